Context: an optimization exercise on an open-source flow, tuned for small area. The choices shown serve that exercise and are no tape-out recipe. Function was checked by simulation only, so behaviour that the tests miss may differ from the original. Runs are listed by start time; runs that overlapped did not see each other's results, and the first one shown may already differ from the original design. Not every run is shown, and edits may drop behaviour that the tests do not exercise. Power figures rest on the tool's default switching activity, not on a simulated workload.

`design/flow/config.mk`:
```
export PLATFORM = sky130hd
export DESIGN_NAME = top_hms_clock
export DESIGN_NICKNAME = top_hms_clock
export VERILOG_FILES = /design/flow/design.v
export SDC_FILE = /design/flow/constraint.sdc
export NUM_CORES = 4
export LEC_CHECK = 0
export CAP_MARGIN = 20
export CORE_MARGIN = 2
export CORE_UTILIZATION = 40
export SLEW_MARGIN = 20
```
`design/flow/constraint.sdc`:
```
create_clock -name core_clock -period 10.0 [get_ports {clk}]
set_input_delay 2.0000 -clock core_clock [delete_from_list [all_inputs] [get_ports {clk}]]
set_output_delay 2.0000 -clock core_clock [all_outputs]
set_load 0.01 [all_outputs]
```
`design/flow/design.v`:
```
module	nco(
		o_gen_clk,
		i_nco_num,
		clk,
		rst_n);
output		o_gen_clk	;	 
input	[31:0]	i_nco_num	;
input		clk		;	 
input		rst_n		;
reg	[15:0]	cnt		;	 
reg		o_gen_clk	;
always @(posedge clk or negedge rst_n) begin
	if(rst_n == 1'b0) begin
		cnt		<= 16'd0;
		o_gen_clk	<= 1'd0	;
	end else begin
		if(cnt >= i_nco_num/2-1) begin
			cnt 	<= 16'd0;
			o_gen_clk	<= ~o_gen_clk;
		end else begin
			cnt <= cnt + 1'b1;
		end
	end
end
endmodule
module	edge_rise(
		o_rise,
		i_sig,
		clk,
		rst_n);
output		o_rise		;
input		i_sig		;
input		clk		;
input		rst_n		;
reg		dly_sig		;
always @(posedge clk or negedge rst_n) begin
	if(rst_n == 1'b0) begin
		dly_sig <= 1'b1;
	end else begin
		dly_sig <= i_sig;
	end
end
assign		o_rise = i_sig & ~dly_sig;
endmodule
module	fnd_dec(
		o_seg,
		i_num);
output	[6:0]	o_seg		;	 
input	[3:0]	i_num		;
reg	[6:0]	o_seg		;
always @(i_num) begin
 	case(i_num)
 		4'd0 : o_seg = 7'b111_1110	;
 		4'd1 : o_seg = 7'b011_0000	;
 		4'd2 : o_seg = 7'b110_1101	;
 		4'd3 : o_seg = 7'b111_1001	;
 		4'd4 : o_seg = 7'b011_0011	;
 		4'd5 : o_seg = 7'b101_1011	;
 		4'd6 : o_seg = 7'b101_1111	;
 		4'd7 : o_seg = 7'b111_0000	;
 		4'd8 : o_seg = 7'b111_1111	;
 		4'd9 : o_seg = 7'b111_0011	;
		default : o_seg = 7'b000_0000	;
	endcase
end
endmodule
module	divide_month(
		o_date_day,
		o_max_hit_date_day,
		i_date_day_28,
		i_date_day_30,
		i_date_day_31,
		i_date_month,
		i_max_hit_date_day_28,
		i_max_hit_date_day_30,
		i_max_hit_date_day_31,
		clk,
		rst_n);
output	[5:0]	o_date_day		;
output		o_max_hit_date_day	;
input	[5:0]	i_date_day_28		;
input	[5:0]	i_date_day_30		;
input	[5:0]	i_date_day_31		;
input	[5:0]	i_date_month		;
input		i_max_hit_date_day_28		;
input		i_max_hit_date_day_30		;
input		i_max_hit_date_day_31		;
input		clk			;
input		rst_n			;
reg		o_max_hit_date_day	;
reg	[5:0]	o_date_day		;
always @ (posedge clk or negedge rst_n )begin
	if(rst_n == 1'b0) begin
		o_date_day <= 6'd0		;
		o_max_hit_date_day <= 1'b0	;
	end else if((i_date_month == 6'd3)||(i_date_month == 6'd5)||(i_date_month == 6'd8)||(i_date_month == 6'd10)) begin
		o_date_day <= i_date_day_30	;
		o_max_hit_date_day <= i_max_hit_date_day_30	;
	end else if ((i_date_month == 6'd0)||(i_date_month == 6'd2)||(i_date_month == 6'd4)||(i_date_month == 6'd6)||(i_date_month == 6'd7)||(i_date_month == 6'd9)||(i_date_month == 6'd11)) begin
		o_date_day <= i_date_day_31	;
		o_max_hit_date_day <= i_max_hit_date_day_31	;
	end else if ((i_date_month == 6'd1)) begin
		o_date_day <= i_date_day_28	;
		o_max_hit_date_day <= i_max_hit_date_day_28	;
	end else begin
		o_date_day <= 6'd0		;
		o_max_hit_date_day <= 1'b0	;
	end
end
endmodule
module	double_fig_sep(
		o_left,
		o_right,
		i_double_fig);
output	[3:0]	o_left		;
output	[3:0]	o_right		;
input	[5:0]	i_double_fig	;
assign		o_left	= i_double_fig / 10	;
assign		o_right	= i_double_fig % 10	;
endmodule
module	led_disp(
		o_seg,
		o_seg_dp,
		o_seg_enb,
		i_six_digit_seg,
		i_six_dp,
		i_blink_position,
		clk,
		rst_n);
output	[5:0]	o_seg_enb		;
output		o_seg_dp		;
output	[6:0]	o_seg			;
input	[41:0]	i_six_digit_seg		;
input	[5:0]	i_six_dp		;
input	[1:0]	i_blink_position	;
input		clk			;
input		rst_n			;
wire		gen_clk		;
nco		u_nco(
		.o_gen_clk	( gen_clk	),
		.i_nco_num	( 32'd2		),
		.clk		( clk		),
		.rst_n		( rst_n		));
wire		gen_clk_rise	;
edge_rise	u_edge_gen_clk(
		.o_rise		( gen_clk_rise	),
		.i_sig		( gen_clk	),
		.clk		( clk		),
		.rst_n		( rst_n		));
reg	[3:0]	cnt_common_node	;
always @(posedge clk or negedge rst_n) begin
	if(rst_n == 1'b0) begin
		cnt_common_node <= 4'd0;
	end else if(gen_clk_rise) begin
		if(cnt_common_node >= 4'd5) begin
			cnt_common_node <= 4'd0;
		end else begin
			cnt_common_node <= cnt_common_node + 1'b1;
		end
	end
end
reg	[5:0]	o_seg_enb		;
always @(cnt_common_node) begin
	case (cnt_common_node)
		4'd0 : o_seg_enb = 6'b111110;
		4'd1 : o_seg_enb = 6'b111101;
		4'd2 : o_seg_enb = 6'b111011;
		4'd3 : o_seg_enb = 6'b110111;
		4'd4 : o_seg_enb = 6'b101111;
		default : o_seg_enb = 6'b011111;
	endcase
end
reg		o_seg_dp		;
always @(*) begin
	case (cnt_common_node)
		4'd0 : o_seg_dp = i_six_dp[0];
		4'd1 : o_seg_dp = i_six_dp[1];
		4'd2 : o_seg_dp = i_six_dp[2];
		4'd3 : o_seg_dp = i_six_dp[3];
		4'd4 : o_seg_dp = i_six_dp[4];
		default : o_seg_dp = i_six_dp[5];
	endcase
end
reg	[6:0]	o_seg			;
always @(*) begin
	case (cnt_common_node)
		4'd0 : o_seg = i_six_digit_seg[6:0];
		4'd1 : o_seg = i_six_digit_seg[13:7];
		4'd2 : o_seg = i_six_digit_seg[20:14];
		4'd3 : o_seg = i_six_digit_seg[27:21];
		4'd4 : o_seg = i_six_digit_seg[34:28];
		default : o_seg = i_six_digit_seg[41:35];
	endcase
end
endmodule
module 	seg_blink(
		o_seg_sec_left,
		o_seg_sec_right,
		o_seg_min_left,
		o_seg_min_right,
		o_seg_hour_left,
		o_seg_hour_right,
		i_seg_sec_left,
		i_seg_sec_right,
		i_seg_min_left,
		i_seg_min_right,
		i_seg_hour_left,
		i_seg_hour_right,
		i_clock_sec,
		i_clock_min,
		i_clock_hour,
		i_alarm_sec,
		i_alarm_min,
		i_alarm_hour,
		i_position,
		i_mode,
		clk,
		rst_n);
input	[6:0]	i_seg_sec_left		;
input	[6:0]	i_seg_sec_right		;
input	[6:0]	i_seg_min_left		;
input	[6:0]	i_seg_min_right		;
input	[6:0]	i_seg_hour_left		;
input	[6:0]	i_seg_hour_right	;
input	[5:0]	i_clock_sec		;
input	[5:0]	i_clock_min		;
input	[5:0]	i_clock_hour		;
input	[5:0]	i_alarm_sec		;
input	[5:0]	i_alarm_min		;
input	[5:0]	i_alarm_hour		;
input	[1:0]	i_position		;
input	[2:0]	i_mode			;
input		clk			;
input		rst_n			;
output	[6:0]	o_seg_sec_left		;
output	[6:0]	o_seg_sec_right		;
output	[6:0]	o_seg_min_left		;
output	[6:0]	o_seg_min_right		;
output	[6:0]	o_seg_hour_left		;
output	[6:0]	o_seg_hour_right	;
reg	[6:0]	o_seg_sec_left		;
reg	[6:0]	o_seg_sec_right		;
reg	[6:0]	o_seg_min_left		;
reg	[6:0]	o_seg_min_right		;
reg	[6:0]	o_seg_hour_left		;
reg	[6:0]	o_seg_hour_right	;
wire		clk_1hz			;
nco		u1_nco(
		.o_gen_clk	( clk_1hz	),
		.i_nco_num	( 32'd100	),
		.clk		( clk		),
		.rst_n		( rst_n		));
always @ (posedge clk or negedge rst_n)	begin
	if(rst_n == 1'b0) begin
		o_seg_sec_right <= 7'b0000000;
		o_seg_sec_left  <= 7'b0000000;
		o_seg_min_right <= 7'b0000000;
		o_seg_min_left  <= 7'b0000000;
		o_seg_hour_right <= 7'b0000000;
		o_seg_hour_left  <= 7'b0000000;
	end else if(i_mode == 3'b001 || i_mode == 3'b010) begin
		if(i_position == 2'b00) begin
			if(clk_1hz == 1'b0) begin
			o_seg_sec_right <= 7'b0000000;
			o_seg_sec_left  <= 7'b0000000;
			o_seg_min_right <= i_seg_min_right;
			o_seg_min_left  <= i_seg_min_left ;
			o_seg_hour_right <= i_seg_hour_right;
			o_seg_hour_left  <= i_seg_hour_left ;
			end else begin
			o_seg_sec_right <= i_seg_sec_right;
			o_seg_sec_left  <= i_seg_sec_left ;
			o_seg_min_right <= i_seg_min_right;
			o_seg_min_left  <= i_seg_min_left ;
			o_seg_hour_right <= i_seg_hour_right;
			o_seg_hour_left  <= i_seg_hour_left ;
			end
		end else if(i_position == 2'b01) begin
			if(clk_1hz == 1'b0) begin
			o_seg_sec_right <= i_seg_sec_right;
			o_seg_sec_left  <= i_seg_sec_left ;
			o_seg_min_right <= 7'b0000000;
			o_seg_min_left  <= 7'b0000000;
			o_seg_hour_right <= i_seg_hour_right;
			o_seg_hour_left  <= i_seg_hour_left ;
			end else begin
			o_seg_sec_right <= i_seg_sec_right;
			o_seg_sec_left  <= i_seg_sec_left ;
			o_seg_min_right <= i_seg_min_right;
			o_seg_min_left  <= i_seg_min_left ;
			o_seg_hour_right <= i_seg_hour_right;
			o_seg_hour_left  <= i_seg_hour_left ;
			end
		end else if(i_position == 2'b10 ) begin
			if(clk_1hz == 1'b0) begin
			o_seg_sec_right <= i_seg_sec_right;
			o_seg_sec_left  <= i_seg_sec_left ;
			o_seg_min_right <= i_seg_min_right;
			o_seg_min_left  <= i_seg_min_left ;
			o_seg_hour_right <= 7'b0000000;
			o_seg_hour_left  <= 7'b0000000;
			end else begin
			o_seg_sec_right <= i_seg_sec_right;
			o_seg_sec_left  <= i_seg_sec_left ;
			o_seg_min_right <= i_seg_min_right;
			o_seg_min_left  <= i_seg_min_left ;
			o_seg_hour_right<= i_seg_hour_right;
			o_seg_hour_left  <= i_seg_hour_left ;
			end
		end else begin
			o_seg_sec_right <= i_seg_sec_right;
			o_seg_sec_left  <= i_seg_sec_left ;
			o_seg_min_right <= i_seg_min_right;
			o_seg_min_left  <= i_seg_min_left ;
			o_seg_hour_right <= i_seg_hour_right;
			o_seg_hour_left  <= i_seg_hour_left ;
		end
	end else if(i_mode == 3'b000) begin
		if((i_clock_sec + 6'd10  == i_alarm_sec) && (i_clock_min == i_alarm_min) && (i_clock_hour  == i_alarm_hour)) begin
			if(clk_1hz == 1'b0) begin
			o_seg_sec_right <= 7'b0000000;
			o_seg_sec_left  <= 7'b0000000;
			o_seg_min_right <= 7'b0000000;
			o_seg_min_left  <= 7'b0000000;
			o_seg_hour_right <= 7'b0000000;
			o_seg_hour_left  <= 7'b0000000;
			end else begin
			o_seg_sec_right <= i_seg_sec_right;
			o_seg_sec_left  <= i_seg_sec_left ;
			o_seg_min_right <= i_seg_min_right;
			o_seg_min_left  <= i_seg_min_left ;
			o_seg_hour_right<= i_seg_hour_right;
			o_seg_hour_left  <= i_seg_hour_left ;
			end
		end else begin
			o_seg_sec_right <= i_seg_sec_right;
			o_seg_sec_left  <= i_seg_sec_left ;
			o_seg_min_right <= i_seg_min_right;
			o_seg_min_left  <= i_seg_min_left ;
			o_seg_hour_right<= i_seg_hour_right;
			o_seg_hour_left  <= i_seg_hour_left ;
		end
	end else begin
		o_seg_sec_right <= i_seg_sec_right;
		o_seg_sec_left  <= i_seg_sec_left ;
		o_seg_min_right <= i_seg_min_right;
		o_seg_min_left  <= i_seg_min_left ;
		o_seg_hour_right <= i_seg_hour_right;
		o_seg_hour_left  <= i_seg_hour_left ;
	end
end
endmodule
module	hms_cnt(
		o_hms_cnt,
		o_max_hit,
		i_max_cnt,
		i_sw1,
		i_sw2,
		i_mode,
		i_en,
		clk,
		rst_n);
output	[5:0]	o_hms_cnt		;
output		o_max_hit		;
input	[5:0]	i_max_cnt		;
input		i_sw1			;
input		i_sw2			;
input	[2:0]	i_mode			;
input		i_en			;
input		clk			;
input		rst_n			;
reg	[5:0]	o_hms_cnt		;
reg		o_max_hit		;
always @(posedge clk or negedge rst_n) begin
	if(rst_n == 1'b0 ) begin
		o_hms_cnt <= 6'd0;
		o_max_hit <= 1'b0;
	end else if(i_en) begin
		if(o_hms_cnt >= i_max_cnt) begin
			o_hms_cnt <= 6'd0;
			o_max_hit <= 1'b1;
		end else if ( (i_sw1 == 1'b0) && (i_mode == 3'b011) && (i_sw2 == 1'b1)) begin
			o_hms_cnt <= 6'd0;
			o_max_hit <= 1'b0;
		end else begin
			o_hms_cnt <= o_hms_cnt + 1'b1;
			o_max_hit <= 1'b0;
		end
	end
end
endmodule
module  debounce(
		o_sw,
		i_sw,
		i_en,
		clk,
		rst_n);
output		o_sw			;
input		i_sw			;
input		i_en			;
input		clk			;
input		rst_n			;
reg		dly1_sw			;
always @(posedge clk or negedge rst_n) begin
	if(rst_n == 1'b0) begin
		dly1_sw <= 1'b1;
	end else if(i_en) begin
		dly1_sw <= i_sw;
	end
end
reg		dly2_sw			;
always @(posedge clk or negedge rst_n) begin
	if(rst_n == 1'b0) begin
		dly2_sw <= 1'b1;
	end else if(i_en) begin
		dly2_sw <= dly1_sw;
	end
end
assign		o_sw = dly1_sw | ~dly2_sw;
endmodule
module	controller(
		o_mode,
		o_dp,
		o_position,
		o_alarm_en,
		o_timer,             
		o_timer_reset,       
		o_sec_clk,
		o_min_clk,
		o_hour_clk,
		o_alarm_sec_clk,
		o_alarm_min_clk,
		o_alarm_hour_clk,
		o_timer_sec_clk,
		o_timer_min_clk,
		o_timer_hour_clk,
		o_date_day_clk,
		o_date_month_clk,
		o_date_year_clk,
		i_max_hit_clock_sec,
		i_max_hit_clock_min,
		i_max_hit_clock_hour,
		i_max_hit_alarm_sec,
		i_max_hit_alarm_min,
		i_max_hit_alarm_hour,
		i_max_hit_timer_sec,
	  	i_max_hit_timer_min,
  	        i_max_hit_timer_hour,
		i_max_hit_date_day,
		i_max_hit_date_month,
		i_max_hit_date_year,
		i_sw0,
		i_sw1,
		i_sw2,
		i_sw3,
		clk,
		rst_n);
output	[2:0]	o_mode			;
output	[5:0]	o_dp			;
output	[1:0]	o_position		;
output		o_alarm_en		;
output  	o_timer  	        ;
output  	o_timer_reset 		;   
output		o_sec_clk		;
output		o_min_clk		;
output		o_hour_clk		;
output		o_alarm_sec_clk		;
output		o_alarm_min_clk		;
output		o_alarm_hour_clk	;
output		o_timer_sec_clk		;
output		o_timer_min_clk		;
output		o_timer_hour_clk	;
output		o_date_day_clk		;
output		o_date_month_clk	;
output		o_date_year_clk		;
input		i_max_hit_clock_sec	;
input		i_max_hit_clock_min	;
input		i_max_hit_clock_hour	;
input		i_max_hit_alarm_sec	;
input		i_max_hit_alarm_min	;
input		i_max_hit_alarm_hour	;
input		i_max_hit_timer_sec	;
input		i_max_hit_timer_min	;
input		i_max_hit_timer_hour	;
input		i_max_hit_date_day	;
input		i_max_hit_date_month	;
input		i_max_hit_date_year	;
input		i_sw0			;
input		i_sw1			;
input		i_sw2			;
input		i_sw3			;
input		clk			;
input		rst_n			;
parameter	MODE_CLOCK = 3'b000	;
parameter	MODE_SETUP = 3'b001	;
parameter	MODE_ALARM = 3'b010	;
parameter 	MODE_TIMER = 3'b011 	;  
parameter	MODE_DATE  = 3'b100	;
parameter	MODE_DATE_SETUP = 3'b101;
parameter	POS_SEC	= 2'b00		;
parameter	POS_MIN	= 2'b01		;
parameter	POS_HOUR= 2'b10		;
parameter	TIMER_START = 1'b1  	;    
parameter 	TIMER_STOP = 1'b0 	;
parameter 	TIMER_STOP_1 = 1'b0 	;
parameter 	TIMER_STOP_RESET = 1'b1	;
wire		clk_100hz		;
nco		u0_nco(
		.o_gen_clk	( clk_100hz	),
		.i_nco_num	( 32'd4		),
		.clk		( clk		),
		.rst_n		( rst_n		));
wire		clk_100hz_rise		;
edge_rise	u_edge_100hz(
		.o_rise		( clk_100hz_rise	),
		.i_sig		( clk_100hz	),
		.clk		( clk		),
		.rst_n		( rst_n		));
wire		sw0			;
debounce	u0_debounce(
		.o_sw		( sw0		),
		.i_sw		( i_sw0		),
		.i_en		( clk_100hz_rise),
		.clk		( clk		),
		.rst_n		( rst_n		));
wire		sw1			;
debounce	u1_debounce(
		.o_sw		( sw1		),
		.i_sw		( i_sw1		),
		.i_en		( clk_100hz_rise),
		.clk		( clk		),
		.rst_n		( rst_n		));
wire		sw2			;
debounce	u2_debounce(
		.o_sw		( sw2		),
		.i_sw		( i_sw2		),
		.i_en		( clk_100hz_rise),
		.clk		( clk		),
		.rst_n		( rst_n		));
wire		sw3			;
debounce	u3_debounce(
		.o_sw		( sw3		),
		.i_sw		( i_sw3		),
		.i_en		( clk_100hz_rise),
		.clk		( clk		),
		.rst_n		( rst_n		));
wire		sw0_rise, sw1_rise, sw2_rise, sw3_rise;
edge_rise	u_edge_sw0( .o_rise( sw0_rise ), .i_sig( sw0 ), .clk( clk ), .rst_n( rst_n ));
edge_rise	u_edge_sw1( .o_rise( sw1_rise ), .i_sig( sw1 ), .clk( clk ), .rst_n( rst_n ));
edge_rise	u_edge_sw2( .o_rise( sw2_rise ), .i_sig( sw2 ), .clk( clk ), .rst_n( rst_n ));
edge_rise	u_edge_sw3( .o_rise( sw3_rise ), .i_sig( sw3 ), .clk( clk ), .rst_n( rst_n ));
reg	[2:0]	o_mode			;
reg	[5:0]	o_dp			;
always @(posedge clk or negedge rst_n) begin
	if(rst_n == 1'b0) begin
		o_mode <= MODE_CLOCK;
		o_dp   <= 6'b010101;	 
	end else if(sw0_rise) begin
		if(o_mode >= MODE_DATE_SETUP) begin
			o_mode <= MODE_CLOCK;
			o_dp   <= 6'b010101; 	 
		end else begin
			o_mode <= o_mode + 1'b1;
			o_dp   <= o_mode + 1'b1;	 
		end
	end
end
reg	[1:0]	o_position		;
always @(posedge clk or negedge rst_n) begin
	if(rst_n == 1'b0) begin
		o_position <= POS_SEC;
	end else if(sw1_rise) begin
		if(o_position >= POS_HOUR) begin
		o_position <= POS_SEC;
		end else begin
		o_position <= o_position + 1'b1;
		end
	end
end
reg 	 o_timer ;
always @(posedge clk or negedge rst_n) begin
	if(rst_n == 1'b0) begin
		o_timer <= TIMER_STOP;
	end else if(sw1_rise) begin
		o_timer <= o_timer + 1'b1;
	end
end
reg	o_reset;
always @(posedge clk or negedge rst_n) begin
	if(rst_n == 1'b0) begin
		o_reset <= 1'b0;
	end else if(sw2_rise) begin
		o_reset <= o_reset + 1'b1;
	end
end
assign	o_timer_reset = o_reset	;
reg		o_alarm_en		;
always @(posedge clk or negedge rst_n) begin
	if(rst_n == 1'b0) begin
		o_alarm_en <= 1'b0;
	end else if(sw3_rise) begin
		o_alarm_en <= o_alarm_en + 1'b1;
	end
end
wire		clk_1hz			;
nco		u1_nco(
		.o_gen_clk	( clk_1hz	),
		.i_nco_num	( 32'd100	),
		.clk		( clk		),
		.rst_n		( rst_n		));
reg		o_sec_clk		;
reg		o_min_clk		;
reg		o_hour_clk		;
reg		o_alarm_sec_clk		;
reg		o_alarm_min_clk		;
reg		o_alarm_hour_clk	;
reg		o_timer_sec_clk		;
reg		o_timer_min_clk		;
reg		o_timer_hour_clk	;
reg		o_date_day_clk		;
reg		o_date_month_clk	;
reg		o_date_year_clk		;
reg	[11:0]	hold_clk		;
always @(posedge clk or negedge rst_n) begin
	if(rst_n == 1'b0) begin
		hold_clk <= 12'd0;
	end else begin
		hold_clk <= {o_sec_clk, o_min_clk, o_hour_clk,
			     o_alarm_sec_clk, o_alarm_min_clk, o_alarm_hour_clk,
			     o_timer_sec_clk, o_timer_min_clk, o_timer_hour_clk,
			     o_date_day_clk, o_date_month_clk, o_date_year_clk};
	end
end
always @(*) begin
	{o_sec_clk, o_min_clk, o_hour_clk,
	 o_alarm_sec_clk, o_alarm_min_clk, o_alarm_hour_clk,
	 o_timer_sec_clk, o_timer_min_clk, o_timer_hour_clk,
	 o_date_day_clk, o_date_month_clk, o_date_year_clk} = hold_clk;
	case(o_mode)
		MODE_CLOCK : begin
			o_sec_clk = clk_1hz;
			o_min_clk = i_max_hit_clock_sec;
			o_hour_clk= i_max_hit_clock_min;
		end
		MODE_SETUP : begin
			case(o_position)
				POS_SEC	 : begin
					o_sec_clk = ~sw2;
					o_min_clk = 1'b0;
					o_hour_clk= 1'b0;
				end
				POS_MIN	 : begin
					o_sec_clk = 1'b0;
					o_min_clk = ~sw2;
					o_hour_clk= 1'b0;
				end
				POS_HOUR : begin
					o_sec_clk = 1'b0;
					o_min_clk = 1'b0;
					o_hour_clk= ~sw2;
				end
				default : begin
				end
			endcase
		end
		MODE_ALARM : begin
			case(o_position)
				POS_SEC	 : begin
					o_sec_clk = clk_1hz;
					o_min_clk = i_max_hit_clock_sec;
					o_hour_clk= i_max_hit_clock_min;
					o_alarm_sec_clk  = ~sw2;
					o_alarm_min_clk  = 1'b0;
					o_alarm_hour_clk = 1'b0;
				end
				POS_MIN  : begin
					o_sec_clk = clk_1hz;
					o_min_clk = i_max_hit_clock_sec;
					o_hour_clk= i_max_hit_clock_min;
					o_alarm_sec_clk = 1'b0;
					o_alarm_min_clk = ~sw2;
					o_alarm_hour_clk = 1'b0;
				end
				POS_HOUR : begin
					o_sec_clk = clk_1hz;
					o_min_clk = i_max_hit_clock_sec;
					o_hour_clk= i_max_hit_clock_min;
					o_alarm_sec_clk = 1'b0;
					o_alarm_min_clk = 1'b0;
					o_alarm_hour_clk = ~sw2;
				end
				default : begin
				end
			endcase
		end
	     	 MODE_TIMER : begin         
	               case(o_timer)
	                  TIMER_START : begin
			   o_sec_clk = clk_1hz;
			   o_min_clk = i_max_hit_clock_sec;
			   o_hour_clk= i_max_hit_clock_min;
	        	   o_timer_sec_clk = clk_1hz;
	      		   o_timer_min_clk = i_max_hit_timer_sec;
	       		   o_timer_hour_clk= i_max_hit_timer_min;
			 end
			  TIMER_STOP : begin
				case(o_reset)
				 TIMER_STOP_1 : begin        
				   o_sec_clk = clk_1hz;
				   o_min_clk = i_max_hit_clock_sec;
				   o_hour_clk= i_max_hit_clock_min;
				   o_timer_sec_clk = 1'b0;
				   o_timer_min_clk = 1'b0;
				   o_timer_hour_clk= 1'b0;
				end
				TIMER_STOP_RESET : begin       
				   o_sec_clk = clk_1hz;
				   o_min_clk = i_max_hit_clock_sec;
				   o_hour_clk= i_max_hit_clock_min;
				    o_timer_sec_clk = 1'b0;
	      			   o_timer_min_clk = 1'b0;
	       			   o_timer_hour_clk= 1'b0;
				 end
				endcase
			 end
			endcase
		end
		MODE_DATE : begin
				o_sec_clk = clk_1hz;
				o_min_clk = i_max_hit_clock_sec;
				o_hour_clk= i_max_hit_clock_min;
				o_date_day_clk = i_max_hit_clock_hour;
				o_date_month_clk  = i_max_hit_date_day;
				o_date_year_clk = i_max_hit_date_month;
		end
		MODE_DATE_SETUP : begin
			case(o_position)
				POS_SEC  : begin
					o_sec_clk = clk_1hz;
					o_min_clk = i_max_hit_clock_sec;
					o_hour_clk= i_max_hit_clock_min;
					o_date_day_clk = ~sw2;
					o_date_month_clk = 1'b0;
					o_date_year_clk = 1'b0;
				end
				POS_MIN  : begin
					o_sec_clk = clk_1hz;
					o_min_clk = i_max_hit_clock_sec;
					o_hour_clk= i_max_hit_clock_min;
					o_date_day_clk = 1'b0;
					o_date_month_clk =~sw2;
					o_date_year_clk = 1'b0;
				end
				POS_HOUR : begin
					o_sec_clk = clk_1hz;
					o_min_clk = i_max_hit_clock_sec;
					o_hour_clk= i_max_hit_clock_min;
					o_date_day_clk = 1'b0;
					o_date_month_clk = 1'b0;
					o_date_year_clk = ~sw2;
				end
				default : begin
				end
			endcase
		end
		default: begin
			o_sec_clk = 1'b0;
			o_min_clk = 1'b0;
			o_hour_clk= 1'b0;
			o_alarm_sec_clk = 1'b0;
			o_alarm_min_clk = 1'b0;
			o_alarm_hour_clk= 1'b0;
			o_timer_sec_clk = 1'b0;
			o_timer_min_clk = 1'b0;
			o_timer_hour_clk= 1'b0;
			o_date_day_clk = 1'b0;
			o_date_month_clk = 1'b0;
			o_date_year_clk = 1'b0;
			end
		endcase
		end
endmodule
module	minsec(
		o_sec,
		o_min,
		o_hour,
		o_clock_sec,
		o_clock_min,
		o_clock_hour,
		o_alarm_sec,
		o_alarm_min,
		o_alarm_hour,
		o_date_day,
		o_date_month,
		o_date_year,
		o_max_hit_clock_sec,
		o_max_hit_clock_min,
		o_max_hit_clock_hour,
		o_max_hit_alarm_sec,
		o_max_hit_alarm_min,
		o_max_hit_alarm_hour,
		o_max_hit_timer_sec,
		o_max_hit_timer_min,
		o_max_hit_timer_hour,
		o_max_hit_date_day,
		o_max_hit_date_month,
		o_max_hit_date_year,
		o_alarm,
		o_alarm_ontime,
		i_mode,
		i_sec_clk,
		i_min_clk,
		i_hour_clk,
		i_alarm_sec_clk,
		i_alarm_min_clk,
		i_alarm_hour_clk,
		i_alarm_en,
		i_timer_sec_clk,
		i_timer_min_clk,
		i_timer_hour_clk,
		i_date_day_clk,
		i_date_month_clk,
		i_date_year_clk,
		i_sw1,
		i_sw2,
		clk,
		rst_n);
output	[5:0]	o_sec			;
output	[5:0]	o_min			;
output	[5:0]	o_hour			;
output		o_max_hit_clock_sec	;
output		o_max_hit_clock_min	;
output		o_max_hit_clock_hour	;
output		o_max_hit_alarm_sec	;
output		o_max_hit_alarm_min	;
output		o_max_hit_alarm_hour	;
output		o_alarm			;
output  o_alarm_ontime ;
output		o_max_hit_timer_sec	;
output		o_max_hit_timer_min	;
output		o_max_hit_timer_hour	;
output		o_max_hit_date_day	;
output		o_max_hit_date_month	;
output		o_max_hit_date_year	;
output	[5:0]	o_clock_sec		;
output	[5:0]	o_clock_min		;
output	[5:0]	o_clock_hour		;
output	[5:0]	o_alarm_sec		;
output	[5:0]	o_alarm_min		;
output	[5:0]	o_alarm_hour		;
output	[5:0]	o_date_day		;
output	[5:0]	o_date_month		;
output	[5:0]	o_date_year		;
input	[2:0]	i_mode		;
input		i_sec_clk	;
input		i_min_clk	;
input		i_hour_clk	;
input		i_alarm_sec_clk	;
input		i_alarm_min_clk	;
input		i_alarm_hour_clk;
input		i_alarm_en	;
input		i_timer_sec_clk	;
input		i_timer_min_clk	;
input		i_timer_hour_clk;
input		i_date_day_clk	;
input		i_date_month_clk	;
input		i_date_year_clk;
input		i_sw1		;
input		i_sw2		;
input		clk		;
input		rst_n		;
parameter	MODE_CLOCK = 3'b000	;
parameter	MODE_SETUP = 3'b001	;
parameter	MODE_ALARM = 3'b010	;
parameter 	MODE_TIMER = 3'b011 	;  
parameter	MODE_DATE  = 3'b100	;
parameter	MODE_DATE_SETUP  = 3'b101	;
wire	sec_en, min_en, hour_en;
wire	alarm_sec_en, alarm_min_en, alarm_hour_en;
wire	timer_sec_en, timer_min_en, timer_hour_en;
wire	date_day_en, date_month_en, date_year_en;
edge_rise	u_edge_sec	( .o_rise( sec_en	), .i_sig( i_sec_clk		), .clk( clk ), .rst_n( rst_n ));
edge_rise	u_edge_min	( .o_rise( min_en	), .i_sig( i_min_clk		), .clk( clk ), .rst_n( rst_n ));
edge_rise	u_edge_hour	( .o_rise( hour_en	), .i_sig( i_hour_clk		), .clk( clk ), .rst_n( rst_n ));
edge_rise	u_edge_asec	( .o_rise( alarm_sec_en	), .i_sig( i_alarm_sec_clk	), .clk( clk ), .rst_n( rst_n ));
edge_rise	u_edge_amin	( .o_rise( alarm_min_en	), .i_sig( i_alarm_min_clk	), .clk( clk ), .rst_n( rst_n ));
edge_rise	u_edge_ahour	( .o_rise( alarm_hour_en), .i_sig( i_alarm_hour_clk	), .clk( clk ), .rst_n( rst_n ));
edge_rise	u_edge_tsec	( .o_rise( timer_sec_en	), .i_sig( i_timer_sec_clk	), .clk( clk ), .rst_n( rst_n ));
edge_rise	u_edge_tmin	( .o_rise( timer_min_en	), .i_sig( i_timer_min_clk	), .clk( clk ), .rst_n( rst_n ));
edge_rise	u_edge_thour	( .o_rise( timer_hour_en), .i_sig( i_timer_hour_clk	), .clk( clk ), .rst_n( rst_n ));
edge_rise	u_edge_dday	( .o_rise( date_day_en	), .i_sig( i_date_day_clk	), .clk( clk ), .rst_n( rst_n ));
edge_rise	u_edge_dmonth	( .o_rise( date_month_en), .i_sig( i_date_month_clk	), .clk( clk ), .rst_n( rst_n ));
edge_rise	u_edge_dyear	( .o_rise( date_year_en	), .i_sig( i_date_year_clk	), .clk( clk ), .rst_n( rst_n ));
wire	[5:0]	clock_sec	;
hms_cnt		u0_hms_cnt(
		.o_hms_cnt	( clock_sec		),
		.o_max_hit	( o_max_hit_clock_sec	),
		.i_max_cnt	( 6'd59			),
		.i_sw1	( i_sw1),
		.i_sw2	( i_sw2),
		.i_mode	( i_mode),
		.i_en		( sec_en		),
		.clk		( clk			),
		.rst_n		( rst_n			));
wire	[5:0]	clock_min	;
hms_cnt		u1_hms_cnt(
		.o_hms_cnt	( clock_min	),
		.o_max_hit	( o_max_hit_clock_min	),
		.i_max_cnt	( 6'd59			),
		.i_sw1	( i_sw1),
		.i_sw2	( i_sw2),
		.i_mode	( i_mode),
		.i_en		( min_en		),
		.clk		( clk			),
		.rst_n		( rst_n			));
wire	[5:0]	clock_hour	;
hms_cnt		u2_hms_cnt(
		.o_hms_cnt	( clock_hour		),
		.o_max_hit	( o_max_hit_clock_hour	),
		.i_max_cnt	( 6'd23			),
		.i_sw1	( i_sw1),
		.i_sw2	( i_sw2),
		.i_mode	( i_mode),
		.i_en		( hour_en		),
		.clk		( clk			),
		.rst_n		( rst_n			));
wire	[5:0]	alarm_sec	;
hms_cnt		u_hms_cnt_alarm_sec(
		.o_hms_cnt	( alarm_sec		),
		.o_max_hit	( o_max_hit_alarm_sec	),
		.i_max_cnt	( 6'd59			),
		.i_sw1	( i_sw1),
		.i_sw2	( i_sw2),
		.i_mode	( i_mode),
		.i_en		( alarm_sec_en		),
		.clk		( clk			),
		.rst_n		( rst_n			));
wire	[5:0]	alarm_min	;
hms_cnt		u_hms_cnt_alarm_min(
		.o_hms_cnt	( alarm_min		),
		.o_max_hit	( o_max_hit_alarm_min	),
		.i_max_cnt	( 6'd59			),
		.i_sw1	( i_sw1),
		.i_sw2	( i_sw2),
		.i_mode	( i_mode),
		.i_en		( alarm_min_en		),
		.clk		( clk			),
		.rst_n		( rst_n			));
wire	[5:0]	alarm_hour	;
hms_cnt		u_hms_cnt_alarm_hour(
		.o_hms_cnt	( alarm_hour		),
		.o_max_hit	( o_max_hit_alarm_hour	),
		.i_max_cnt	( 6'd23			),
		.i_sw1	( i_sw1),
		.i_sw2	( i_sw2),
		.i_mode	( i_mode),
		.i_en		( alarm_hour_en		),
		.clk		( clk			),
		.rst_n		( rst_n			));
wire	[5:0]	timer_sec	;
hms_cnt		u_hms_cnt_timer_sec(
		.o_hms_cnt	( timer_sec		),
		.o_max_hit	( o_max_hit_timer_sec	),
		.i_max_cnt	( 6'd59			),
		.i_sw1	( i_sw1),
		.i_sw2	( i_sw2),
		.i_mode	( i_mode),
		.i_en		( timer_sec_en		),
		.clk		( clk			),
		.rst_n		( rst_n			));
wire	[5:0]	timer_min	;
hms_cnt		u_hms_cnt_timer_min(
		.o_hms_cnt	( timer_min	),
		.o_max_hit	( o_max_hit_timer_min	),
		.i_max_cnt	( 6'd59			),
		.i_sw1	( i_sw1),
		.i_sw2	( i_sw2),
		.i_mode	( i_mode),
		.i_en		( timer_min_en		),
		.clk		( clk			),
		.rst_n		( rst_n			));
wire	[5:0]	timer_hour	;
hms_cnt		u_hms_cnt_timer_hour(
		.o_hms_cnt	( timer_hour		),
		.o_max_hit	( o_max_hit_timer_hour	),
		.i_max_cnt	( 6'd23			),
		.i_sw1	( i_sw1),
		.i_sw2	( i_sw2),
		.i_mode	( i_mode),
		.i_en		( timer_hour_en		),
		.clk		( clk			),
		.rst_n		( rst_n			));
wire	[5:0]	date_day_28	;
wire		max_hit_date_day_28	;
hms_cnt		u_hms_cnt_date_day_28(
		.o_hms_cnt	( date_day_28		),
		.o_max_hit	( max_hit_date_day_28	),
		.i_max_cnt	( 6'd27			),
		.i_sw1	( i_sw1),
		.i_sw2	( i_sw2),
		.i_mode	( i_mode),
		.i_en		( date_day_en		),
		.clk		( clk			),
		.rst_n		( rst_n			));
wire	[5:0]	date_day_30	;
wire		max_hit_date_day_30	;
hms_cnt		u_hms_cnt_date_day_30(
		.o_hms_cnt	( date_day_30		),
		.o_max_hit	( max_hit_date_day_30	),
		.i_max_cnt	( 6'd29			),
		.i_sw1	( i_sw1),
		.i_sw2	( i_sw2),
		.i_mode	( i_mode),
		.i_en		( date_day_en		),
		.clk		( clk			),
		.rst_n		( rst_n			));
wire	[5:0]	date_day_31	;
wire		max_hit_date_day_31	;
hms_cnt		u_hms_cnt_date_day_31(
		.o_hms_cnt	( date_day_31		),
		.o_max_hit	( max_hit_date_day_31	),
		.i_max_cnt	( 6'd30			),
		.i_sw1	( i_sw1),
		.i_sw2	( i_sw2),
		.i_mode	( i_mode),
		.i_en		( date_day_en		),
		.clk		( clk			),
		.rst_n		( rst_n			));
wire	[5:0]	date_month	;
hms_cnt		u_hms_cnt_date_month(
		.o_hms_cnt	( date_month	),
		.o_max_hit	( o_max_hit_date_month	),
		.i_max_cnt	( 6'd11			),
		.i_sw1	( i_sw1),
		.i_sw2	( i_sw2),
		.i_mode	( i_mode),
		.i_en		( date_month_en		),
		.clk		( clk			),
		.rst_n		( rst_n			));
wire	[5:0]	date_year	;
hms_cnt		u_hms_cnt_date_year(
		.o_hms_cnt	( date_year		),
		.o_max_hit	( o_max_hit_date_year	),
		.i_max_cnt	( 6'd35			),	 
		.i_sw1	( i_sw1),
		.i_sw2	( i_sw2),
		.i_mode	( i_mode),
		.i_en		( date_year_en		),
		.clk		( clk			),
		.rst_n		( rst_n			));
wire	[5:0]	date_day	;
divide_month	u_divide_month(
				.o_date_day	(date_day),
				.o_max_hit_date_day	( o_max_hit_date_day),
				.i_date_day_28	(date_day_28),
				.i_date_day_30	(date_day_30),
				.i_date_day_31	(date_day_31),
				.i_date_month	(date_month),
				.i_max_hit_date_day_28	( max_hit_date_day_28),
				.i_max_hit_date_day_30	( max_hit_date_day_30),
				.i_max_hit_date_day_31	( max_hit_date_day_31),
				.clk		(clk	),
				.rst_n		(rst_n));
assign	o_clock_sec	= clock_sec	;
assign	o_clock_min	= clock_min	;
assign	o_clock_hour	= clock_hour	;
assign	o_alarm_sec	= alarm_sec	;
assign	o_alarm_min	= alarm_min	;
assign	o_alarm_hour	= alarm_hour	;
assign	o_date_day	= date_day	;
assign	o_date_month	= date_month	;
assign	o_date_year	= date_year	;
reg	[5:0]	o_sec		;
reg	[5:0]	o_min		;
reg	[5:0]	o_hour		;
always @ (*) begin
	case(i_mode)
		MODE_ALARM:	begin
			o_sec	= alarm_sec	;
			o_min	= alarm_min	;
			o_hour	= alarm_hour	;
		end
		MODE_TIMER : begin
		  	o_sec	= timer_sec	;
			o_min	= timer_min	;
			o_hour	= timer_hour	;
		end
		MODE_DATE : begin
			o_sec	= date_day + 1'b1	;
			o_min	= date_month + 1'b1	;
			o_hour	= date_year		;
		end
		MODE_DATE_SETUP : begin
			o_sec	= date_day + 1'b1	;
			o_min	= date_month + 1'b1	;
			o_hour	= date_year		;
		end
		default : begin	 
			o_sec	= clock_sec	;
			o_min	= clock_min	;
			o_hour	= clock_hour	;
		end
	endcase
end
reg		o_alarm		;
always @ (posedge clk or negedge rst_n) begin
	if (rst_n == 1'b0) begin
		o_alarm <= 1'b0		;
	end else begin
		if( (clock_sec == alarm_sec) && (clock_min == alarm_min) && (clock_hour == alarm_hour)) begin
			o_alarm <= 1'b1 & i_alarm_en	;
		end else begin
			o_alarm <= o_alarm & i_alarm_en	;
		end
	end
end
reg		o_alarm_ontime	;
always @ (posedge clk or negedge rst_n) begin
	if (rst_n == 1'b0) begin
		o_alarm_ontime <= 1'b0		;  
	end else begin
		if( (clock_sec == 6'd00) && (clock_min == 6'd00) && (clock_hour == 6'd12)) begin
			o_alarm_ontime <=  1'b1 	;  
		end else begin
			o_alarm_ontime <=  1'b0;
		end
	end
end
endmodule
module	buzz(
		o_buzz,
		i_buzz_en,
		clk,
		rst_n);
output		o_buzz		;
input		i_buzz_en	;
input		clk		;
input		rst_n		;
parameter	C = 96	;
parameter	D = 85	;
parameter	E = 76	;
parameter	F = 72	;
parameter	G = 64	;
parameter	A = 57	;
parameter	B = 51	;
parameter C0 = 48 ;
parameter D0 = 43 ;
parameter E2 = 40 ;  
parameter E0 = 38 ;
parameter F0 = 36 ;
parameter F1 = 34 ;  
parameter G0 = 32 ;
parameter A0 = 28 ;
parameter B0 = 25 ;
parameter C1 = 24 ;
parameter D1 = 21 ;
parameter E1 = 19 ;
parameter F2 = 18 ;
parameter F3 = 17 ; 
parameter G1 = 16 ;
parameter A1 = 14 ;
parameter B1 = 13 ;
wire		clk_bit		;
nco	u_nco_bit(
		.o_gen_clk	( clk_bit	),
		.i_nco_num	( 32'd100	),
		.clk		( clk		),
		.rst_n		( rst_n		));
wire		clk_bit_rise	;
edge_rise	u_edge_bit(
		.o_rise		( clk_bit_rise	),
		.i_sig		( clk_bit	),
		.clk		( clk		),
		.rst_n		( rst_n		));
reg	[6:0]	cnt		;
always @ (posedge clk or negedge rst_n) begin
	if(rst_n == 1'b0) begin
		cnt <= 7'd0;
	end else if(clk_bit_rise) begin
	  if(i_buzz_en == 1'b0) begin
	    cnt <= 7'd0 ;
	  end else begin
		if(cnt >= 7'd127) begin
			cnt <= 7'd0;
		end else begin
			cnt <= cnt + 1'd1;
		end
	  end
	end
end
reg	[127:0]	nco_num		;
always @ (*) begin
	case(cnt)
		7'd00: nco_num = G	;
		7'd01: nco_num = G	;
		7'd02: nco_num = B	;
		7'd03: nco_num = B	;
		7'd04: nco_num = D0	;
		7'd05: nco_num = D0	;
		7'd06: nco_num = F1	;
		7'd07: nco_num = G0 ;
		7'd08: nco_num = G0 ;
		7'd09: nco_num = F1	;
		7'd10: nco_num = F1	;
		7'd11: nco_num = E0	;
		7'd12: nco_num = E0	;
		7'd13: nco_num = D0	;
		7'd14: nco_num = D0	;
		7'd15: nco_num = A0	;
		7'd16: nco_num = A0	;
		7'd17: nco_num = G0	;
		7'd18: nco_num = G0	;
		7'd19: nco_num = G0	;
		7'd20: nco_num = G0	;
		7'd21: nco_num = F1	;
		7'd22: nco_num = G0	;
		7'd23: nco_num = G0	;
		7'd24: nco_num = F1	; 
		7'd25: nco_num = E0	;
		7'd26: nco_num = E0	;
		7'd27: nco_num = D0	;
		7'd28: nco_num = D0	;
		7'd29: nco_num = C0	;
		7'd30: nco_num = C0	;
		7'd31: nco_num = E0	;
		7'd32: nco_num = E0	;
		7'd33: nco_num = G0	;
		7'd34: nco_num = G0	;
		7'd35: nco_num = A0	;
		7'd36: nco_num = B0	;
		7'd37: nco_num = B0	;
		7'd38: nco_num = A0	;
		7'd39: nco_num = G0	;
		7'd40: nco_num = G0	;
		7'd41: nco_num = E0	;
		7'd42: nco_num = E0	;
		7'd43: nco_num = B0	;
		7'd44: nco_num = B0	;
		7'd45: nco_num = D1	;
		7'd46: nco_num = D1	;
		7'd47: nco_num = B0	;
		7'd48: nco_num = A0	;
		7'd49: nco_num = G0	;
		7'd50: nco_num = A0	;
		7'd51: nco_num = A0	;
		7'd52: nco_num = G0	;
		7'd53: nco_num = E2	;
		7'd54: nco_num = E2	;
		7'd55: nco_num = D0	;
		7'd56: nco_num = D0	;
		7'd57: nco_num = G0	;
		7'd58: nco_num = G0	;
		7'd59: nco_num = A0	;
		7'd60: nco_num = A0	;
		7'd61: nco_num = F1	;
		7'd62: nco_num = F1	;
		7'd63: nco_num = G0	;
		7'd64: nco_num = G0	;
		7'd65: nco_num = E0	;
		7'd66: nco_num = E0	;
		7'd67: nco_num = F1	;
		7'd68: nco_num = F1	;
		7'd69: nco_num = E2	;
		7'd70: nco_num = E2	;
		7'd71: nco_num = E2	;
		7'd72: nco_num = E2	;
		7'd73: nco_num = B0	;
		7'd74: nco_num = B0	;
		7'd75: nco_num = A0	;
		7'd76: nco_num = A0	;
		7'd77: nco_num = A0	;
		7'd78: nco_num = G0	;
		7'd79: nco_num = G0	;
		7'd80: nco_num = F1	;
		7'd81: nco_num = F1	;
		7'd82: nco_num = G0	;
		7'd83: nco_num = G0	;
		7'd84: nco_num = E2	;
		7'd85: nco_num = E2	;
		7'd86: nco_num = E2	;
		7'd87: nco_num = E2	;
		7'd88: nco_num = D0	;
		7'd89: nco_num = D0	;
		7'd90: nco_num = E0	;
		7'd91: nco_num = E0	;
		7'd92: nco_num = G0	;
		7'd93: nco_num = D1	;
		7'd94: nco_num = D1	;
		7'd95: nco_num = C1	;
		7'd96: nco_num = C1	;
		7'd97: nco_num = C1	;
		7'd98: nco_num = C1	;
		7'd99: nco_num = C1	;
		7'd100: nco_num = C1	;
		7'd101: nco_num = C1	;
		7'd102: nco_num = C1	;
		7'd103: nco_num = C1	;
		7'd104: nco_num = B0	;
		7'd105: nco_num = B0	;
		7'd106: nco_num = A0	;
		7'd107: nco_num = A0	;
		7'd108: nco_num = G0	;
		7'd109: nco_num = G0	;
		7'd110: nco_num = E0	;
		7'd111: nco_num = E0	;
		7'd112: nco_num = E2	;
		7'd113: nco_num = A0	;
		7'd114: nco_num = A0	;
		7'd115: nco_num = A0	;
		7'd116: nco_num = A0	;
		7'd117: nco_num = A0	;
		7'd118: nco_num = B0	;
		7'd119: nco_num = B0	;
		7'd120: nco_num = G0	;
		7'd121: nco_num = G0	;
		7'd122: nco_num = G0	;
		7'd123: nco_num = G0	;
		7'd124: nco_num = G0	;
		7'd125: nco_num = G0	;
		7'd126: nco_num = G0	;
		7'd127: nco_num = G0	;
	endcase
end
wire		buzz		;
nco	u_nco_buzz(
		.o_gen_clk	( buzz		),
		.i_nco_num	( nco_num[31:0]	),
		.clk		( clk		),
		.rst_n		( rst_n		));
assign		o_buzz = buzz & i_buzz_en;
endmodule
module	buzz0(
		o_buzz0,
		i_buzz_en0,
		clk,
		rst_n);
output		o_buzz0	;
input		i_buzz_en0	;
input		clk		;
input		rst_n		;
parameter G0 = 32 ;
parameter B0 = 25 ;
parameter D1 = 21 ;
wire		clk_bit		;
nco	u_nco_bit(
		.o_gen_clk	( clk_bit	),
		.i_nco_num	( 32'd100	),
		.clk		( clk		),
		.rst_n		( rst_n		));
wire		clk_bit_rise	;
edge_rise	u_edge_bit(
		.o_rise		( clk_bit_rise	),
		.i_sig		( clk_bit	),
		.clk		( clk		),
		.rst_n		( rst_n		));
reg	[6:0]	cnt		;
always @ (posedge clk or negedge rst_n) begin
	if(rst_n == 1'b0) begin
		cnt <= 7'd0;
	end else if(clk_bit_rise) begin
	  if(i_buzz_en0 == 1'b0) begin
	    cnt <= 7'd0 ;
	  end else begin
		if(cnt >= 7'd126) begin
			cnt <= 7'd0;
		end else begin
			cnt <= cnt + 1'd1;
		end
	  end
	end
end
reg	[127:0]	nco_num		;
always @ (*) begin
	case(cnt)
		7'd00: nco_num = D1	;
		7'd01: nco_num = B0	;
		default: nco_num = G0	;
	endcase
end
wire		buzz		;
nco	u_nco_buzz(
		.o_gen_clk	( buzz		),
		.i_nco_num	( nco_num[31:0]	),
		.clk		( clk		),
		.rst_n		( rst_n		));
assign		o_buzz0 = buzz & i_buzz_en0;
endmodule
module buzz_mux(
    o_buzz_mux,
    i_buzz_en,
    i_buzz_en0,
    clk,
    rst_n
      );
input clk ;
input rst_n;
input i_buzz_en;
input i_buzz_en0 ;
output  o_buzz_mux   ;
wire  buzz0   ;
wire  buzz   ;
buzz u_buzz(
      .o_buzz     ( buzz      ),
		  .i_buzz_en  ( i_buzz_en     ),
		  .clk        ( clk      ),
		  .rst_n      ( rst_n      ));
buzz0 u_buzz0(
      .o_buzz0    ( buzz0      ),
		  .i_buzz_en0 ( i_buzz_en0     ),
		  .clk        ( clk      ),
		  .rst_n      ( rst_n      ));
reg	[1:0]	sel		;
always @ (*) begin
	if ( buzz == 1'b0 && buzz0 == 1'b0 ) begin
		sel = 2'b00	;
	end else if ( buzz0 == 1'b1 && buzz == 1'b0 ) begin
		sel = 2'b01 	;
	end else if ( buzz0 == 1'b0 && buzz == 1'b1 ) begin
		sel = 2'b10	;
	end else begin
		sel = 2'b11	;
	end
end
reg o_buzz_mux  ;
always @ (*) begin
  	if ( sel == 2'b00 ) begin
    	  o_buzz_mux = 1'b0	;
  	end else if( sel == 2'b01 ) begin
    	  o_buzz_mux = buzz0	;
	end else if( sel == 2'b10 || sel == 2'b11 ) begin
    	  o_buzz_mux = buzz	;
	end else begin
	  o_buzz_mux = 1'b0	;
  	end
end
endmodule
module	top_hms_clock(
		o_seg_enb,
		o_seg_dp,
		o_seg,
		o_buzz_mux,
		i_sw0,
		i_sw1,
		i_sw2,
		i_sw3,
		clk,
		rst_n);
output	[5:0]	o_seg_enb	;
output		o_seg_dp	;
output	[6:0]	o_seg		;
output		o_buzz_mux		;
input		i_sw0		;
input		i_sw1		;
input		i_sw2		;
input		i_sw3		;
input		clk		;
input		rst_n		;
wire	[2:0]	mode		;
wire	[5:0]	dp		;
wire	[1:0]	position	;
wire     	timer  ;
wire		alarm_en	;
wire		sec_clk		;
wire		min_clk		;
wire		hour_clk	;
wire		max_hit_clock_sec	;
wire		max_hit_clock_min	;
wire		max_hit_clock_hour	;
wire		max_hit_alarm_sec	;
wire		max_hit_alarm_min	;
wire		max_hit_alarm_hour	;
wire		max_hit_timer_sec	;
wire		max_hit_timer_min	;
wire		max_hit_timer_hour	;
wire		max_hit_date_day	;
wire		max_hit_date_month	;
wire		max_hit_date_year	;
wire		alarm_sec_clk	;
wire		alarm_min_clk	;
wire		alarm_hour_clk	;
wire		timer_sec_clk	;
wire		timer_min_clk	;
wire		timer_hour_clk	;
wire		date_day_clk	;
wire		date_month_clk	;
wire		date_year_clk	;
controller	u_controller(	.o_mode			( mode			),
				.o_dp			( dp			),
				.o_position		( position		),
				.o_alarm_en		( alarm_en		),
				.o_timer     (  timer   ),
				.o_timer_reset (          ),
				.o_sec_clk		( sec_clk		),
				.o_min_clk		( min_clk		),
				.o_hour_clk		( hour_clk		),
				.o_alarm_sec_clk	( alarm_sec_clk		),
				.o_alarm_min_clk	( alarm_min_clk		),
				.o_alarm_hour_clk	( alarm_hour_clk	),
				.o_timer_sec_clk	( timer_sec_clk		),
				.o_timer_min_clk	( timer_min_clk		),
				.o_timer_hour_clk	( timer_hour_clk	),
				.o_date_day_clk		( date_day_clk		),
				.o_date_month_clk	( date_month_clk	),
				.o_date_year_clk	( date_year_clk		),
				.i_max_hit_clock_sec	( max_hit_clock_sec	),
				.i_max_hit_clock_min	( max_hit_clock_min	),
				.i_max_hit_clock_hour	( max_hit_clock_hour	),
				.i_max_hit_alarm_sec	( max_hit_alarm_sec	),
				.i_max_hit_alarm_min	( max_hit_alarm_min	),
				.i_max_hit_alarm_hour	( max_hit_alarm_hour	),
				.i_max_hit_timer_sec	( max_hit_timer_sec	),
				.i_max_hit_timer_min	( max_hit_timer_min	),
				.i_max_hit_timer_hour	( max_hit_timer_hour	),
				.i_max_hit_date_day	( max_hit_date_day	),
				.i_max_hit_date_month	( max_hit_date_month	),
				.i_max_hit_date_year	( max_hit_date_year	),
				.i_sw0			( i_sw0			),
				.i_sw1			( i_sw1			),
				.i_sw2			( i_sw2			),
				.i_sw3			( i_sw3			),
				.clk			  ( clk			),
				.rst_n			( rst_n			));
wire	[5:0]	min_double_fig	;
wire	[5:0]	sec_double_fig	;
wire	[5:0]	hour_double_fig	;
wire	 	    alarm			;
wire       alarm_ontime ;
wire	[5:0]	i_clock_sec		;
wire	[5:0]	i_clock_min		;
wire	[5:0]	i_clock_hour		;
wire	[5:0]	i_alarm_sec		;
wire	[5:0]	i_alarm_min		;
wire	[5:0]	i_alarm_hour		;
wire	[5:0]	i_date_day		;
wire	[5:0]	i_date_month		;
wire	[5:0]	i_date_year		;
minsec		u_minsec(	.o_sec			( sec_double_fig 	),
				.o_min			( min_double_fig 	),
				.o_hour			( hour_double_fig	),
				.o_clock_sec		( i_clock_sec		),
				.o_clock_min		( i_clock_min		),
				.o_clock_hour		( i_clock_hour		),
				.o_alarm_sec		( i_alarm_sec		),
				.o_alarm_min		( i_alarm_min		),
				.o_alarm_hour		( i_alarm_hour		),
				.o_date_day		( i_date_day		),
				.o_date_month		( i_date_month		),
				.o_date_year		( i_date_year		),
				.o_max_hit_clock_sec	( max_hit_clock_sec	),
				.o_max_hit_clock_min	( max_hit_clock_min	),
				.o_max_hit_clock_hour	( max_hit_clock_hour	),
				.o_max_hit_alarm_sec	( max_hit_alarm_sec	),
				.o_max_hit_alarm_min	( max_hit_alarm_min	),
				.o_max_hit_alarm_hour	( max_hit_alarm_hour	),
			   	.o_max_hit_timer_sec	( max_hit_timer_sec	),
				.o_max_hit_timer_min	( max_hit_timer_min	),
				.o_max_hit_timer_hour	( max_hit_timer_hour	),
				.o_max_hit_date_day	(max_hit_date_day),
				.o_max_hit_date_month	(max_hit_date_month),
				.o_max_hit_date_year	(max_hit_date_year),
				.o_alarm		( alarm		 	),
				.o_alarm_ontime		( alarm_ontime		 	),
				.i_mode			( mode			),
				.i_sec_clk		( sec_clk		),
				.i_min_clk		( min_clk	 	),
				.i_hour_clk		( hour_clk	 	),
				.i_alarm_sec_clk	( alarm_sec_clk		),
				.i_alarm_min_clk	( alarm_min_clk		),
				.i_alarm_hour_clk	( alarm_hour_clk	),
				.i_alarm_en		( alarm_en		),
				.i_timer_sec_clk	( timer_sec_clk		),
				.i_timer_min_clk	( timer_min_clk		),
				.i_timer_hour_clk	( timer_hour_clk	),
				.i_date_day_clk		( date_day_clk		),
				.i_date_month_clk	( date_month_clk	),
				.i_date_year_clk	( date_year_clk		),
				.i_sw1			( i_sw1			),
				.i_sw2			( i_sw2			),
				.clk			( clk			),
				.rst_n			( rst_n			));
wire	[3:0]	left_min_num	;
wire	[3:0]	right_min_num	;
wire	[3:0]	left_sec_num	;
wire	[3:0]	right_sec_num	;
wire	[3:0]	left_hour_num	;
wire	[3:0]	right_hour_num	;
double_fig_sep	u_double_fig_sep0(	.o_left		( left_hour_num		),
					.o_right	( right_hour_num	),
					.i_double_fig	( hour_double_fig	));
double_fig_sep	u_double_fig_sep1(	.o_left		( left_min_num		),
					.o_right	( right_min_num		),
					.i_double_fig	( min_double_fig	));
double_fig_sep	u_double_fig_sep2(	.o_left		( left_sec_num		),
					.o_right	( right_sec_num		),
					.i_double_fig	( sec_double_fig	));
wire	[6:0]	seg_hour_left	;
wire	[6:0]	seg_hour_right	;
wire	[6:0]	seg_min_left	;
wire	[6:0]	seg_min_right	;
wire	[6:0]	seg_sec_left	;
wire	[6:0]	seg_sec_right	;
fnd_dec		u_fnd_dec_hour0	(	.o_seg		( seg_hour_left		),
					.i_num		( left_hour_num		));
fnd_dec		u_fnd_dec_hour1	(	.o_seg		( seg_hour_right	),
					.i_num		( right_hour_num	));
fnd_dec		u_fnd_dec_min0	(	.o_seg		( seg_min_left		),
					.i_num		( left_min_num		));
fnd_dec		u_fnd_dec_min1	(	.o_seg		( seg_min_right		),
					.i_num		( right_min_num		));
fnd_dec		u_fnd_dec_sec0	(	.o_seg		( seg_sec_left		),
					.i_num		( left_sec_num		));
fnd_dec		u_fnd_dec_sec1	(	.o_seg		( seg_sec_right		),
					.i_num		( right_sec_num		));
wire	[6:0]	o_seg_hour_left	;
wire	[6:0]	o_seg_hour_right;
wire	[6:0]	o_seg_min_left	;
wire	[6:0]	o_seg_min_right	;
wire	[6:0]	o_seg_sec_left	;
wire	[6:0]	o_seg_sec_right	;
seg_blink	u_seg_blink	(	.o_seg_sec_left		(o_seg_sec_left),
					.o_seg_sec_right	(o_seg_sec_right),
					.o_seg_min_left		(o_seg_min_left),
					.o_seg_min_right	(o_seg_min_right),
					.o_seg_hour_left	(o_seg_hour_left),
					.o_seg_hour_right	(o_seg_hour_right),
					.i_seg_sec_left		(seg_sec_left),
					.i_seg_sec_right	(seg_sec_right),
					.i_seg_min_left		(seg_min_left),
					.i_seg_min_right	(seg_min_right),
					.i_seg_hour_left	(seg_hour_left),
					.i_seg_hour_right	(seg_hour_right),
					.i_clock_sec		( i_clock_sec		),
					.i_clock_min		( i_clock_min		),
					.i_clock_hour		( i_clock_hour		),
					.i_alarm_sec		( i_alarm_sec		),
					.i_alarm_min		( i_alarm_min		),
					.i_alarm_hour		( i_alarm_hour		),
					.i_position		( position),
					.i_mode			( mode		),
					.clk			(clk),
					.rst_n			( rst_n		));
wire	[41:0]	six_digit_seg	;
assign	six_digit_seg = {o_seg_hour_left, o_seg_hour_right, o_seg_min_left, o_seg_min_right, o_seg_sec_left, o_seg_sec_right};
led_disp	u_led_disp(	.o_seg		( o_seg		),
				.o_seg_dp	( o_seg_dp	),
				.o_seg_enb	( o_seg_enb	),
				.i_six_digit_seg( six_digit_seg	),
				.i_six_dp	( dp		),
				.i_blink_position( position	),
				.clk		( clk		),
				.rst_n		( rst_n		));
buzz_mux    u_buzz_mux(
               .o_buzz_mux     ( o_buzz_mux   ),
               .i_buzz_en      ( alarm        ),
               .i_buzz_en0     ( alarm_ontime ),
               .clk            ( clk          ),
               .rst_n          ( rst_n        ));
endmodule
```
`design/flow/run.sh`:
```
#!/bin/bash
# synth_recipe.tcl (not shown) runs the flow's synth.tcl, then flattens the netlist and writes it again
# the make line also repeats each setting of config.mk as NAME=value (left out here)
make -C /OpenROAD-flow-scripts/flow DESIGN_CONFIG=/design/flow/config.mk WORK_HOME=/design/flow/orfs CLKGATE_MAP_FILE= SYNTH_SCRIPT=/design/flow/synth_recipe.tcl finish
```
==> flow_summary_export.csv, run 1 <==
group,metric,value,unit
clocking,ctsHoldBuffers,0,
placement,dp.final_hpwl,30000,um
logic_synthesis,synth_largest_area_cell,"dfrtp_1",
clocking,clkLatencyLatePin,0.56,ns
clocking,cts_setup_buffers,0,
route,wl_per_cell,15.9,um
route,routed-via-count,14543,
global_routing,grt_pass1_wl,71400,um
logic_synthesis,synth_cell_types,99,
run,maxCapViolCount,0,
global_routing,grt_max_degree,170,
timing,fmax,0.162,GHz
clocking,clk_pin_slew,0.06,ns
route,wl_met3,1560,um
logic_synthesis,yosysMostFrequentCell,"dfrtp_1",
critical_path,cp.required,10.43,ns
critical_path,crit_slowest_cell,"dfrtp_1",
critical_path,rr_endpoint,"u_seg_blink.o_seg_min_right[2]$_DFF_PN0_",
critical_path,worstPathCellList,"inv_1 > ha_1 > buf_4 > or4b_4 > nand2_2 > a211oi_2 > nor2_1 > inv_1 > ha_1 > inv_1 > ha_1 > nor2b_1 > and3_1 > a221o_1 > a21oi_1 > or2_0 > o21ai_0 > a21o_1 > inv_1 > ha_1 > nor3_1 > o21ai_0 > o2111a_1 > a32o_1",
hold_path,min_path_type,"flip-flop to flip-flop",
floorplan,die_w,222,um
timing,relSlewSlack,32.1,%
route,ant_nets,0,
clocking,cts-root-buf,"clkbuf_16",
critical_path,rr_worst_depth,24,
clocking,cts_buffers,38,
logic_synthesis,syn-cell-area,0.0190,mm2
timing,fin_crit,6.17,ns
logic_synthesis,ys_top_cells_by_count,"dfrtp_1 (302), nor2_1 (175), nand2_1 (166), o21ai_0 (146), ha_1 (140)",
logic_synthesis,async_flop_share,100,%
logic_synthesis,synth_ff_type,"dfrtp_1",
clocking,cts.htree.levels,2,
hold_path,hold_start,"u_led_disp.u_nco.o_gen_clk$_DFF_PN0_",
timing,fin_crit_sh,61.7,%
clocking,cts_tree,"done",
floorplan,dieArea,0.0491,mm2
logic_synthesis,ys_warn_count,13,
route,top_layer_used,"met4",
timing,hold_violations,0,
critical_path,cp_max_fo,30,
outcome,status,"finished clean",
critical_path,crit_path_start_kind,"flip-flop",
logic_synthesis,ys_ff_latch,332,
hold_path,min_to,"u_led_disp.u_edge_gen_clk.dly_sig$_DFF_PN1_",
layout,drive_gt1_share,8.69,%
route,wl_met2,19600,um
floorplan,fp.coreArea,0.0467,mm2
critical_path,worstSetupEndpointType,"flip-flop",
layout,nets,2188,
layout,num_antenna_cells,0,
layout,synthToLayoutAreaGrowth,12.1,%
floorplan,num_rows,79,
floorplan,dieHeight,222,um
route,dr.pass1.iters,5,
logic_synthesis,syn_inst,1999,
clocking,cts_resized,0,
logic_synthesis,ys_seq_area_share,44.0,%
timing,clock_skew,0.0183,ns
logic_synthesis,avgSynthCellArea,9.48,um2
placement,gp_congestion,0.862,
critical_path,critical_path_arrival,6.60,ns
route,drc,0,
timing,setup_violations,0,
clocking,cts_buffer_depth,3,
timing,drv_slew,0,
logic_synthesis,synthTopCellsByArea,"dfrtp_1 (40%), ha_1 (9.2%), dfstp_2 (4.2%)",
global_routing,antenna_found_initial,0,
floorplan,pin_count,21,
critical_path,cpPeakStageDelay,0.79,ns
route,drt-initial-drc-count,1264,
route,viasPerCell,5.43,
global_routing,overflow,0,
logic_synthesis,yosysTopAreaCellShare,39.9,%
route,met1_length,20200,um
hold_path,hold_path_depth,0,
clocking,cts_sinks,332,
logic_synthesis,synth_edf_count,0,
route,wirelength,42600,um
global_routing,grt_usage,17.5,%
global_routing,grt_pass1_vias,13886,
placement,placement.io_buffers,20,
critical_path,ff2ff_setup_slack,3.83,ns
timing,worst_slew_pin_slew,1.02,ns
critical_path,reg2reg_from,"u_controller.o_mode[2]$_DFFE_PN0P_",
critical_path,worstSetupPathType,"flip-flop to flip-flop",
floorplan,initial_core_util,40.6,%
timing,rsz0062_at_grt,"no",
timing,fin_tns_setup,0,ns
## how the worst max path moves through the flow
| stage | from | endpoint | slack, ns | depth (start not counted) |
|---|---|---|---|---|
| global route | u_controller.o_mode[2]$_DFFE_PN0P_ | u_seg_blink.o_seg_min_right[2]$_DFF_PN0_ | 3.29 | 24 |
| CTS | u_controller.o_mode[2]$_DFFE_PN0P_ | u_seg_blink.o_seg_min_right[2]$_DFF_PN0_ | 3.95 | 24 |
| finish | u_controller.o_mode[2]$_DFFE_PN0P_ | u_seg_blink.o_seg_min_right[2]$_DFF_PN0_ | 3.83 | 24 |
| floorplan | u_controller.o_mode[2]$_DFFE_PN0P_ | u_seg_blink.o_seg_min_right[2]$_DFF_PN0_ | 4.71 | 27 |
| global placement | u_controller.o_mode[2]$_DFFE_PN0P_ | u_seg_blink.o_seg_min_right[2]$_DFF_PN0_ | 4.17 | 23 |
| detailed placement | u_controller.o_mode[2]$_DFFE_PN0P_ | u_seg_blink.o_seg_sec_right[2]$_DFF_PN0_ | 3.99 | 22 |
## kinds of logic after synthesis
logic type,synth area share (%)
AO/OA/AOI/OAI,20.0
XOR/XNOR,3.33
adder cells (fa/ha/maj),9.24
buffers and inverters,4.42
flip-flops,44.0
multiplexers,1.44
other,0.0198
AND/OR/NAND/NOR,17.6
## per-stage QoR
stage	area, um2	utilization (%)	setup WS [ns]	hold slack, ns	std cells
floorplan	19200	-	4.71	0.375	2062
global placement	19800	42.5	4.17	0.387	2607
detailed placement	19800	42.5	3.99	0.396	2609
CTS	21200	45.5	3.95	0.407	2678
global route	21200	45.5	3.29	0.419	2678
finish	21200	45.5	3.83	0.402	2678
## routing by layer
metal | vias to the layer above | global-route usage, %
met5 | - | 0
met4 | 0 | 5.78
met3 | 68 | 2.98
met2 | 244 | 28.2
met1 | 7030 | 24.0
li1 | 7201 | -
## flip-flops by register name, indices dropped and copies added (netlist names), 7 cells and up
name                               flops
u_buzz_mux.u_buzz0.u_nco_buzz.cnt     16
u_buzz_mux.u_buzz0.cnt                 7
u_controller.u1_nco.cnt               16
u_seg_blink.o_seg_sec_right            7
u_seg_blink.o_seg_hour_right           7
u_buzz_mux.u_buzz0.u_nco_bit.cnt      16
u_controller.hold_clk                 12
u_seg_blink.o_seg_hour_left            7
u_seg_blink.o_seg_min_left             7
u_seg_blink.o_seg_min_right            7
u_buzz_mux.u_buzz.cnt                  7
u_controller.u0_nco.cnt               16
u_buzz_mux.u_buzz.u_nco_bit.cnt       16
u_seg_blink.u1_nco.cnt                16
u_seg_blink.o_seg_sec_left             7
u_buzz_mux.u_buzz.u_nco_buzz.cnt      16
## layout make-up
| class | count | area [um2] |
|---|---|---|
| fill | 4435 | 25400 |
| timing repair buffer | 30 | 288 |
| clock buffer | 52 | 1100 |
| multi-input combinational | 1526 | 10000 |
| clock inverter | 17 | 279 |
| inverter | 114 | 428 |
| sequential | 332 | 8350 |
| tap | 607 | 759 |
## worst max-delay path: cells and delay by family (launching register included)
| family | cells | cell delay, ns |
|---|---|---|
| AO/OA/AOI/OAI | 8 | 1.50 |
| buffers and inverters | 5 | 0.67 |
| AND/OR/NAND/NOR | 7 | 2.17 |
| adder cells (fa/ha/maj) | 4 | 0.92 |
| flip-flops | 1 | 0.79 |
## cell usage in the layout (no fill, tap or decap), types with 32 or more instances in the layout
cell type and count:
nor2_1 175, a21oi_1 102, clkbuf_16 39, nand3_1 80, dfrtp_1 302, inv_1 106, nor2b_1 32, conb_1 64
ha_1 140, nand2b_1 36, xnor2_1 33, o31ai_1 33, xor2_1 39, nand2_1 166, and3_1 33, o21ai_0 146
Power of run 1 is not shown: the default activity estimate is doubtful for this run.
==> run 2, diff against run 1 <==
==> design/flow/design.v (replaced) <==
module	top_hms_clock(
		o_seg_enb,
		o_seg_dp,
		o_seg,
		o_buzz_mux,
		i_sw0,
		i_sw1,
		i_sw2,
		i_sw3,
		clk,
		rst_n);
output	[5:0]	o_seg_enb	;
output		o_seg_dp	;
output	[6:0]	o_seg		;
output		o_buzz_mux	;
input		i_sw0		;
input		i_sw1		;
input		i_sw2		;
input		i_sw3		;
input		clk		;
input		rst_n		;
reg	[5:0]	tb_m	;
reg		tb_h	;
always @(posedge clk or negedge rst_n) begin
	if(rst_n == 1'b0) begin
		tb_m <= 6'd0;
		tb_h <= 1'b0;
	end else if(tb_m == 6'd49) begin
		tb_m <= 6'd0;
		tb_h <= ~tb_h;
	end else begin
		tb_m <= tb_m + 1'b1;
	end
end
wire	clk_1hz		= tb_h;				 
wire	tick_1hz	= tb_h & (tb_m == 6'd0);	 
wire	tick_scan	= tb_m[0];			 
wire	tick_sample	= ~tb_m[0] & (tb_m[1] ^ tb_h);	 
reg	[3:0]	db1	;
reg	[3:0]	db2	;
always @(posedge clk or negedge rst_n) begin
	if(rst_n == 1'b0) begin
		db1 <= 4'hf;
		db2 <= 4'hf;
	end else if(tick_sample) begin
		db1 <= {i_sw3, i_sw2, i_sw1, i_sw0};
		db2 <= db1;
	end
end
wire	[3:0]	sw = db1 | ~db2;
reg	[2:0]	sw_dly	;	 
always @(posedge clk or negedge rst_n) begin
	if(rst_n == 1'b0) begin
		sw_dly <= 3'b111;
	end else begin
		sw_dly <= {sw[3], sw[1], sw[0]};
	end
end
wire	sw0_rise = sw[0] & ~sw_dly[0];
wire	sw1_rise = sw[1] & ~sw_dly[1];
wire	sw3_rise = sw[3] & ~sw_dly[2];
wire	sw2_low  = ~sw[2];
reg	[2:0]	mode	;
reg	[1:0]	pos	;
reg		timer	;
reg		alarm_en;
always @(posedge clk or negedge rst_n) begin
	if(rst_n == 1'b0) begin
		mode <= 3'd0;
	end else if(sw0_rise) begin
		mode <= (mode >= 3'd5) ? 3'd0 : mode + 1'b1;
	end
end
always @(posedge clk or negedge rst_n) begin
	if(rst_n == 1'b0) begin
		pos   <= 2'd0;
		timer <= 1'b0;
	end else if(sw1_rise) begin
		pos   <= (pos >= 2'd2) ? 2'd0 : pos + 1'b1;
		timer <= ~timer;
	end
end
always @(posedge clk or negedge rst_n) begin
	if(rst_n == 1'b0) begin
		alarm_en <= 1'b0;
	end else if(sw3_rise) begin
		alarm_en <= ~alarm_en;
	end
end
wire	m_clock	= (mode == 3'd0);
wire	m_setup	= (mode == 3'd1);
wire	m_alarm	= (mode == 3'd2);
wire	m_timer	= (mode == 3'd3);
wire	m_date	= (mode == 3'd4);
wire	m_dset	= (mode == 3'd5);
wire	p0 = (pos == 2'd0);
wire	p1 = (pos == 2'd1);
wire	p2 = (pos == 2'd2);
wire		mh_csec, mh_cmin, mh_chour, mh_tsec, mh_tmin, mh_dd, mh_month;
reg	[11:0]	sel_dly	;
reg	[11:0]	sel	;
always @(*) begin
	sel = sel_dly;
	sel[0] = m_setup ? (p0 & sw2_low) : clk_1hz;
	sel[1] = m_setup ? (p1 & sw2_low) : mh_csec;
	sel[2] = m_setup ? (p2 & sw2_low) : mh_cmin;
	if(m_alarm) begin
		sel[3] = p0 & sw2_low;
		sel[4] = p1 & sw2_low;
		sel[5] = p2 & sw2_low;
	end
	if(m_timer) begin
		sel[6] = timer & clk_1hz;
		sel[7] = timer & mh_tsec;
		sel[8] = timer & mh_tmin;
	end
	if(m_date) begin
		sel[9]  = mh_chour;
		sel[10] = mh_dd;
		sel[11] = mh_month;
	end
	if(m_dset) begin
		sel[9]  = p0 & sw2_low;
		sel[10] = p1 & sw2_low;
		sel[11] = p2 & sw2_low;
	end
end
always @(posedge clk or negedge rst_n) begin
	if(rst_n == 1'b0) begin
		sel_dly <= 12'd0;
	end else begin
		sel_dly <= sel;
	end
end
wire	[11:0]	en = sel & ~sel_dly;
wire	clr = m_timer & ~i_sw1 & i_sw2;
reg	[5:0]	csec, cmin, asec, amin, tsec, tmin;
reg	[4:0]	chour, ahour, thour;
reg		r_mh_csec, r_mh_cmin, r_mh_chour, r_mh_tsec, r_mh_tmin;
assign	mh_csec	 = r_mh_csec;
assign	mh_cmin	 = r_mh_cmin;
assign	mh_chour = r_mh_chour;
assign	mh_tsec	 = r_mh_tsec;
assign	mh_tmin	 = r_mh_tmin;
always @(posedge clk or negedge rst_n) begin
	if(rst_n == 1'b0) begin
		csec <= 6'd0; r_mh_csec <= 1'b0;
	end else if(en[0]) begin
		if(csec == 6'd59) begin
			csec <= 6'd0; r_mh_csec <= 1'b1;
		end else if(clr) begin
			csec <= 6'd0; r_mh_csec <= 1'b0;
		end else begin
			csec <= csec + 1'b1; r_mh_csec <= 1'b0;
		end
	end
end
always @(posedge clk or negedge rst_n) begin
	if(rst_n == 1'b0) begin
		cmin <= 6'd0; r_mh_cmin <= 1'b0;
	end else if(en[1]) begin
		if(cmin == 6'd59) begin
			cmin <= 6'd0; r_mh_cmin <= 1'b1;
		end else if(clr) begin
			cmin <= 6'd0; r_mh_cmin <= 1'b0;
		end else begin
			cmin <= cmin + 1'b1; r_mh_cmin <= 1'b0;
		end
	end
end
always @(posedge clk or negedge rst_n) begin
	if(rst_n == 1'b0) begin
		chour <= 5'd0; r_mh_chour <= 1'b0;
	end else if(en[2]) begin
		if(chour == 5'd23) begin
			chour <= 5'd0; r_mh_chour <= 1'b1;
		end else if(clr) begin
			chour <= 5'd0; r_mh_chour <= 1'b0;
		end else begin
			chour <= chour + 1'b1; r_mh_chour <= 1'b0;
		end
	end
end
always @(posedge clk or negedge rst_n) begin
	if(rst_n == 1'b0) begin
		asec <= 6'd0;
	end else if(en[3]) begin
		asec <= (asec == 6'd59) ? 6'd0 : asec + 1'b1;
	end
end
always @(posedge clk or negedge rst_n) begin
	if(rst_n == 1'b0) begin
		amin <= 6'd0;
	end else if(en[4]) begin
		amin <= (amin == 6'd59) ? 6'd0 : amin + 1'b1;
	end
end
always @(posedge clk or negedge rst_n) begin
	if(rst_n == 1'b0) begin
		ahour <= 5'd0;
	end else if(en[5]) begin
		ahour <= (ahour == 5'd23) ? 5'd0 : ahour + 1'b1;
	end
end
always @(posedge clk or negedge rst_n) begin
	if(rst_n == 1'b0) begin
		tsec <= 6'd0; r_mh_tsec <= 1'b0;
	end else if(en[6]) begin
		if(tsec == 6'd59) begin
			tsec <= 6'd0; r_mh_tsec <= 1'b1;
		end else if(clr) begin
			tsec <= 6'd0; r_mh_tsec <= 1'b0;
		end else begin
			tsec <= tsec + 1'b1; r_mh_tsec <= 1'b0;
		end
	end
end
always @(posedge clk or negedge rst_n) begin
	if(rst_n == 1'b0) begin
		tmin <= 6'd0; r_mh_tmin <= 1'b0;
	end else if(en[7]) begin
		if(tmin == 6'd59) begin
			tmin <= 6'd0; r_mh_tmin <= 1'b1;
		end else if(clr) begin
			tmin <= 6'd0; r_mh_tmin <= 1'b0;
		end else begin
			tmin <= tmin + 1'b1; r_mh_tmin <= 1'b0;
		end
	end
end
always @(posedge clk or negedge rst_n) begin
	if(rst_n == 1'b0) begin
		thour <= 5'd0;
	end else if(en[8]) begin
		if(thour == 5'd23) begin
			thour <= 5'd0;
		end else if(clr) begin
			thour <= 5'd0;
		end else begin
			thour <= thour + 1'b1;
		end
	end
end
reg	[4:0]	d28, d30, d31;
reg		day_ticked;	 
always @(posedge clk or negedge rst_n) begin
	if(rst_n == 1'b0) begin
		d28 <= 5'd1;
		d30 <= 5'd1;
		d31 <= 5'd1;
	end else if(en[9]) begin
		d28 <= (d28 == 5'd28) ? 5'd1 : d28 + 1'b1;
		d30 <= (d30 == 5'd30) ? 5'd1 : d30 + 1'b1;
		d31 <= (d31 == 5'd31) ? 5'd1 : d31 + 1'b1;
	end
end
always @(posedge clk or negedge rst_n) begin
	if(rst_n == 1'b0) begin
		day_ticked <= 1'b0;
	end else if(d28 != 5'd1) begin
		day_ticked <= 1'b1;
	end
end
reg	[3:0]	month	;
reg		r_mh_month;
assign	mh_month = r_mh_month;
always @(posedge clk or negedge rst_n) begin
	if(rst_n == 1'b0) begin
		month <= 4'd1; r_mh_month <= 1'b0;
	end else if(en[10]) begin
		if(month == 4'd12) begin
			month <= 4'd1; r_mh_month <= 1'b1;
		end else begin
			month <= month + 1'b1; r_mh_month <= 1'b0;
		end
	end
end
reg	[5:0]	year	;
always @(posedge clk or negedge rst_n) begin
	if(rst_n == 1'b0) begin
		year <= 6'd0;
	end else if(en[11]) begin
		year <= (year == 6'd35) ? 6'd0 : year + 1'b1;
	end
end
reg	[4:0]	day	;
always @(posedge clk or negedge rst_n) begin
	if(rst_n == 1'b0) begin
		day <= 5'd1;
	end else begin
		case(month)
			4'd2 : day <= d28;
			4'd4, 4'd6, 4'd9, 4'd11 : day <= d30;
			default : day <= d31;
		endcase
	end
end
assign	mh_dd = (day == 5'd1) & day_ticked;
wire	eq_hm = (cmin == amin) & (chour == ahour);
reg	alarm	;
reg	ontime	;
always @(posedge clk or negedge rst_n) begin
	if(rst_n == 1'b0) begin
		alarm  <= 1'b0;
		ontime <= 1'b0;
	end else begin
		alarm  <= alarm_en & (alarm | ((csec == asec) & eq_hm));
		ontime <= (csec == 6'd0) & (cmin == 6'd0) & (chour == 5'd12);
	end
end
reg	[2:0]	node	;
always @(posedge clk or negedge rst_n) begin
	if(rst_n == 1'b0) begin
		node <= 3'd0;
	end else if(tick_scan) begin
		node <= (node >= 3'd5) ? 3'd0 : node + 1'b1;
	end
end
wire	[2:0]	node_nx = tick_scan ? ((node >= 3'd5) ? 3'd0 : node + 1'b1) : node;
wire	[1:0]	pair = node_nx[2:1];
reg	[5:0]	val	;
always @(*) begin
	case(mode)
		3'd2 : val = (pair == 2'd0) ? asec : (pair == 2'd1) ? amin : {1'b0, ahour};
		3'd3 : val = (pair == 2'd0) ? tsec : (pair == 2'd1) ? tmin : {1'b0, thour};
		3'd4, 3'd5 : val = (pair == 2'd0) ? {1'b0, day} : (pair == 2'd1) ? {2'b0, month} : year;
		default : val = (pair == 2'd0) ? csec : (pair == 2'd1) ? cmin : {1'b0, chour};
	endcase
end
wire	pre_alarm = ((csec + 6'd10) == asec) & eq_hm;
wire	blank = ~clk_1hz & (((m_setup | m_alarm) & (pos == pair)) | (m_clock & pre_alarm));
wire	[3:0]	tens = val / 10;
wire	[3:0]	ones = val % 10;
reg	[3:0]	digit	;	 
always @(posedge clk or negedge rst_n) begin
	if(rst_n == 1'b0) begin
		digit <= 4'hf;
	end else begin
		digit <= blank ? 4'hf : (node_nx[0] ? tens : ones);
	end
end
reg	[6:0]	o_seg	;
always @(*) begin
	case(digit)
		4'd0 : o_seg = 7'b111_1110;
		4'd1 : o_seg = 7'b011_0000;
		4'd2 : o_seg = 7'b110_1101;
		4'd3 : o_seg = 7'b111_1001;
		4'd4 : o_seg = 7'b011_0011;
		4'd5 : o_seg = 7'b101_1011;
		4'd6 : o_seg = 7'b101_1111;
		4'd7 : o_seg = 7'b111_0000;
		4'd8 : o_seg = 7'b111_1111;
		4'd9 : o_seg = 7'b111_0011;
		default : o_seg = 7'b000_0000;
	endcase
end
reg	[5:0]	o_seg_enb	;
always @(*) begin
	case(node)
		3'd0 : o_seg_enb = 6'b111110;
		3'd1 : o_seg_enb = 6'b111101;
		3'd2 : o_seg_enb = 6'b111011;
		3'd3 : o_seg_enb = 6'b110111;
		3'd4 : o_seg_enb = 6'b101111;
		default : o_seg_enb = 6'b011111;
	endcase
end
wire	[5:0]	dp = m_clock ? 6'b010101 : {3'b000, mode};
assign	o_seg_dp = (node >= 3'd5) ? dp[5] : dp[node];
reg	[6:0]	mel	;
reg	[6:0]	mel0	;
always @(posedge clk or negedge rst_n) begin
	if(rst_n == 1'b0) begin
		mel  <= 7'd0;
		mel0 <= 7'd0;
	end else if(tick_1hz) begin
		mel  <= alarm ? mel + 1'b1 : 7'd0;
		mel0 <= (ontime & (mel0 != 7'd126)) ? mel0 + 1'b1 : 7'd0;
	end
end
reg	[4:0]	mel_th	;
always @(*) begin
	case(mel)
		7'd0: mel_th = 5'd31;
		7'd1: mel_th = 5'd31;
		7'd2: mel_th = 5'd24;
		7'd3: mel_th = 5'd24;
		7'd4: mel_th = 5'd20;
		7'd5: mel_th = 5'd20;
		7'd6: mel_th = 5'd16;
		7'd7: mel_th = 5'd15;
		7'd8: mel_th = 5'd15;
		7'd9: mel_th = 5'd16;
		7'd10: mel_th = 5'd16;
		7'd11: mel_th = 5'd18;
		7'd12: mel_th = 5'd18;
		7'd13: mel_th = 5'd20;
		7'd14: mel_th = 5'd20;
		7'd15: mel_th = 5'd13;
		7'd16: mel_th = 5'd13;
		7'd17: mel_th = 5'd15;
		7'd18: mel_th = 5'd15;
		7'd19: mel_th = 5'd15;
		7'd20: mel_th = 5'd15;
		7'd21: mel_th = 5'd16;
		7'd22: mel_th = 5'd15;
		7'd23: mel_th = 5'd15;
		7'd24: mel_th = 5'd16;
		7'd25: mel_th = 5'd18;
		7'd26: mel_th = 5'd18;
		7'd27: mel_th = 5'd20;
		7'd28: mel_th = 5'd20;
		7'd29: mel_th = 5'd23;
		7'd30: mel_th = 5'd23;
		7'd31: mel_th = 5'd18;
		7'd32: mel_th = 5'd18;
		7'd33: mel_th = 5'd15;
		7'd34: mel_th = 5'd15;
		7'd35: mel_th = 5'd13;
		7'd36: mel_th = 5'd11;
		7'd37: mel_th = 5'd11;
		7'd38: mel_th = 5'd13;
		7'd39: mel_th = 5'd15;
		7'd40: mel_th = 5'd15;
		7'd41: mel_th = 5'd18;
		7'd42: mel_th = 5'd18;
		7'd43: mel_th = 5'd11;
		7'd44: mel_th = 5'd11;
		7'd45: mel_th = 5'd9;
		7'd46: mel_th = 5'd9;
		7'd47: mel_th = 5'd11;
		7'd48: mel_th = 5'd13;
		7'd49: mel_th = 5'd15;
		7'd50: mel_th = 5'd13;
		7'd51: mel_th = 5'd13;
		7'd52: mel_th = 5'd15;
		7'd53: mel_th = 5'd19;
		7'd54: mel_th = 5'd19;
		7'd55: mel_th = 5'd20;
		7'd56: mel_th = 5'd20;
		7'd57: mel_th = 5'd15;
		7'd58: mel_th = 5'd15;
		7'd59: mel_th = 5'd13;
		7'd60: mel_th = 5'd13;
		7'd61: mel_th = 5'd16;
		7'd62: mel_th = 5'd16;
		7'd63: mel_th = 5'd15;
		7'd64: mel_th = 5'd15;
		7'd65: mel_th = 5'd18;
		7'd66: mel_th = 5'd18;
		7'd67: mel_th = 5'd16;
		7'd68: mel_th = 5'd16;
		7'd69: mel_th = 5'd19;
		7'd70: mel_th = 5'd19;
		7'd71: mel_th = 5'd19;
		7'd72: mel_th = 5'd19;
		7'd73: mel_th = 5'd11;
		7'd74: mel_th = 5'd11;
		7'd75: mel_th = 5'd13;
		7'd76: mel_th = 5'd13;
		7'd77: mel_th = 5'd13;
		7'd78: mel_th = 5'd15;
		7'd79: mel_th = 5'd15;
		7'd80: mel_th = 5'd16;
		7'd81: mel_th = 5'd16;
		7'd82: mel_th = 5'd15;
		7'd83: mel_th = 5'd15;
		7'd84: mel_th = 5'd19;
		7'd85: mel_th = 5'd19;
		7'd86: mel_th = 5'd19;
		7'd87: mel_th = 5'd19;
		7'd88: mel_th = 5'd20;
		7'd89: mel_th = 5'd20;
		7'd90: mel_th = 5'd18;
		7'd91: mel_th = 5'd18;
		7'd92: mel_th = 5'd15;
		7'd93: mel_th = 5'd9;
		7'd94: mel_th = 5'd9;
		7'd95: mel_th = 5'd11;
		7'd96: mel_th = 5'd11;
		7'd97: mel_th = 5'd11;
		7'd98: mel_th = 5'd11;
		7'd99: mel_th = 5'd11;
		7'd100: mel_th = 5'd11;
		7'd101: mel_th = 5'd11;
		7'd102: mel_th = 5'd11;
		7'd103: mel_th = 5'd11;
		7'd104: mel_th = 5'd11;
		7'd105: mel_th = 5'd11;
		7'd106: mel_th = 5'd13;
		7'd107: mel_th = 5'd13;
		7'd108: mel_th = 5'd15;
		7'd109: mel_th = 5'd15;
		7'd110: mel_th = 5'd18;
		7'd111: mel_th = 5'd18;
		7'd112: mel_th = 5'd19;
		7'd113: mel_th = 5'd13;
		7'd114: mel_th = 5'd13;
		7'd115: mel_th = 5'd13;
		7'd116: mel_th = 5'd13;
		7'd117: mel_th = 5'd13;
		7'd118: mel_th = 5'd11;
		7'd119: mel_th = 5'd11;
		7'd120: mel_th = 5'd15;
		7'd121: mel_th = 5'd15;
		7'd122: mel_th = 5'd15;
		7'd123: mel_th = 5'd15;
		7'd124: mel_th = 5'd15;
		7'd125: mel_th = 5'd15;
		7'd126: mel_th = 5'd15;
		7'd127: mel_th = 5'd15;
	endcase
end
wire	[3:0]	mel0_th = (mel0 == 7'd0) ? 4'd9 : (mel0 == 7'd1) ? 4'd11 : 4'd15;
reg	[4:0]	tone_cnt	;
reg		tone		;
always @(posedge clk or negedge rst_n) begin
	if(rst_n == 1'b0) begin
		tone_cnt <= 5'd0;
		tone     <= 1'b0;
	end else if(tone_cnt >= mel_th) begin
		tone_cnt <= 5'd0;
		tone     <= ~tone;
	end else begin
		tone_cnt <= tone_cnt + 1'b1;
	end
end
reg	[3:0]	tone0_cnt	;
reg		tone0		;
always @(posedge clk or negedge rst_n) begin
	if(rst_n == 1'b0) begin
		tone0_cnt <= 4'd0;
		tone0     <= 1'b0;
	end else if(tone0_cnt >= mel0_th) begin
		tone0_cnt <= 4'd0;
		tone0     <= ~tone0;
	end else begin
		tone0_cnt <= tone0_cnt + 1'b1;
	end
end
assign	o_buzz_mux = (tone & alarm) | (tone0 & ontime);
endmodule
==> run 2 against run 1 <==
Wire length shrank 40%. Utilization is 1.4 points lower. Area after synthesis decreased by 45%. Maximum frequency increased by 23%. Final cell count fell by 44%. Critical endpoint is now digit[2]$_DFF_PN1_. First-iteration DRC count down 46%. Still clean on timing, DRC and antenna. Clock-buffer cell count down 33.
==> flow_summary_export.csv, run 2 <==
group,metric,value,unit
logic_synthesis,synth_edf_count,0,
layout,top_regs,"sel_dly (12), mel0 (7), mel (7)",
clocking,clkLatencyLatePin,0.44,ns
layout,drive_gt1_share,9.53,%
global_routing,antenna_found_initial,0,
logic_synthesis,syn_inst,1174,
power,power_density,225,mW/mm2
logic_synthesis,ys_ff_latch,159,
power,peakVddDrop,0.121,mV
floorplan,initial_core_util,40.3,%
clocking,cts_buffers,17,
logic_synthesis,synth_largest_area_cell,"dfrtp_1",
timing,fin_crit,5.00,ns
placement,placement.io_buffers,20,
timing,fmax,0.200,GHz
logic_synthesis,synth_ff_type,"dfrtp_1",
layout,final_core_util,44.1,%
timing,drv_slew,0,
route,dr.pass1.iters,5,
timing,relSlewSlack,20.2,%
layout,largest-register,"sel_dly",
timing,setup_ws,5.00,ns
clocking,cts_tree,"done",
floorplan,dieArea,0.0274,mm2
floorplan,dieHeight,165,um
timing,rsz0062_at_grt,"no",
floorplan,num_rows,59,
floorplan,die_w,165,um
clocking,clk_pin_slew,0.07,ns
power,power.static_leakage,4.69,nW
logic_synthesis,yosysMostFrequentCell,"nand2_1",
layout,layout_common_cells,"nand2_1 (147), dfrtp_1 (139), o21ai_0 (114), nor2_1 (88), ha_1 (73)",
critical_path,critical_path_arrival,5.34,ns
clocking,cts_sinks,159,
layout,synthToLayoutAreaGrowth,9.34,%
route,wirelength,25500,um
placement,dp.final_hpwl,18500,um
clocking,ctsHoldBuffers,0,
logic_synthesis,synthTopCellsByArea,"dfrtp_1 (33%), ha_1 (8.8%), o21ai_0 (5.5%)",
clocking,cts_resized,0,
timing,worst_slew_pin_slew,1.16,ns
logic_synthesis,ys_seq_area_share,38.4,%
route,wl_met3,999,um
global_routing,grt_pass1_wl,41300,um
logic_synthesis,ys_warn_count,1,
critical_path,cp.required,10.34,ns
clocking,cts_setup_buffers,0,
logic_synthesis,async_flop_share,100,%
layout,final_common_cell,"nand2_1",
layout,nets,1241,
layout,largest_reg_flops,12,
logic_synthesis,yosysTopAreaCellShare,33.4,%
floorplan,pin_count,21,
hold_path,min_path_type,"flip-flop to flip-flop",
global_routing,overflow,0,
placement,placed_cell_area,0.0108,mm2
timing,clock_skew,0.0132,ns
global_routing,grt_usage,19.1,%
logic_synthesis,ys_top_cells_by_count,"nand2_1 (147), dfrtp_1 (139), o21ai_0 (114), nor2_1 (88), ha_1 (73)",
floorplan,fp.coreArea,0.0258,mm2
route,top_layer_used,"met4",
timing,fin_crit_sh,50.0,%
route,wl_per_cell,16.9,um
route,wl_met2,12200,um
outcome,status,"finished clean",
critical_path,cp_max_fo,18,
route,drt-initial-drc-count,682,
logic_synthesis,syn-cell-area,0.0104,mm2
placement,gp_congestion,0.964,
route,ant_nets,0,
placement,place_ws,5.12,ns
power,power,2.56,mW
timing,setup_violations,0,
run,maxCapViolCount,0,
route,viasPerCell,5.61,
critical_path,crit_path_start_kind,"flip-flop",
timing,fin_tns_setup,0,ns
global_routing,grt_pass1_vias,7952,
route,met1_length,11800,um
clocking,cts_buffer_depth,2,
timing,hold_violations,0,
critical_path,worstSetupPathType,"flip-flop to flip-flop",
critical_path,worstSetupEndpointType,"flip-flop",
logic_synthesis,synth_cell_types,92,
logic_synthesis,avgSynthCellArea,8.88,um2
route,drc,0,
layout,num_antenna_cells,0,
clocking,cts-root-buf,"clkbuf_16",
global_routing,grt_max_degree,94,
route,routed-via-count,8472,
layout,finalInstanceArea,0.0114,mm2
clocking,cts.htree.levels,4,
## run 2: final cells by class
cell class,count,area [um2]
clock buffers,19,443
clock inverters,13,145
inverters,57,214
flip-flops and latches,159,4000
well taps,335,419
multi-input cells,904,5950
fillers,2543,14400
repair buffers,23,224
## run 2: per-layer routing
| metal | up-vias | global-route usage [%] |
|---|---|---|
| met5 | - | 0 |
| met2 | 171 | 31.7 |
| met3 | 40 | 3.47 |
| li1 | 4208 | - |
| met1 | 4053 | 25.5 |
| met4 | 0 | 5.64 |
## run 2: kinds of logic (layout without fill, tap and decap cells)
kind of cell	after synthesis	in the layout	share of synthesized area (%)
AOI/OAI and AO/OA	319	319	20.2
xor gates and xnor gates	54	54	4.54
adders and majority gates	73	73	8.76
buffers and inverters	111	112	4.55
DFF	159	159	38.4
muxes	31	31	3.25
and+or+nand+nor	427	427	20.3
## run 2: stage by stage
stage          hold WS (ns)  cells
3_3_place_gp          0.461   1478
5_1_grt               0.487   1510
4_1_cts               0.474   1510
3_5_place_dp          0.461   1478
6_report              0.467   1510
2_1_floorplan         0.439   1174
## run 2: worst paths after layout
path                                      startpoint                    to  slack (ns)  cells after the start
worst max-delay path               node[1]$_DFF_PN0_    digit[2]$_DFF_PN1_        5.00                     16
worst min-delay path            alarm_en$_DFFE_PN0P_  alarm_en$_DFFE_PN0P_        0.47                      1
worst max register to register     node[1]$_DFF_PN0_    digit[2]$_DFF_PN1_        5.00                     16
worst min register to register  alarm_en$_DFFE_PN0P_  alarm_en$_DFFE_PN0P_        0.47                      1
max in group asynchronous                      rst_n  chour[3]$_DFFE_PN0P_        6.98                      2
min in group asynchronous                      rst_n     timer$_DFFE_PN0P_        1.65                      1
## run 2: report_power, final
group	total, mW	leakage, nW	switching [mW]	internal (mW)
registers	0.972	1.95	0.196	0.776
clock network	0.650	0.275	0.291	0.359
logic	0.939	2.46	0.525	0.414
## run 2: critical path: stages (launching register included)
cell	delay [ns]
dfrtp_1	0.59
inv_1	0.19
ha_1	0.41
nor4b_4	0.12
nor3_4	0.64
a311oi_1	0.29
o41ai_4	0.79
nand2_1	0.18
ha_1	0.30
nand2b_1	0.25
a21oi_1	0.16
nor2_1	0.07
o32ai_1	0.35
ha_1	0.30
nor2_1	0.10
a21oi_1	0.08
o31ai_1	0.08

==> re-timing with driven ports <==
The flow's constraints put no driver on any port. The routed layouts listed below were extracted and timed again, unchanged, in two steps.
Step 1 (the two cells are an assumption about what drives the block):
set clk [get_ports {clk}]
set_driving_cell -lib_cell sky130_fd_sc_hd__clkbuf_16 $clk
set_driving_cell -lib_cell sky130_fd_sc_hd__buf_2 [delete_from_list [all_inputs] $clk]
Step 2 adds t to the input delays and takes it off the output delays; t is the mean of the earliest and latest rising clock arrival at the registers after step 1. Input paths then give back, and output paths get back, about the clock's delay inside the block.
Three values: ideal ports, drivers, drivers and shift; two values: the first two.
run | shift t [ns] | setup WS [ns] | worst data-port slew with drivers (ns)
run 1 | 0.595 | 3.831 / 3.831 / 3.831 | 0.05
run 2 | 0.475 | 4.995 / 4.995 / 4.995 | 0.04
After both steps every run listed still meets setup and hold.
